Context: an optimization exercise on an open-source flow, tuned for small area. The choices shown serve that exercise and are no tape-out recipe. RTL that was checked went through simulation tests only; none was proved equivalent to the original. Runs are listed by start time; runs that overlapped did not see each other's results, and the first one shown may already differ from the original design. Not every run is shown, and edits may drop behaviour that the tests do not exercise. Only the layout flow was run in runs 2 to 4; the RTL was not checked for function there. No activity file was given, so power comes from the tool's default toggle rates.

`design/flow/run.sh`:
```
#!/bin/bash
# synth_recipe.tcl (not shown) runs the flow's synth.tcl, then flattens the netlist and writes it again
# the make line also repeats each setting of config.mk as NAME=value (left out here)
make -C /OpenROAD-flow-scripts/flow DESIGN_CONFIG=/design/flow/config.mk WORK_HOME=/design/flow/orfs CLKGATE_MAP_FILE= SYNTH_SCRIPT=/design/flow/synth_recipe.tcl finish
```
`design/flow/config.mk`:
```
export PLATFORM = sky130hd
export DESIGN_NAME = main
export DESIGN_NICKNAME = main
export VERILOG_FILES = /design/flow/design.v
export SDC_FILE = /design/flow/constraint.sdc
export NUM_CORES = 4
export LEC_CHECK = 0
export CAP_MARGIN = 20
export CORE_MARGIN = 2
export CORE_UTILIZATION = 40
export SLEW_MARGIN = 20
```
`design/flow/constraint.sdc`:
```
create_clock -name core_clock -period 10.0 [get_ports {clk}]
set_input_delay 2.0000 -clock core_clock [delete_from_list [all_inputs] [get_ports {clk}]]
set_output_delay 2.0000 -clock core_clock [all_outputs]
set_load 0.01 [all_outputs]
```
`design/flow/design.v`:
```
module clkDivider(input clk, input reset, output tick);
    parameter DIVISOR = 10;
    reg[3:0] counter;
    always@(posedge clk) begin
        if(reset) counter <= 0;
        else if(counter == DIVISOR - 1) counter <= 0;
        else counter <= counter + 1;
    end
    assign tick = (counter == DIVISOR - 1);
endmodule
module decodeState(
    input[2:0] state,
    output reg[2:0] led1,
    output reg[2:0] led2
);  
    parameter RR = 0;
    parameter GG = 1;
    parameter YY = 2;
    parameter GR = 3;
    parameter YR = 4;
    parameter RG = 5;
    parameter RY = 6;
    always@(*) begin
        case(state)
            RR: begin
                led1 = 3'b001;
                led2 = 3'b001;
            end
            GG: begin
                led1 = 3'b100;
                led2 = 3'b100;
            end
            YY: begin
                led1 = 3'b010;
                led2 = 3'b010;
            end
            GR: begin
                led1 = 3'b100;
                led2 = 3'b001;
            end
            YR: begin
                led1 = 3'b010;
                led2 = 3'b001;
            end
            RG: begin
                led1 = 3'b001;
                led2 = 3'b100;
            end
            RY: begin
                led1 = 3'b001;
                led2 = 3'b010;
            end
            default: begin
                led1 = 3'b000;
                led2 = 3'b000;
            end
        endcase
    end
endmodule
module sevenSegmentDisplay(input[6:0] dataIn, output[6:0] dataOut1, output[6:0] dataOut2);
    parameter NONE = 7'b111_1111;    
    parameter ZERO = 7'b000_0001;    
    parameter ONE = 7'b100_1111;     
    parameter TWO = 7'b001_0010;     
    parameter THREE = 7'b000_0110;   
    parameter FOUR = 7'b100_1100;    
    parameter FIVE = 7'b010_0100;    
    parameter SIX = 7'b010_0000;     
    parameter SEVEN = 7'b000_1111;   
    parameter EIGHT = 7'b000_0000;   
    parameter NINE = 7'b000_0100;    
    reg [6:0] led_1;  
    reg [6:0] led_2;  
    wire [3:0] temp[1:0];  
    assign temp[0] = dataIn == 7'b1111111 ? 10 : dataIn % 10;  
    assign temp[1] = dataIn == 7'b1111111 ? 10 : dataIn / 10;  
    always@(*)
        begin
                case(temp[0])
                    4'd0: led_1 = ZERO;
                    4'd1: led_1 = ONE;
                    4'd2: led_1 = TWO;
                    4'd3: led_1 = THREE;
                    4'd4: led_1 = FOUR;
                    4'd5: led_1 = FIVE;
                    4'd6: led_1 = SIX;
                    4'd7: led_1 = SEVEN;
                    4'd8: led_1 = EIGHT;
                    4'd9: led_1 = NINE;
                    default: led_1 = NONE;
                endcase
                case(temp[1])
                    4'd0: led_2 = ZERO;
                    4'd1: led_2 = ONE;
                    4'd2: led_2 = TWO;
                    4'd3: led_2 = THREE;
                    4'd4: led_2 = FOUR;
                    4'd5: led_2 = FIVE;
                    4'd6: led_2 = SIX;
                    4'd7: led_2 = SEVEN;
                    4'd8: led_2 = EIGHT;
                    4'd9: led_2 = NINE;
                    default: led_2 = NONE;
                endcase
            end
        assign dataOut1 = led_1;
        assign dataOut2 = led_2;    
endmodule
module autoMode(
    input clk,
    input tick,
    input reset,
    input enable,
    input[6:0] greenTime,
    input[6:0] yellowTime,
    input[6:0] redTime,
    output reg[6:0] timeLane1,
    output reg[6:0] timeLane2,
    output reg[2:0] state 
);
    parameter GR = 3;
    parameter YR = 4;
    parameter RG = 5;
    parameter RY = 6;    
    always @(posedge clk) begin
        if (reset) begin
            state <= GR;
            timeLane1 <= 5;
            timeLane2 <= 9;
        end else if (tick) begin
        if (enable == 1) begin
            case (state)
                GR: begin
                    if (timeLane1 == 0) begin
                        state <= YR;
                        timeLane1 <= yellowTime - 1;
                    end else begin
                        timeLane1 <= timeLane1 - 1;
                        timeLane2 <= timeLane2 - 1;
                    end 
                end
                YR: begin
                    if (timeLane1 == 0) begin
                        state <= RG;
                        timeLane2 <= greenTime - 1;
                        timeLane1 <= redTime - 1;
                    end else begin
                        timeLane1 <= timeLane1 - 1;
                        timeLane2 <= timeLane2 - 1;
                    end
                end
                RG: begin
                    if (timeLane2 == 0) begin
                        state <= RY;
                        timeLane2 <= yellowTime - 1;
                    end else begin
                        timeLane1 <= timeLane1 - 1;
                        timeLane2 <= timeLane2 - 1;                    
                    end 
                end
                RY: begin
                    if (timeLane2 == 0) begin
                        state <= GR;
                        timeLane1 <= greenTime - 1;
                        timeLane2 <= redTime - 1;
                    end else begin
                        timeLane1 <= timeLane1 - 1;
                        timeLane2 <= timeLane2 - 1; 
                    end
                end
                default: begin
                    state <= GR;
                    timeLane1 <= greenTime - 1;
                    timeLane2 <= redTime - 1;
                end
            endcase
        end else begin
            state <= GR;
            timeLane1 <= greenTime;
            timeLane2 <= redTime;
        end
        end
    end
endmodule
module mannualMode(
    input clk,
    input tick,
    input reset,
    input enable,
    input buttonChangeLight,
    input[6:0] greenTime,
    input[6:0] yellowTime,
    input[6:0] redTime,    
    output reg[6:0] timeLane1,
    output reg[6:0] timeLane2,
    output reg[2:0] state
);
    parameter GR = 3;
    parameter YR = 4;
    parameter RG = 5;
    parameter RY = 6; 
    reg[6:0] tempYellowTime;
    always@(posedge clk) begin
        if(reset) begin
            tempYellowTime <= 4;
            state <= GR;
            timeLane1 <= 7'b1111111;
            timeLane2 <= 7'b1111111;
        end else if(tick) begin
        if(enable == 1) begin
            case (state)
                GR: begin
                    if(buttonChangeLight == 1) state <= YR;
                end
                YR: begin
                    if(tempYellowTime == 1) begin
                        tempYellowTime <= yellowTime;
                        state <= RG;
                    end else tempYellowTime <= tempYellowTime - 1;
                end
                RG: begin
                    if(buttonChangeLight == 1) state <= RY;
                end
                RY: begin
                    if(tempYellowTime == 1) begin
                        tempYellowTime <= yellowTime;
                        state <= GR;
                    end else tempYellowTime <= tempYellowTime - 1;
                end
                default: state <= GR;                
            endcase
        end else begin
            tempYellowTime <= yellowTime;
            state <= GR;    
            timeLane1 <= 7'b1111111;
            timeLane2 <= 7'b1111111;
        end
        end
    end
endmodule
module configMode(
    input clk,
    input tick,
    input reset,
    input enable,
    input buttonChangeLight,
    input buttonIncreaseTime,
    input buttonDecreaseTime,
    input buttonConfirm,
    input[6:0] greenTime,
    input[6:0] yellowTime,
    input[6:0] redTime,
    output reg[6:0] greenTimeModified,
    output reg[6:0] yellowTimeModified,
    output reg[6:0] redTimeModified,
    output reg[6:0] timeLane1,
    output reg[6:0] timeLane2,
    output reg[2:0] state 
);
    parameter RR = 0;
    parameter GG = 1;
    parameter YY = 2;   
    reg[6:0] redTemp;
    reg[6:0] greenTemp;
    reg[6:0] yellowTemp;
    reg[2:0] state_n;
    reg[6:0] redTemp_n;
    reg[6:0] greenTemp_n;
    reg[6:0] yellowTemp_n;
    reg[6:0] greenTimeModified_n;
    reg[6:0] yellowTimeModified_n;
    reg[6:0] redTimeModified_n;
    reg[6:0] timeLane1_n;
    reg[6:0] timeLane2_n;
    always@(*) begin
        state_n = state;
        redTemp_n = redTemp;
        greenTemp_n = greenTemp;
        yellowTemp_n = yellowTemp;
        greenTimeModified_n = greenTimeModified;
        yellowTimeModified_n = yellowTimeModified;
        redTimeModified_n = redTimeModified;
        timeLane1_n = timeLane1;
        timeLane2_n = timeLane2;
        if(enable == 1) begin
            case(state)
                RR: begin
                    if(buttonChangeLight) begin
                        state_n = GG;
                        timeLane1_n = greenTimeModified_n;
                        timeLane2_n = greenTimeModified_n;                            
                    end
                    if(buttonIncreaseTime) begin
                        redTemp_n = redTemp_n + 1; 
                        timeLane1_n = redTemp_n;
                        timeLane2_n = redTemp_n;
                        if(redTemp_n > 99) begin
                            redTemp_n = 1;
                            timeLane1_n = redTemp_n;
                            timeLane2_n = redTemp_n;
                        end
                    end
                    if(buttonDecreaseTime) begin
                        redTemp_n = redTemp_n - 1;
                        timeLane1_n = redTemp_n;
                        timeLane2_n = redTemp_n;
                        if(redTemp_n == 0) begin
                            redTemp_n = 99;
                            timeLane1_n = redTemp_n;
                            timeLane2_n = redTemp_n;                            
                        end
                    end
                    if(buttonConfirm) begin
                        if(redTemp_n > greenTemp_n && redTemp_n > yellowTemp_n && redTemp_n == greenTemp_n + yellowTemp_n) begin
                            redTimeModified_n = redTemp_n;
                            greenTimeModified_n = greenTemp_n;
                            yellowTimeModified_n = yellowTemp_n;
                        end
                    end
                end
                GG: begin
                    if(buttonChangeLight) begin 
                        state_n = YY;
                        timeLane1_n = yellowTimeModified_n;
                        timeLane2_n = yellowTimeModified_n;                        
                    end
                    if(buttonIncreaseTime) begin
                        greenTemp_n = greenTemp_n + 1; 
                        timeLane1_n = greenTemp_n;
                        timeLane2_n = greenTemp_n;
                        if(greenTemp_n > 99) begin
                            greenTemp_n = 1;
                            timeLane1_n = greenTemp_n;
                            timeLane2_n = greenTemp_n;                            
                        end
                    end
                    if(buttonDecreaseTime) begin
                        greenTemp_n = greenTemp_n - 1;
                        timeLane1_n = greenTemp_n;
                        timeLane2_n = greenTemp_n;                        
                        if(greenTemp_n == 0) begin
                            greenTemp_n = 99;
                            timeLane1_n = greenTemp_n;
                            timeLane2_n = greenTemp_n;                            
                        end
                    end
                    if(buttonConfirm) begin
                        if(redTemp_n > greenTemp_n && redTemp_n > yellowTemp_n && redTemp_n == greenTemp_n + yellowTemp_n) begin
                            redTimeModified_n = redTemp_n;
                            greenTimeModified_n = greenTemp_n;
                            yellowTimeModified_n = yellowTemp_n;
                        end
                    end                    
                end
                YY: begin
                    if(buttonChangeLight) begin
                        state_n = RR;
                        timeLane1_n = redTimeModified_n;
                        timeLane2_n = redTimeModified_n;                        
                    end 
                    if(buttonIncreaseTime) begin
                        yellowTemp_n = yellowTemp_n + 1; 
                        timeLane1_n = yellowTemp_n;
                        timeLane2_n = yellowTemp_n;
                        if(yellowTemp_n > 99) begin
                            yellowTemp_n = 1;
                            timeLane1_n = yellowTemp_n;
                            timeLane2_n = yellowTemp_n;                            
                        end
                    end
                    if(buttonDecreaseTime) begin
                        yellowTemp_n = yellowTemp_n - 1;
                        timeLane1_n = yellowTemp_n;
                        timeLane2_n = yellowTemp_n;                        
                        if(yellowTemp_n == 0) begin
                            yellowTemp_n = 99;
                            timeLane1_n = yellowTemp_n;
                            timeLane2_n = yellowTemp_n;                            
                        end
                    end
                    if(buttonConfirm) begin
                        if(redTemp_n > greenTemp_n && redTemp_n > yellowTemp_n && redTemp_n == greenTemp_n + yellowTemp_n) begin
                            redTimeModified_n = redTemp_n;
                            greenTimeModified_n = greenTemp_n;
                            yellowTimeModified_n = yellowTemp_n;
                        end
                    end                    
                end
                default: state_n = RR;
            endcase
        end else begin
            state_n = RR;
            redTemp_n = redTime;
            greenTemp_n = greenTime;
            yellowTemp_n = yellowTime;
            greenTimeModified_n = greenTime;
            redTimeModified_n = redTime;
            yellowTimeModified_n = yellowTime;
            timeLane1_n = redTime;
            timeLane2_n = redTime;
        end
    end
    always@(posedge clk) begin
        if(reset) begin
            state <= RR;
            redTemp <= 9;
            greenTemp <= 5;
            yellowTemp <= 4;
            greenTimeModified <= 5;
            redTimeModified <= 9;
            yellowTimeModified <= 4;
            timeLane1 <= 9;
            timeLane2 <= 9;
        end else if(tick) begin
            state <= state_n;
            redTemp <= redTemp_n;
            greenTemp <= greenTemp_n;
            yellowTemp <= yellowTemp_n;
            greenTimeModified <= greenTimeModified_n;
            redTimeModified <= redTimeModified_n;
            yellowTimeModified <= yellowTimeModified_n;
            timeLane1 <= timeLane1_n;
            timeLane2 <= timeLane2_n;
        end
    end
endmodule
module main(
    input clk,   
    input reset,
    input buttonChangeMode,  
    input buttonConfig,  
    input buttonChangeLight,  
    input buttonIncreaseTime,  
    input buttonDecreaseTime,  
    input buttonConfirm,  
    output[6:0] led7_1,
    output[6:0] led7_2,
    output[6:0] led7_3,
    output[6:0] led7_4,
    output[2:0] led1,
    output[2:0] led2
);
    reg[2:0] enable;
    parameter autoMode = 3'b100;
    parameter configMode = 3'b010;
    parameter mannualMode = 3'b001;
    wire[2:0] stateAuto;
    wire[2:0] stateMannual;
    wire[2:0] stateConfig;
    wire[2:0] state;
    reg[6:0] greenTime;
    reg[6:0] redTime;
    reg[6:0] yellowTime;
    wire[6:0] redTimeModified;
    wire[6:0] greenTimeModified;
    wire[6:0] yellowTimeModified;
    wire[6:0] timeLane1;
    wire[6:0] timeLane1Auto;
    wire[6:0] timeLane1Mannual;
    wire[6:0] timeLane1Config;
    wire[6:0] timeLane2;
    wire[6:0] timeLane2Auto;
    wire[6:0] timeLane2Mannual;  
    wire[6:0] timeLane2Config;  
    always@(posedge clk) begin
        if(reset) begin
            enable <= autoMode;
            greenTime <= 5;
            redTime <= 9;
            yellowTime <= 4;
        end else begin
            case(enable)
                autoMode: begin 
                    if(buttonChangeMode == 1) enable <= mannualMode;
                    else if (buttonConfig == 1) enable <= configMode;
                end 
                mannualMode: begin
                    if(buttonChangeMode == 1) enable <= autoMode;
                end
                configMode: begin
                    if(buttonConfig == 1) begin
                        greenTime <= greenTimeModified;
                        redTime <= redTimeModified;
                        yellowTime <= yellowTimeModified;
                        enable <= autoMode;
                    end
                end
                default: enable <= autoMode;
            endcase
        end
    end
    wire tick;
    decodeState decode(state, led1, led2);
    sevenSegmentDisplay display7Led1(timeLane1, led7_1, led7_2);
    sevenSegmentDisplay display7Led2(timeLane2, led7_3, led7_4);
    clkDivider clkDiv(clk, reset, tick);
    assign state     = enable == autoMode    ? stateAuto :
                       enable == mannualMode ? stateMannual : 
                                               stateConfig;
    assign timeLane1 = enable == autoMode    ? timeLane1Auto :
                       enable == mannualMode ? timeLane1Mannual : 
                                               timeLane1Config;
    assign timeLane2 = enable == autoMode    ? timeLane2Auto : 
                       enable == mannualMode ? timeLane2Mannual : 
                                               timeLane2Config;
    autoMode auto(
        .clk(clk),
        .tick(tick),
        .reset(reset),
        .enable(enable[2]),
        .greenTime(greenTime),
        .yellowTime(yellowTime),
        .redTime(redTime),
        .timeLane1(timeLane1Auto),
        .timeLane2(timeLane2Auto),
        .state(stateAuto) 
    );
    mannualMode mannual(
        .clk(clk),
        .tick(tick),
        .reset(reset),
        .enable(enable[0]),
        .buttonChangeLight(buttonChangeLight),
        .greenTime(greenTime),
        .yellowTime(yellowTime),
        .redTime(redTime),    
        .timeLane1(timeLane1Mannual),
        .timeLane2(timeLane2Mannual),
        .state(stateMannual)
    );
    configMode configuration(
        .clk(clk),
        .tick(tick),
        .reset(reset),
        .enable(enable[1]),
        .buttonChangeLight(buttonChangeLight),
        .buttonIncreaseTime(buttonIncreaseTime),
        .buttonDecreaseTime(buttonDecreaseTime),
        .buttonConfirm(buttonConfirm),
        .greenTime(greenTime),
        .yellowTime(yellowTime),
        .redTime(redTime),
        .greenTimeModified(greenTimeModified),
        .yellowTimeModified(yellowTimeModified),
        .redTimeModified(redTimeModified),
        .timeLane1(timeLane1Config),
        .timeLane2(timeLane2Config),
        .state(stateConfig) 
    );
endmodule
```
==> results of run 1 <==
metal layers:
| metal | vias up | part of all wire [%] | global-route usage (%) |
|---|---|---|---|
| li1 | 6588 | - | - |
| met1 | 6358 | 45 | 34.0 |
| met2 | 498 | 46 | 43.1 |
| met4 | 0 | 2.9 | 7.37 |
| met5 | - | 0 | 0 |
| met3 | 81 | 5.7 | 3.40 |
final cells by class:
cell class / count / area, µm²
fill: 3330 / 18300
multi-input combinational: 1501 / 10100
sequential: 106 / 2130
timing repair buffer: 64 / 583
tap: 442 / 553
inverter: 108 / 410
clock buffer: 10 / 239
clock inverter: 6 / 75.1
worst paths after layout:
check                                   startpoint                            endpoint  depth (start not counted)
setup / recovery                         enable[0]                           led7_4[6]                         27
hold / removal    configuration.redTimeModified[2]                          redTime[2]                          2
setup reg to reg       configuration.yellowTemp[0]  configuration.greenTimeModified[5]                         31
hold reg to reg   configuration.redTimeModified[2]                          redTime[2]                          2
power breakdown:
| part | total [mW] | switching [mW] | internal, mW | leakage (nW) |
|---|---|---|---|---|
| sequential | 0.430 | 0.00606 | 0.424 | 0.856 |
| combinational | 1.19 | 0.633 | 0.558 | 4.26 |
| clock | 0.380 | 0.175 | 0.204 | 0.151 |
| total | 2.00 | 0.814 | 1.19 | 5.27 |
cells by family after synthesis:
group,after synthesis
AND/OR/NAND/NOR,597
multiplexers,67
adder cells (fa/ha/maj),129
buffers and inverters,220
flip-flops,106
XOR/XNOR,104
AO/OA/AOI/OAI,604
worst register-to-register path, delay by kind of cell (launching register included):
family                     cells  cell delay (ns)
AOI/OAI and AO/OA             11             3.80
xor gates and xnor gates       3             0.70
adders and majority gates      4             1.20
buffers and inverters          4             0.51
DFF                            1             0.64
muxes                          2             0.58
and+or+nand+nor                7             1.36
synth_stat cells (all sizes together) (10+ instances only):
library cell    n
nand2         175
a21oi         171
nor2          167
ha            122
o21ai         117
dfxtp         106
inv           105
clkbuf         80
nor3           68
xnor2          65
mux2i          56
a211oi         44
nand3          44
xor2           39
buf            32
o211ai         32
o22ai          25
a21o           24
nor2b          24
o21a           23
nand4          20
o221ai         20
nand2b         17
a31oi          15
a221oi         14
or3            13
or2            12
mux2           11
o31ai          11
a211o          10
and2           10
and3           10
nand3b         10
state kept, by name, indices dropped and copies added (netlist names):
name	cells
configuration.timeLane1	7
mannual.state	3
auto.state	3
greenTime	7
yellowTime	7
configuration.greenTimeModified	7
clkDiv.counter	4
configuration.redTemp	7
configuration.state	2
auto.timeLane2	7
configuration.yellowTemp	7
mannual.tempYellowTime	7
enable	3
configuration.yellowTimeModified	7
configuration.greenTemp	7
configuration.redTimeModified	7
redTime	7
auto.timeLane1	7
through the flow:
step           util (%)  area, µm²  worst slack (ns)  instances  power (mW)
2_1_floorplan         -      13100             0.862       1827        1.23
3_3_place_gp       42.6      13800             0.848       2221        1.62
3_5_place_dp       42.6      13800             0.837       2221        1.63
4_1_cts            43.5      14100             0.602       2237        2.01
5_1_grt            43.5      14100             0.132       2237        2.14
6_report           43.5      14100             0.906       2237        2.00
cell usage in the layout, fill, tap and decap left out, drive strengths merged, types with 14 or more instances in the layout:
master           n
a211oi          44
a21o            24
a21oi          171
a221oi          14
a31oi           15
buf             26
clkdlybuf4s50   38
dfxtp          106
ha             122
inv            106
mux2i           56
nand2          175
nand2b          17
nand3           44
nand4           20
nor2           167
nor2b           24
nor3            68
o211ai          32
o21a            23
o21ai          117
o221ai          20
o22ai           25
xnor2           65
xor2            39
==> results.toml, run 1 <==
[outcome]
status = "finished clean"

[logic_synthesis]
synth_xor_area_share_pct = 6.94
synth_compound_area_share_pct = 30.7
syn-num-nets = 1960
yosys.cell_types.count = 103
synthMuxAreaShare_pct = 5.27
synth_top_family_by_area = "compound AO/OA/AOI/OAI gates"
synth_top_area_cell = "dfxtp_1"
synth_cells = 1827
yosysSeqAreaShare_pct = 16.2
synth_top_flop_cell = "dfxtp_1"
syn_area_um2 = 13100
synth_area_leaders = "dfxtp_1, ha_1, a21oi_1"
synthAdderAreaFrac_pct = 12.4
synth_top_area_share_pct = 16.2
yosys.area_share.simple_pct = 21.8
ys_warn_count = 7
avgSynthCellArea_um2 = 7.19
synth-seq-cells = 106
ys_async_sr_fraction_pct = 0
synth_edf_count = 0

[sta]
period_needed_ns = 9.09
finalSetupViolations = 0
slew_headroom_pct = 28.1
clock_skew_ns = 0.00990
period_share_pct = 90.9
tightest_slew_ns = 1.08
slew_violations = 0
timing.fmax_mhz = 110
tns_ns = 0
grt_setup_unrepaired = "false"
hold_ws_ns = 0.479
finalHoldViolCount = 0

[finish]
area_growth_pct = 7.55
fin_nets = 1923
antenna_cells = 0
drive_gt1_share_pct = 5.74

[floorplanning]
die_h_um = 185
std_cell_rows = 66
start_util_pct = 40.5
core_um2 = 32500
fp.dieArea_um2 = 34300
die_w_um = 185
io_pins = 42

[clock_network]
root_buffer = "clkbuf_16"
numClockSinks = 106
worstSkewPairLatency_ns = 0.37
cts_resized = 0
clk_pin_slew_ns = 0.08
cts_max_level = 3
ctsHoldBuffers = 0
tritoncts = "yes"
postCtsSetupBuffers = 0
clockBufferDepth = 2
cts_buffers = 9

[routing]
vias = 13500
wirelength_um = 43600
drc_errors = 0
first_pass_iters = 7
ant_nets = 0
via_per_inst = 6.05
drtIter0Drc = 1252
wire_per_inst_um = 19.5

[setup_path]
startpoint_type = "register"
cpLargestDelayFamily = "compound AO/OA/AOI/OAI gates"
crit_required_ns = 8.00
critPathMaxFanout = 17
arrival_ns = 7.09
max_stage_delay_ns = 0.63
cpMaxStageDelayCell = "dfxtp_1"
end_kind = "primary output"
crit_buf_inv = 7
reg2reg_slack_ns = 1.01
path_class = "reg2out"

[power_and_ir_drop]
power_density_nw_per_um2 = 142
p_leak_nw = 5.27
ir_drop_mv = 0.136

[placement]
place_hpwl_um = 33100
place.gp.congestion = 0.983
port_buffers = 41

[global_routing]
grt-ovfl-total = 0
grt_max_degree = 100
grt_pass1_vias = 12600
antenna_found_initial = 0
grt_usage_pct = 25.6
grt_pass1_wl_um = 69700

[worst_hold_path]
hp-class = "reg2reg"

[flow_run]
drv_cap = 0
==> run 2, diff against run 1 <==
==> design/flow/design.v (replaced) <==
module sevenSegmentDisplay(input [6:0] dataIn, output reg [6:0] dataOut1, output reg [6:0] dataOut2);
    function [6:0] seg(input [3:0] d);
        case (d)
            4'd0: seg = 7'b000_0001;
            4'd1: seg = 7'b100_1111;
            4'd2: seg = 7'b001_0010;
            4'd3: seg = 7'b000_0110;
            4'd4: seg = 7'b100_1100;
            4'd5: seg = 7'b010_0100;
            4'd6: seg = 7'b010_0000;
            4'd7: seg = 7'b000_1111;
            4'd8: seg = 7'b000_0000;
            4'd9: seg = 7'b000_0100;
            default: seg = 7'b111_1111;
        endcase
    endfunction
    always @(*) begin
        if (dataIn == 7'b1111111) begin
            dataOut1 = 7'b111_1111;
            dataOut2 = 7'b111_1111;
        end else begin
            dataOut1 = seg(dataIn % 10);
            dataOut2 = seg(dataIn / 10);
        end
    end
endmodule
module main(
    input clk,
    input reset,
    input buttonChangeMode,
    input buttonConfig,
    input buttonChangeLight,
    input buttonIncreaseTime,
    input buttonDecreaseTime,
    input buttonConfirm,
    output [6:0] led7_1,
    output [6:0] led7_2,
    output [6:0] led7_3,
    output [6:0] led7_4,
    output reg [2:0] led1,
    output reg [2:0] led2
);
    localparam M_AUTO = 2'd0, M_CONF = 2'd1, M_MAN = 2'd2;
    reg [1:0] mode;
    reg [6:0] gT, yT, rT;            
    reg [6:0] mg, my, mr;            
    wire inAuto = (mode == M_AUTO);
    wire inConf = (mode == M_CONF);
    wire inMan  = (mode == M_MAN);
    always @(posedge clk) begin
        if (reset) begin
            mode <= M_AUTO;
            gT <= 7'd5; yT <= 7'd4; rT <= 7'd9;
        end else begin
            case (mode)
                M_AUTO: if (buttonChangeMode) mode <= M_MAN;
                        else if (buttonConfig) mode <= M_CONF;
                M_MAN:  if (buttonChangeMode) mode <= M_AUTO;
                default: if (buttonConfig) begin
                        mode <= M_AUTO;
                        gT <= mg; yT <= my; rT <= mr;
                    end
            endcase
        end
    end
    reg [3:0] cnt;
    wire tick = cnt[3] & cnt[0];     
    always @(posedge clk) begin
        if (reset | tick) cnt <= 4'd0;
        else cnt <= cnt + 4'd1;
    end
    reg [1:0] aPh;
    reg [6:0] a1, a2;
    wire aLane2 = aPh[1];
    wire aZero = ((aLane2 ? a2 : a1) == 7'd0);
    always @(posedge clk) begin
        if (reset) begin
            aPh <= 2'd0; a1 <= 7'd5; a2 <= 7'd9;
        end else if (tick) begin
            if (!inAuto) begin
                aPh <= 2'd0; a1 <= gT; a2 <= rT;
            end else if (!aZero) begin
                a1 <= a1 - 7'd1; a2 <= a2 - 7'd1;
            end else begin
                aPh <= aPh + 2'd1;
                case (aPh)
                    2'd0: a1 <= yT - 7'd1;
                    2'd1: begin a1 <= rT - 7'd1; a2 <= gT - 7'd1; end
                    2'd2: a2 <= yT - 7'd1;
                    default: begin a1 <= gT - 7'd1; a2 <= rT - 7'd1; end
                endcase
            end
        end
    end
    reg [1:0] nPh;
    reg [6:0] nY;
    always @(posedge clk) begin
        if (reset) begin
            nPh <= 2'd0; nY <= 7'd4;
        end else if (tick) begin
            if (!inMan) begin
                nPh <= 2'd0; nY <= yT;
            end else if (!nPh[0]) begin
                if (buttonChangeLight) nPh <= nPh + 2'd1;
            end else if (nY == 7'd1) begin
                nY <= yT; nPh <= nPh + 2'd1;
            end else nY <= nY - 7'd1;
        end
    end
    reg [1:0] cPh;
    reg [6:0] tg, ty, tr;
    reg [6:0] cD;
    wire [6:0] cur = cPh[1] ? ty : cPh[0] ? tg : tr;
    wire incB = buttonIncreaseTime, decB = buttonDecreaseTime;
    wire [6:0] curN = (incB & ~decB) ? ((cur == 7'd99) ? 7'd1 : cur + 7'd1) :
                      (decB & ~incB) ? ((cur == 7'd1) ? 7'd99 : cur - 7'd1) : cur;
    wire [6:0] trN = (cPh == 2'd0) ? curN : tr;
    wire [6:0] tgN = (cPh == 2'd1) ? curN : tg;
    wire [6:0] tyN = cPh[1] ? curN : ty;
    wire ok = ({1'b0, trN} == {1'b0, tgN} + {1'b0, tyN});
    wire [6:0] nextMod = cPh[1] ? mr : cPh[0] ? my : mg;
    always @(posedge clk) begin
        if (reset) begin
            cPh <= 2'd0;
            tr <= 7'd9; tg <= 7'd5; ty <= 7'd4;
            mr <= 7'd9; mg <= 7'd5; my <= 7'd4;
            cD <= 7'd9;
        end else if (tick) begin
            if (!inConf) begin
                cPh <= 2'd0;
                tr <= rT; tg <= gT; ty <= yT;
                mr <= rT; mg <= gT; my <= yT;
                cD <= rT;
            end else begin
                if (buttonChangeLight) cPh <= cPh[1] ? 2'd0 : cPh + 2'd1;
                if (incB | decB) cD <= curN;
                else if (buttonChangeLight) cD <= nextMod;
                tr <= trN; tg <= tgN; ty <= tyN;
                if (buttonConfirm & ok) begin
                    mr <= trN; mg <= tgN; my <= tyN;
                end
            end
        end
    end
    wire [6:0] lane1 = inAuto ? a1 : inConf ? cD : 7'h7f;
    wire [6:0] lane2 = inAuto ? a2 : inConf ? cD : 7'h7f;
    sevenSegmentDisplay d1(lane1, led7_1, led7_2);
    sevenSegmentDisplay d2(lane2, led7_3, led7_4);
    always @(*) begin
        if (inConf) begin
            led1 = cPh[1] ? 3'b010 : cPh[0] ? 3'b100 : 3'b001;
            led2 = led1;
        end else begin : lights
            reg [1:0] ph;
            ph = inAuto ? aPh : nPh;
            case (ph)
                2'd0: begin led1 = 3'b100; led2 = 3'b001; end
                2'd1: begin led1 = 3'b010; led2 = 3'b001; end
                2'd2: begin led1 = 3'b001; led2 = 3'b100; end
                default: begin led1 = 3'b001; led2 = 3'b010; end
            endcase
        end
    end
endmodule
==> design/flow/flow/run.sh (new file) <==
#!/bin/bash
# Own layout flow: the standard ORFS flow with an area-oriented synthesis mapping
# (see synth.tcl). Each tool's output goes to its own log under orfs/logs/; make's own
# output goes to flow_make.log in this folder.
set -euo pipefail
HERE=$(pwd)
bash standard.sh SYNTH_SCRIPT="$HERE/flow/synth.tcl" ADDER_MAP_FILE= finish > "$HERE/flow_make.log" 2>&1
==> design/flow/flow/abc.script (new file) <==
strash
dc2
&get -n
&dch -f
&nf -R 1000
&put
==> design/flow/flow/synth.tcl (new file) <==
set ::my_abc_script [file join [file dirname [file normalize [info script]]] abc.script]
proc synth {args} { yosys synth -nofsm -noshare {*}$args }
proc abc {args} {
  foreach opt {-script -D -constr} {
    set i [lsearch -exact $args $opt]
    if {$i >= 0} { set args [lreplace $args $i [expr {$i + 1}]] }
  }
  yosys abc -script $::my_abc_script {*}$args
}
source $::env(SCRIPTS_DIR)/synth.tcl
# left out here: clear keep_hierarchy, flatten, clean up, hide names made inside functions, write 1_2_yosys.v
==> design/flow/standard.sh (new file) <==
#!/bin/bash
# synth_recipe.tcl (not shown) runs the flow's synth.tcl, then flattens the netlist and writes it again
# the make line also repeats each setting of config.mk as NAME=value (left out here)
make -C /OpenROAD-flow-scripts/flow DESIGN_CONFIG=/design/flow/config.mk WORK_HOME=/design/flow/orfs CLKGATE_MAP_FILE= SYNTH_SCRIPT=/design/flow/synth_recipe.tcl "${@:-finish}"
removed: design/flow/run.sh
==> run 2 against run 1 <==
  * Power fell by 36%
  * Routed wire length down 51%
  * Non-clock buffer count is 11 lower
  * Fmax grew 4.0%
  * Sequential power is 2% lower
  * Clock power is 5.3% lower
  * Sequential cell count down 3
  * Largest cell class unchanged
  * Setup slack better by 0.35 ns
==> results.toml, run 2 <==
[outcome]
status = "finished clean"

[finish]
antenna_cells = 0
drive_gt1_share_pct = 3.34
final_common_cell = "nand2_1"
final_cell_mix = "nand2_1, nor2_1, a21oi_1"
fin_nets = 990
area_growth_pct = 16.5

[power_and_ir_drop]
power_density_nw_per_um2 = 168
p_leak_nw = 2.69
ir_drop_mv = 0.0944

[logic_synthesis]
ys_async_sr_fraction_pct = 0
synth_top_area_cell = "dfxtp_1"
syn-num-nets = 926
yosysSeqAreaShare_pct = 31.6
synth_top_flop_cell = "dfxtp_1"
avgSynthCellArea_um2 = 7.11
synth_top_area_share_pct = 31.6
syn_area_um2 = 6530
synth_area_leaders = "dfxtp_1, a21oi_1, nand2_1"
synth_edf_count = 0
synth_cells = 918
synth_most_common_cell = "nand2_1"
yosys.cell_types.count = 50
synth-seq-cells = 103
ys_warn_count = 2
synthTopCellsByCount = "nand2_1, nor2_1, a21oi_1"

[worst_hold_path]
holdPathStages = 2
hp-class = "reg2reg"
min_to = "gT[0]"
min_from = "mg[0]"

[floorplanning]
std_cell_rows = 46
die_h_um = 132
start_util_pct = 41.0
core_um2 = 15900
fp.dieArea_um2 = 17400
die_w_um = 132
io_pins = 42

[sta]
period_needed_ns = 8.74
tightest_slew_ns = 0.902
timing.fmax_mhz = 114
finalSetupViolations = 0
slew_violations = 0
grt_setup_unrepaired = "false"
finalHoldViolCount = 0
slew_headroom_pct = 39.2
setup_slack_ns = 1.26
clock_skew_ns = 0.0152
period_share_pct = 87.4
tns_ns = 0

[global_routing]
grt_max_degree = 52
grt-ovfl-total = 0
grt_pass1_vias = 6450
grt_usage_pct = 24.7
antenna_found_initial = 0
grt_pass1_wl_um = 34500

[clock_network]
root_buffer = "clkbuf_16"
worstSkewPairLatency_ns = 0.37
clk_pin_slew_ns = 0.08
cts_buffers = 9
tritoncts = "yes"
cts_resized = 0
clockBufferDepth = 2
ctsHoldBuffers = 0
numClockSinks = 103
postCtsSetupBuffers = 0
cts_max_level = 3

[routing]
drtIter0Drc = 647
via_per_inst = 5.87
wire_per_inst_um = 17.9
ant_nets = 0
first_pass_iters = 5
drc_errors = 0
vias = 7056
wirelength_um = 21500

[setup_path]
reg2reg_slack_ns = 3.19
rr_endpoint = "mr[3]"
crit_required_ns = 8.00
r2r_start = "cPh[1]"
end_kind = "primary output"
reg2regPathDepth = 23
startpoint_type = "register"
critPathMaxFanout = 14
path_class = "reg2out"
arrival_ns = 6.74

[placement]
pre_cts_ws_ns = 1.67
port_buffers = 41
place_hpwl_um = 15600
place.gp.congestion = 0.951

[flow_run]
drv_cap = 0
[run 2: where the power goes]
part	internal, mW	switching [mW]	total, mW
Clock	0.177	0.183	0.360
Combinational	0.238	0.261	0.500
Sequential	0.413	0.00637	0.420
[run 2: layout make-up]
cell class | instances | area, µm²
Fill cell | 1661 | 8340
Multi-Input combinational cell | 796 | 4410
Inverter | 19 | 71.3
Clock buffer | 9 | 225
Timing Repair Buffer | 53 | 495
Clock inverter | 7 | 73.8
Sequential cell | 103 | 2060
Tap cell | 216 | 270
[run 2: cells by family after synthesis]
kind of cell	count (synthesis)	share of synthesized area [%]
and+or+nand+nor	377	25.1
AOI/OAI and AO/OA	356	33.6
DFF	103	31.6
xor gates and xnor gates	56	7.51
buffers and inverters	19	1.09
adders and majority gates	4	0.613
muxes	3	0.460
[run 2: layer usage]
layer	vias up	GRT usage (%)	part of all wire (%)
li1	3520	-	-
met1	3269	32.3	46
met2	235	40.8	46
met3	32	5.00	6.2
met4	0	8.09	2.1
met5	-	0	0
[run 2: stage by stage]
| stage | total power [mW] | instances | util (%) | hold WS, ns | instance area (µm²) |
|---|---|---|---|---|---|
| after floorplan | 0.718 | 918 | - | 0.430 | 6530 |
| after global placement | 0.927 | 1187 | 45.8 | 0.449 | 7300 |
| after detailed placement | 0.929 | 1187 | 45.8 | 0.453 | 7300 |
| after CTS | 1.29 | 1203 | 47.7 | 0.465 | 7600 |
| after global routing | 1.35 | 1203 | 47.7 | 0.486 | 7600 |
| final | 1.28 | 1203 | 47.7 | 0.463 | 7600 |
[run 2: how the worst max path moves through the flow]
stage | startpoint | to | slack [ns] | cells after the start
after detailed placement | mode[0] | led7_3[3] | 1.67 | 21
after global routing | mode[0] | led7_3[3] | 0.63 | 21
after floorplan | mode[1] | led7_3[5] | 2.31 | 19
final | mode[0] | led7_3[3] | 1.26 | 21
after global placement | mode[0] | led7_3[3] | 1.85 | 21
after CTS | mode[0] | led7_3[3] | 1.31 | 21
[run 2: critical path, stage by stage (launching register included)]
cell,delay [ns]
dfxtp_1,0.57
or2_0,0.57
o22ai_1,0.32
nand2_1,0.18
nand2_1,0.13
xnor2_1,0.21
nand2_1,0.13
clkinv_1,0.06
o21ai_0,0.62
xor2_1,0.38
nand2_1,0.12
and2_0,0.19
or2_0,0.33
xnor2_1,0.37
nor3_1,0.13
nor3_1,0.75
xnor2_1,0.26
nor2_1,0.21
nand2b_1,0.14
a22oi_1,0.08
nor2_1,0.11
clkdlybuf4s50_1,0.54
==> run 3, diff against run 2 <==
==> design/flow/flow/run.sh (replaced) <==
#!/bin/bash
# Own layout flow: the standard ORFS flow (standard.sh) with
#  - an area-oriented synthesis mapping (see synth.tcl),
#  - the smallest buffer for the port buffers,
#  - clock tree built from small clock buffers, without dummy loads.
# Each tool's output goes to its own log under orfs/logs/; make's output to flow_make.log.
set -euo pipefail
HERE=$(pwd)
bash standard.sh \
  SYNTH_SCRIPT="$HERE/flow/synth.tcl" \
  ADDER_MAP_FILE= \
  BUFFER_PORTS_ARGS="-buffer_cell sky130_fd_sc_hd__buf_1" \
  CTS_ARGS="-sink_clustering_enable -repair_clock_nets -dont_use_dummy_load -buf_list {sky130_fd_sc_hd__clkbuf_8}" \
  finish > "$HERE/flow_make.log" 2>&1
==> run 3 against run 2 <==
  * Synthesized area did not move
  * Clock power shrank 39%
  * Core utilization shrank 2.7 points
  * Critical path depth down 1
  * Clock skew up 0.019 ns
  * Non-clock buffer count increased by 1
  * Routed wire length decreased by 0.74%
  * Sequential power is essentially flat
  * Synthesized cell count unchanged
  * Global-route usage decreased by 0.17 points
  * Critical endpoint is now led7_1[6]
==> results.toml, run 3 <==
[outcome]
status = "finished clean"

[clock_network]
worstSkewPairLatency_ns = 0.40
postCtsSetupBuffers = 0
cts_buffers = 9
tritoncts = "yes"
clk_pin_slew_ns = 0.11
clockBufferDepth = 2
root_buffer = "clkbuf_8"
numClockSinks = 103
cts_max_level = 3
cts_resized = 0
ctsHoldBuffers = 0

[logic_synthesis]
ys_async_sr_fraction_pct = 0
syn_area_um2 = 6530
synth_top_flop_cell = "dfxtp_1"
avgSynthCellArea_um2 = 7.11
synth_top_area_share_pct = 31.6
synth-seq-cells = 103
yosys.cell_types.count = 50
synth_cells = 918
synth_top_area_cell = "dfxtp_1"
ys_warn_count = 2
synthTopCellsByCount = "nand2_1, nor2_1, a21oi_1"
syn-num-nets = 926
synth_area_leaders = "dfxtp_1, a21oi_1, nand2_1"
synth_edf_count = 0
synth_most_common_cell = "nand2_1"
yosysSeqAreaShare_pct = 31.6

[global_routing]
grt_max_degree = 66
grt_pass1_vias = 6412
grt-ovfl-total = 0
grt_usage_pct = 24.5
grt_pass1_wl_um = 34700
antenna_found_initial = 0

[setup_path]
path_common_cell = "nor2_1"
arrival_ns = 6.05
max_stage_delay_ns = 0.70
reg2reg_slack_ns = 3.21
cpMaxStageDelayCell = "o21ai_0"
startpoint_type = "register"
path_class = "reg2out"
rr_endpoint = "mr[5]"
critPathMaxFanout = 58
reg2regPathDepth = 20
path_cells = "nand2b_2 -> buf_4 -> o22ai_1 -> a21boi_0 -> xor2_1 -> nand2_1 -> nand2b_1 -> nand2_1 -> xnor2_1 -> nor2_1 -> nor2_1 -> nor2_1 -> nor2_1 -> xnor2_1 -> o21ai_0 -> xnor2_1 -> or3_1 -> a21boi_0 -> o21ai_0 -> buf_1"
r2r_start = "cPh[1]"
crit_required_ns = 8.00
end_kind = "primary output"

[placement]
place.gp.congestion = 0.882
dpl_cell_area_um2 = 7060
pre_cts_ws_ns = 2.41
dp.cells = 1188
port_buffers = 41
place_hpwl_um = 15400

[sta]
setup_slack_ns = 1.95
slew_headroom_pct = 22.5
period_needed_ns = 8.05
clock_skew_ns = 0.0342
finalHoldViolCount = 0
tightest_slew_ns = 1.15
timing.fmax_mhz = 124
finalSetupViolations = 0
period_share_pct = 80.5
tns_ns = 0
grt_setup_unrepaired = "false"
slew_violations = 0

[floorplanning]
fp.dieArea_um2 = 17400
std_cell_rows = 46
core_um2 = 15900
start_util_pct = 41.0
die_w_um = 132
io_pins = 42
die_h_um = 132

[routing]
via_per_inst = 5.92
wirelength_um = 21400
ant_nets = 0
drtIter0Drc = 677
drc_errors = 0
first_pass_iters = 6
vias = 7089
wire_per_inst_um = 17.8

[worst_hold_path]
hp-class = "reg2reg"
min_from = "mg[2]"
holdPathStages = 2
min_to = "gT[2]"

[finish]
final_cell_mix = "nand2_1, nor2_1, a21oi_1"
design_area_um2 = 7180
fin_nets = 991
final_common_cell = "nand2_1"
area_growth_pct = 9.98
drive_gt1_share_pct = 2.55
fin_cells = 1197
antenna_cells = 0

[power_and_ir_drop]
p_leak_nw = 2.51
total_power_mw = 1.05
ir_drop_mv = 0.0991
power_density_nw_per_um2 = 146

[flow_run]
drv_cap = 0
-- run 3: cell counts after synthesis --
No cell type changed its count.
-- run 3: cell families after synthesis --
kind of cell / share of synthesized area [%]
DFF: 31.6
AOI/OAI and AO/OA: 33.6
buffers and inverters: 1.09
and+or+nand+nor: 25.1
xor gates and xnor gates: 7.51
muxes: 0.460
adders and majority gates: 0.613
-- run 3: report_power, final --
group,switching (mW),internal (mW),leakage [nW]
Clock,0.137,0.0812,0.0647
Combinational,0.265,0.143,1.61
Sequential,0.00624,0.413,0.832
Total,0.408,0.637,2.51
-- run 3: cell type report --
cell class | count | area, µm²
fillers | 1677 | 8760
repair buffers | 54 | 253
well taps | 216 | 270
clock buffers | 9 | 124
inverters | 19 | 71.3
multi-input cells | 796 | 4400
flip-flops and latches | 103 | 2060
-- run 3: per-stage QoR --
stage	util (%)	hold slack, ns
3_5_place_dp	44.3	0.460
2_1_floorplan	-	0.430
5_1_grt	45.0	0.492
6_report	45.0	0.461
4_1_cts	45.0	0.465
3_3_place_gp	44.3	0.452
-- run 3: critical path, delay by kind of cell (launching register included) --
kind | cells | cell delay (ns)
xor+xnor | 4 | 0.94
simple gates | 9 | 1.79
flops | 1 | 0.47
compound gates | 5 | 1.83
buf+inv | 2 | 0.65
-- run 3: layer usage --
| metal | global-route usage, % | share of wire (%) | up-vias |
|---|---|---|---|
| met3 | 4.84 | 6.9 | 43 |
| met1 | 33.2 | 45 | 3257 |
| met4 | 8.88 | 3.2 | 0 |
| met2 | 38.8 | 45 | 273 |
| li1 | - | - | 3516 |
| met5 | 0 | 0 | - |
-- run 3: worst max path at each step --
stage | cells after the start | startpoint | endpoint
final | 20 | mode[1] | led7_1[6]
after floorplan | 19 | mode[1] | led7_3[5]
after global placement | 21 | mode[0] | led7_3[3]
after global routing | 20 | mode[1] | led7_1[6]
after detailed placement | 20 | mode[1] | led7_1[6]
after CTS | 20 | mode[1] | led7_1[6]
==> run 4, diff against run 3 <==
==> design/flow/design.v (replaced) <==
module sevenSegmentDisplay(input [6:0] dataIn, output reg [6:0] dataOut1, output reg [6:0] dataOut2);
    function [6:0] seg(input [3:0] d);
        case (d)
            4'd0: seg = 7'b000_0001;
            4'd1: seg = 7'b100_1111;
            4'd2: seg = 7'b001_0010;
            4'd3: seg = 7'b000_0110;
            4'd4: seg = 7'b100_1100;
            4'd5: seg = 7'b010_0100;
            4'd6: seg = 7'b010_0000;
            4'd7: seg = 7'b000_1111;
            4'd8: seg = 7'b000_0000;
            4'd9: seg = 7'b000_0100;
            default: seg = 7'b111_1111;
        endcase
    endfunction
    always @(*) begin
        if (dataIn == 7'b1111111) begin
            dataOut1 = 7'b111_1111;
            dataOut2 = 7'b111_1111;
        end else begin
            dataOut1 = seg(dataIn % 10);
            dataOut2 = seg(dataIn / 10);
        end
    end
endmodule
module main(
    input clk,
    input reset,
    input buttonChangeMode,
    input buttonConfig,
    input buttonChangeLight,
    input buttonIncreaseTime,
    input buttonDecreaseTime,
    input buttonConfirm,
    output [6:0] led7_1,
    output [6:0] led7_2,
    output [6:0] led7_3,
    output [6:0] led7_4,
    output reg [2:0] led1,
    output reg [2:0] led2
);
    localparam M_AUTO = 2'd0, M_CONF = 2'd1, M_MAN = 2'd2;
    reg [1:0] mode;
    wire inAuto = (mode == M_AUTO);
    wire inConf = (mode == M_CONF);
    wire inMan  = (mode == M_MAN);
    wire leave  = inConf & buttonConfig;     
    always @(posedge clk) begin
        if (reset) mode <= M_AUTO;
        else case (mode)
            M_AUTO: if (buttonChangeMode) mode <= M_MAN;
                    else if (buttonConfig) mode <= M_CONF;
            M_MAN:  if (buttonChangeMode) mode <= M_AUTO;
            default: if (buttonConfig) mode <= M_AUTO;
        endcase
    end
    reg [3:0] cnt;
    wire tick = cnt[3] & cnt[0];     
    always @(posedge clk) begin
        if (reset | tick) cnt <= 4'd0;
        else cnt <= cnt + 4'd1;
    end
    reg L;       
    reg X;       
    reg P;       
    wire useBank = inConf & L & ~X;
    always @(posedge clk) begin
        if (reset) L <= 1'b0;
        else if (tick) L <= inConf;
    end
    always @(posedge clk) begin      
        if (tick) X <= leave;
        else if (leave) X <= 1'b1;
    end
    reg [6:0] mg, my;                
    wire [6:0] mr = mg + my;
    reg [1:0] aPh;
    reg [6:0] a1, a2;
    wire aZero = ((aPh[1] ? a2 : a1) == 7'd0);
    wire aRel = ~inAuto;
    reg [6:0] s1, s2;
    always @(*) begin
        s1 = a1; s2 = a2;
        if (aRel) begin
            s1 = mg; s2 = mr;
        end else if (aZero) begin
            case (aPh)
                2'd0: s1 = my;
                2'd1: begin s1 = mr; s2 = mg; end
                2'd2: s2 = my;
                default: begin s1 = mg; s2 = mr; end
            endcase
        end
    end
    wire dn1 = ~aRel & ~(aZero & (aPh == 2'd2));
    wire dn2 = ~aRel & ~(aZero & (aPh == 2'd0));
    always @(posedge clk) begin
        if (reset) begin
            aPh <= 2'd0; a1 <= 7'd5; a2 <= 7'd9;
        end else if (tick & ~(aRel & useBank)) begin
            a1 <= s1 - {6'd0, dn1};
            a2 <= s2 - {6'd0, dn2};
            if (aRel) aPh <= 2'd0;
            else if (aZero) aPh <= aPh + 2'd1;
        end
    end
    reg [1:0] nPh;
    reg [6:0] nY;
    always @(posedge clk) begin
        if (reset) begin
            nPh <= 2'd0; nY <= 7'd4;
        end else if (tick) begin
            if (!inMan) begin
                if (!useBank) begin
                    nPh <= 2'd0; nY <= my;
                end
            end else if (!nPh[0]) begin
                if (buttonChangeLight) nPh <= nPh + 2'd1;
            end else if (nY == 7'd1) begin
                nY <= my; nPh <= nPh + 2'd1;
            end else nY <= nY - 7'd1;
        end
    end
    reg [1:0] cPh;
    reg [6:0] tg, ty, tr;
    reg [6:0] cD;
    wire [6:0] cur = cPh[1] ? ty : cPh[0] ? tg : tr;
    wire incB = buttonIncreaseTime, decB = buttonDecreaseTime;
    wire edit = incB ^ decB;
    wire [6:0] run = incB ? cur : ~cur;
    wire [6:0] tgl = {&run[5:0], &run[4:0], &run[3:0], &run[2:0], &run[1:0], run[0], 1'b1};
    wire wrap = incB ? (cur == 7'd99) : (cur == 7'd1);
    wire [6:0] curN = ~edit ? cur : wrap ? (incB ? 7'd1 : 7'd99) : (cur ^ tgl);
    wire selR = (cPh == 2'd0), selG = (cPh == 2'd1), selY = cPh[1];
    wire [6:0] trN = selR ? curN : tr;
    wire [6:0] tgN = selG ? curN : tg;
    wire [6:0] tyN = selY ? curN : ty;
    wire ok = buttonConfirm & ({1'b0, trN} == {1'b0, tgN} + {1'b0, tyN});
    wire [6:0] eg = P ? tg : mg;
    wire [6:0] ey = P ? ty : my;
    wire [6:0] er = P ? tr : mr;
    wire [6:0] nextMod = cPh[1] ? er : cPh[0] ? ey : eg;
    wire cTick = tick & inConf;
    wire takeNew = cTick & ok & ~buttonConfig;
    wire loadM = takeNew | (P & inConf & (tick | buttonConfig));
    wire [6:0] z = takeNew ? curN : cur;
    always @(posedge clk) begin
        if (reset) begin
            mg <= 7'd5; my <= 7'd4;
        end else if (loadM) begin
            mg <= selG ? z : tg;
            my <= selY ? z : ty;
        end
    end
    wire cRel = ~inConf & (tick | ~L);
    always @(posedge clk) begin
        if (cRel) begin
            cPh <= 2'd0;
            tr <= mr; tg <= mg; ty <= my;
            cD <= mr;
        end else if (cTick) begin
            if (buttonChangeLight) cPh <= cPh[1] ? 2'd0 : cPh + 2'd1;
            if (incB | decB) cD <= curN;
            else if (buttonChangeLight) cD <= nextMod;
            tr <= trN; tg <= tgN; ty <= tyN;
        end
    end
    always @(posedge clk) begin
        if (tick) P <= cTick & buttonConfig & ok;
        else if (leave) P <= 1'b0;
    end
    wire [6:0] lane1 = inAuto ? a1 : inConf ? cD : 7'h7f;
    wire [6:0] lane2 = inAuto ? a2 : inConf ? cD : 7'h7f;
    sevenSegmentDisplay d1(lane1, led7_1, led7_2);
    sevenSegmentDisplay d2(lane2, led7_3, led7_4);
    always @(*) begin
        if (inConf) begin
            led1 = cPh[1] ? 3'b010 : cPh[0] ? 3'b100 : 3'b001;
            led2 = led1;
        end else begin : lights
            reg [1:0] ph;
            ph = inAuto ? aPh : nPh;
            case (ph)
                2'd0: begin led1 = 3'b100; led2 = 3'b001; end
                2'd1: begin led1 = 3'b010; led2 = 3'b001; end
                2'd2: begin led1 = 3'b001; led2 = 3'b100; end
                default: begin led1 = 3'b001; led2 = 3'b010; end
            endcase
        end
    end
endmodule
==> design/flow/flow/abc.script (replaced) <==
strash
dc2
balance -l
resub -K 6 -l
rewrite -l
resub -K 6 -N 2 -l
refactor -l
resub -K 8 -l
balance -l
resub -K 8 -N 2 -l
rewrite -l
resub -K 10 -l
rewrite -z -l
resub -K 10 -N 2 -l
balance -l
resub -K 12 -l
refactor -z -l
resub -K 12 -N 2 -l
rewrite -z -l
balance -l
balance -l
resub -K 6 -l
rewrite -l
resub -K 6 -N 2 -l
refactor -l
resub -K 8 -l
balance -l
resub -K 8 -N 2 -l
rewrite -l
resub -K 10 -l
rewrite -z -l
resub -K 10 -N 2 -l
balance -l
resub -K 12 -l
refactor -z -l
resub -K 12 -N 2 -l
rewrite -z -l
balance -l
dc2
dch -f
amap
==> run 4 against run 3 <==
  * First-iteration DRC count fell by 2.5%
  * Critical endpoint is now led7_1[5]
  * Combinational power down 1%
  * Synthesized area shrank 13%
  * Fmax fell by 8.6%
  * Die area down 13%
  * Synthesized cell count fell by 12%
  * Largest cell class unchanged
==> results.toml, run 4 <==
[outcome]
status = "finished clean"

[clock_network]
numClockSinks = 78
tritoncts = "yes"
root_buffer = "clkbuf_8"
ctsHoldBuffers = 0
worstSkewPairLatency_ns = 0.37
clk_pin_slew_ns = 0.07
cts_max_level = 3
cts_buffers = 9
clockBufferDepth = 2
postCtsSetupBuffers = 0
cts_resized = 0

[power_and_ir_drop]
ir_drop_mv = 0.0984
switching_share_pct = 41.3
p_switching_mw = 0.393
seqPwrFrac_pct = 37.9
combPwrFrac_pct = 42.2
power_density_nw_per_um2 = 152
intPower_mw = 0.559
pwr-share-clk_pct = 20.0
p_leak_nw = 2.02

[setup_path]
end_kind = "primary output"
crit_required_ns = 8.00
reg2regPathDepth = 37
arrival_ns = 6.81
rr_endpoint = "mg[0]"
critPathMaxFanout = 20
max_stage_delay_ns = 0.64
reg2reg_slack_ns = 1.92
path_class = "reg2out"
startpoint_type = "register"
r2r_start = "cPh[1]"
cpMaxStageDelayCell = "clkinv_1"
path_common_cell = "nor2_1"

[sta]
tns_ns = 0
hold_ws_ns = 0.480
grt_setup_unrepaired = "false"
period_needed_ns = 8.81
finalSetupViolations = 0
timing.fmax_mhz = 114
finalHoldViolCount = 0
setup_slack_ns = 1.19
slew_violations = 0
period_share_pct = 88.1
clock_skew_ns = 0.0238
tightest_slew_ns = 0.927
slew_headroom_pct = 38.1

[floorplanning]
die_w_um = 123
std_cell_rows = 43
die_h_um = 123
io_pins = 42
start_util_pct = 40.9
core_um2 = 13800
fp.dieArea_um2 = 15100

[global_routing]
grt-ovfl-total = 0
grt_pass1_wl_um = 29700
grt_usage_pct = 25.1
grt_max_degree = 29
grt_pass1_vias = 5667
antenna_found_initial = 0

[logic_synthesis]
syn-num-nets = 815
ys_warn_count = 2
yosysSeqAreaShare_pct = 32.9
synth-seq-cells = 78
syn_area_um2 = 5660
yosys.cell_types.count = 44
synthTopCellsByCount = "nor2_1, o21ai_0, clkinv_1"
synth_top_area_cell = "dfxtp_1"
avgSynthCellArea_um2 = 7.02
ys_async_sr_fraction_pct = 0
synth_area_leaders = "dfxtp_1, edfxtp_1, nor2_1"
synth_most_common_cell = "nor2_1"
synth_cells = 807
synth_top_area_share_pct = 17.0
synth_edf_count = 30
synth_top_flop_cell = "dfxtp_1"

[routing]
drtIter0Drc = 660
vias = 6443
drc_errors = 0
wirelength_um = 18500
ant_nets = 0
first_pass_iters = 7
wire_per_inst_um = 17.6
via_per_inst = 6.15

[placement]
dp.cells = 1039
pre_cts_ws_ns = 1.61
port_buffers = 41
place.gp.congestion = 0.890
place_hpwl_um = 14000

[finish]
area_growth_pct = 10.4
fin_cells = 1048
drive_gt1_share_pct = 2.42
fin_nets = 878
final_common_cell = "nor2_1"
fin_util_pct = 45.2
antenna_cells = 0
final_cell_mix = "nor2_1, o21ai_0, clkinv_1"

[worst_hold_path]
hp-class = "reg2reg"
min_to = "cnt[0]"
holdPathStages = 1
min_from = "cnt[0]"

[flow_run]
drv_cap = 0
[run 4: cell count changes in the layout (fill, tap and decap cells not counted), moves of 30 or more]
| cell | before | now |
|---|---|---|
| xnor2_1 | 34 | 0 |
| a21oi_1 | 112 | 61 |
| dfxtp_1 | 103 | 48 |
| o22ai_1 | 27 | 73 |
| nand2_1 | 149 | 77 |
| edfxtp_1 | 0 | 30 |
| clkinv_1 | 19 | 94 |
[run 4: cells by family after synthesis]
group / count (synthesis) / synth area share [%]
AND/OR/NAND/NOR: 279 / 20.9
flip-flops: 78 / 32.9
AO/OA/AOI/OAI: 356 / 40.0
buffers and inverters: 94 / 6.23
[run 4: metal layers]
metal | global-route usage [%] | wire length (µm)
met1 | 34.3 | 8370
met2 | 39.2 | 8110
met4 | 8.45 | 576
met3 | 5.86 | 1400
met5 | 0 | 0
[run 4: final cells by class]
cell class,instances,area (µm²)
Fill cell,1468,7580
Multi-Input combinational cell,635,3450
Sequential cell,78,1860
Inverter,94,353
Timing Repair Buffer,52,236
Tap cell,180,225
Clock buffer,9,124
[run 4: power by group through the flow]
stage               logic [mW]  clock network [mW]  registers (mW)
floorplan                0.288                   0           0.361
global placement         0.400                   0           0.367
detailed placement       0.398                   0           0.367
CTS                      0.400               0.194           0.359
global route             0.459               0.204           0.362
finish                   0.401               0.190           0.360
[run 4: through the flow]
stage / cell area, µm² / power (mW)
3_5_place_dp: 6130 / 0.765
6_report: 6250 / 0.951
5_1_grt: 6250 / 1.02
4_1_cts: 6250 / 0.954
2_1_floorplan: 5660 / 0.649
3_3_place_gp: 6130 / 0.767
[run 4: worst max-delay path by stage]
stage | cells after the start | endpoint | slack, ns | startpoint
after floorplan | 35 | mg[1] | 2.33 | cPh[1]
after global placement | 32 | led7_1[5] | 1.64 | mode[0]
after detailed placement | 32 | led7_1[5] | 1.61 | mode[0]
after CTS | 32 | led7_1[5] | 1.18 | mode[0]
after global routing | 32 | led7_1[5] | 0.25 | mode[0]
final | 32 | led7_1[5] | 1.19 | mode[0]
[run 4: critical path: cells and delay by family, from the launching register on]
kind	cells	cell delay, ns
simple gates	14	2.12
buf+inv	7	1.48
flops	1	0.36
compound gates	11	2.44
==> run 5, diff against run 4 <==
--- a/design/flow/design.v
+++ b/design/flow/design.v
@@ -77,29 +77,19 @@
     wire [6:0] mr = mg + my;
     reg [1:0] aPh;
-    reg [6:0] a1, a2;
-    wire aZero = ((aPh[1] ? a2 : a1) == 7'd0);
+    reg [6:0] act, oth;
+    wire [6:0] a1 = aPh[1] ? oth : act;
+    wire [6:0] a2 = aPh[1] ? act : oth;
+    wire aZero = (act == 7'd0);
     wire aRel = ~inAuto;
-    reg [6:0] s1, s2;
-    always @(*) begin
-        s1 = a1; s2 = a2;
-        if (aRel) begin
-            s1 = mg; s2 = mr;
-        end else if (aZero) begin
-            case (aPh)
-                2'd0: s1 = my;
-                2'd1: begin s1 = mr; s2 = mg; end
-                2'd2: s2 = my;
-                default: begin s1 = mg; s2 = mr; end
-            endcase
-        end
-    end
-    wire dn1 = ~aRel & ~(aZero & (aPh == 2'd2));
-    wire dn2 = ~aRel & ~(aZero & (aPh == 2'd0));
+    wire [6:0] sA = aRel ? mg : aZero ? (aPh[0] ? mg : my) : act;
+    wire [6:0] sO = (aRel | (aZero & aPh[0])) ? mr : oth;
+    wire dnA = ~aRel;
+    wire dnO = ~aRel & ~(aZero & ~aPh[0]);
     always @(posedge clk) begin
         if (reset) begin
-            aPh <= 2'd0; a1 <= 7'd5; a2 <= 7'd9;
+            aPh <= 2'd0; act <= 7'd5; oth <= 7'd9;
         end else if (tick & ~(aRel & useBank)) begin
-            a1 <= s1 - {6'd0, dn1};
-            a2 <= s2 - {6'd0, dn2};
+            act <= sA - {6'd0, dnA};
+            oth <= sO - {6'd0, dnO};
             if (aRel) aPh <= 2'd0;
             else if (aZero) aPh <= aPh + 2'd1;
==> run 5 against run 4 <==
  * Hold slack better by 0.0059 ns
  * Highest routed layer unchanged
  * Final area fell by 3.0%
  * Sequential share of layout area is 0.92 points higher
  * Via count fell by 1.7%
==> results.toml, run 5 <==
[outcome]
status = "finished clean"

[setup_path]
arrival_ns = 7.26
cpMaxStageDelayCell = "nor2_1"
max_stage_delay_ns = 0.70
path_class = "reg2out"
startpoint_type = "register"
crit_required_ns = 8.00
path_common_cell = "clkinv_1"
critPathMaxFanout = 13
end_kind = "primary output"

[finish]
antenna_cells = 0
drive_gt1_share_pct = 2.66
area_growth_pct = 10.8
final_common_cell = "nor2_1"
final_cell_mix = "nor2_1, clkinv_1, o21ai_0"
fin_nets = 836

[clock_network]
postCtsSetupBuffers = 0
clockBufferDepth = 2
cts_resized = 0
tritoncts = "yes"
root_buffer = "clkbuf_8"
worstSkewPairLatency_ns = 0.37
cts_max_level = 3
ctsHoldBuffers = 0
clk_pin_slew_ns = 0.08
cts_buffers = 9
numClockSinks = 78

[sta]
period_needed_ns = 9.26
tightest_slew_ns = 1.01
timing.fmax_mhz = 108
slew_violations = 0
period_share_pct = 92.6
finalSetupViolations = 0
clock_skew_ns = 0.0265
setup_slack_ns = 0.742
finalHoldViolCount = 0
slew_headroom_pct = 32.8
grt_setup_unrepaired = "false"
tns_ns = 0

[global_routing]
grt_usage_pct = 25.4
grt_max_degree = 30
grt_pass1_vias = 5834
grt-ovfl-total = 0
antenna_found_initial = 0
grt_pass1_wl_um = 29400

[floorplanning]
die_h_um = 121
die_w_um = 121
std_cell_rows = 42
io_pins = 42
core_um2 = 13300
fp.dieArea_um2 = 14600
start_util_pct = 41.2

[logic_synthesis]
synthTopCellsByCount = "nor2_1, clkinv_1, o21ai_0"
ys_async_sr_fraction_pct = 0
synth-seq-cells = 78
syn_area_um2 = 5470
synth_top_area_share_pct = 17.6
synth_most_common_cell = "nor2_1"
synth_top_flop_cell = "dfxtp_1"
synth_edf_count = 30
synth_top_area_cell = "dfxtp_1"
avgSynthCellArea_um2 = 7.16
synth_area_leaders = "dfxtp_1, edfxtp_1, nor2_1"
synth_cells = 764
yosysSeqAreaShare_pct = 34.0
ys_warn_count = 2
syn-num-nets = 772
yosys.cell_types.count = 39

[placement]
place_hpwl_um = 13500
place.gp.congestion = 0.895
pre_cts_ws_ns = 1.38
port_buffers = 41

[routing]
wire_per_inst_um = 18.4
via_per_inst = 6.32
drtIter0Drc = 552
ant_nets = 0
wirelength_um = 18400
first_pass_iters = 7
drc_errors = 0
vias = 6332

[power_and_ir_drop]
p_leak_nw = 1.93
ir_drop_mv = 0.0586
power_density_nw_per_um2 = 141

[worst_hold_path]
hp-class = "reg2reg"

[flow_run]
drv_cap = 0
[run 5: cell count changes in the layout (fill, tap and decap cells not counted), moves of 4 or more]
cell      previous run  this run
a21oi_1             61        55
a221oi_1            10        23
clkinv_1            94       100
nand2_1             77        59
nor2_1             135       129
nor3_1              20        16
o21ai_0             97        90
o22ai_1             73        67
[run 5: logic make-up (layout without fill, tap and decap cells)]
kind of cell | Yosys count | in the layout | synth area share, %
AO/OA/AOI/OAI | 339 | 339 | 39.9
buffers and inverters | 100 | 162 | 6.86
flip-flops | 78 | 78 | 34.0
AND/OR/NAND/NOR | 247 | 247 | 19.3
[run 5: path summary, 6_finish.rpt]
check	cells after the start	slack, ns	to	start
hold / removal	1	0.49	cnt[0]	cnt[0]
setup / recovery	30	0.74	led7_1[2]	mode[1]
hold reg to reg	1	0.49	cnt[0]	cnt[0]
setup reg to reg	30	2.73	my[2]	cPh[1]
[run 5: where the power goes]
part	total [mW]	switching [mW]	internal [mW]
combinational	0.316	0.214	0.101
clock	0.192	0.111	0.0805
sequential	0.349	0.00823	0.341
[run 5: layout make-up]
cell class                      instances  area (µm²)
Sequential cell                        78        1860
Tap cell                              176         220
Multi-Input combinational cell        586        3240
Timing Repair Buffer                   53         244
Fill cell                            1376        7230
Inverter                              100         375
Clock buffer                            9         124
[run 5: routing by layer]
layer	track usage [%]	part of all wire [%]	up-vias	routed length, µm
li1	-	-	3020	-
met3	3.29	8.2	42	1510
met1	33.0	42	2932	7810
met2	41.7	46	338	8540
met5	0	0	-	0
met4	12.3	3.0	0	547
[run 5: through the flow]
| stage | instances | power [mW] | cell area [µm²] | hold WS (ns) | utilization, % |
|---|---|---|---|---|---|
| detailed placement | 993 | 0.667 | 5940 | 0.465 | 44.7 |
| floorplan | 764 | 0.576 | 5470 | 0.430 | - |
| global route | 1002 | 0.912 | 6060 | 0.509 | 45.6 |
| global placement | 993 | 0.656 | 5940 | 0.446 | 44.7 |
| finish | 1002 | 0.856 | 6060 | 0.486 | 45.6 |
| CTS | 1002 | 0.857 | 6060 | 0.485 | 45.6 |
[run 5: critical path: cells and delay by family, from the launching register on]
kind | cells | cell delay, ns
simple gates | 11 | 2.58
compound gates | 11 | 2.50
buf+inv | 8 | 1.41
flops | 1 | 0.38
==> run 6, diff against run 5 <==
--- a/design/flow/config.mk
+++ b/design/flow/config.mk
@@ -6,6 +6,6 @@
 export NUM_CORES = 4
 export LEC_CHECK = 0
-export CAP_MARGIN = 20
+export CAP_MARGIN = 0
 export CORE_MARGIN = 2
-export CORE_UTILIZATION = 40
-export SLEW_MARGIN = 20
+export CORE_UTILIZATION = 70
+export SLEW_MARGIN = 0
==> run 6 against run 5 <==
  * Still clean on timing, DRC and antenna
  * Setup slack gained 0.11 ns
  * Power is essentially flat
  * Die area down 42%
  * Global-route usage grew 15 points
  * Via count grew 3.2%
  * Clock skew rose by 0.0022 ns
  * Synthesized cell count stayed put
  * Routed wire length is 5.5% lower
  * Register-to-register slack got worse by 0.35 ns
  * Combinational power barely moved
  * First-iteration DRC count up 72%
  * Synthesized area unchanged
==> results.toml, run 6 <==
[clock_network]
postCtsSetupBuffers = 0
clockBufferDepth = 2
cts_resized = 0
root_buffer = "clkbuf_8"
cts_buffers = 9
cts_max_level = 3
tritoncts = "yes"
ctsHoldBuffers = 0
worstSkewPairLatency_ns = 0.36
clk_pin_slew_ns = 0.08
numClockSinks = 78

[logic_synthesis]
avgSynthCellArea_um2 = 7.16
yosys.cell_types.count = 39
synth_top_area_share_pct = 17.6
synth-seq-cells = 78
synthTopCellsByCount = "nor2_1, clkinv_1, o21ai_0"
synth_top_area_cell = "dfxtp_1"
synth_most_common_cell = "nor2_1"
ys_async_sr_fraction_pct = 0
yosysSeqAreaShare_pct = 34.0
synth_top_flop_cell = "dfxtp_1"
syn_area_um2 = 5470
syn-num-nets = 772
synth_area_leaders = "dfxtp_1, edfxtp_1, nor2_1"
synth_cells = 764
synth_edf_count = 30
ys_warn_count = 2

[finish]
area_growth_pct = 9.05
multi_input_area_um2 = 3240
fin_util_pct = 78.0
drive_gt1_share_pct = 2.54
final_common_cell = "nor2_1"
fin_cells = 928
final_cell_mix = "nor2_1, clkinv_1, o21ai_0"
fin_nets = 836
fillers = 605
design_area_um2 = 5970
antenna_cells = 0
regArea_um2 = 1860

[routing]
wirelength_um = 17400
vias = 6535
first_pass_iters = 9
wire_per_inst_um = 18.7
ant_nets = 0
drtIter0Drc = 952
via_per_inst = 7.04
drc_errors = 0

[setup_path]
arrival_ns = 7.15
startpoint_type = "register"
r2r_start = "cPh[1]"
path_class = "reg2out"
cpMaxStageDelayCell = "nor2_1"
end_kind = "primary output"
cpLargestDelayFamily = "simple AND/OR/NAND/NOR gates"
reg2regPathDepth = 33
crit_buf_inv = 8
max_stage_delay_ns = 0.70
path_depth = 30
crit_required_ns = 8.00
rr_endpoint = "mg[3]"
reg2reg_slack_ns = 2.38
path_common_cell = "clkinv_1"
critPathMaxFanout = 13

[power_and_ir_drop]
power_density_nw_per_um2 = 143
total_power_mw = 0.855
p_leak_nw = 1.93
ir_drop_mv = 0.0928

[outcome]
status = "finished clean"

[global_routing]
grt_usage_pct = 40.7
grt_max_degree = 30
antenna_found_initial = 0
grt_pass1_vias = 5862
grt-ovfl-total = 0
grt_pass1_wl_um = 27800

[worst_hold_path]
min_to = "cnt[3]"
holdPathStages = 2
hp-class = "reg2reg"
min_from = "cnt[3]"

[sta]
setup_slack_ns = 0.853
finalSetupViolations = 0
period_share_pct = 91.5
slew_violations = 0
slew_headroom_pct = 29.6
grt_setup_unrepaired = "false"
tns_ns = 0
timing.fmax_mhz = 109
tightest_slew_ns = 1.05
period_needed_ns = 9.15
hold_ws_ns = 0.479
finalHoldViolCount = 0
clock_skew_ns = 0.0287

[placement]
dpl_cell_area_um2 = 5840
port_buffers = 41
pre_cts_ws_ns = 1.50
place_hpwl_um = 12700
dp.cells = 919
place.gp.congestion = 0.989

[floorplanning]
io_pins = 42
start_util_pct = 71.6
die_h_um = 92.4
die_w_um = 92.4
core_um2 = 7650
std_cell_rows = 32
fp.dieArea_um2 = 8540

[flow_run]
drv_cap = 0
run 6: cell families (layout without fill, tap and decap cells):
group,count (synthesis),after routing,share of synthesized area [%]
buffers and inverters,100,162,6.86
AOI/OAI and AO/OA,339,339,39.9
and+or+nand+nor,247,247,19.3
DFF,78,78,34.0
run 6: layer usage:
metal	global-route usage (%)	part of all wire, %
met5	0	0
met4	19.8	5.3
met3	9.85	13
met2	65.6	45
met1	51.3	37
run 6: how the worst max path moves through the flow:
stage,start,to,slack [ns]
after detailed placement,mode[1],led7_1[2],1.50
final,mode[1],led7_1[2],0.85
after global placement,mode[1],led7_1[2],2.18
after global routing,mode[1],led7_1[2],0.006
after floorplan,cPh[1],my[6],2.56
after CTS,mode[1],led7_1[2],1.07
run 6: area by class of cell:
cell class	instances	share of cell area [%]
repair buffers	53	4.09
inverters	100	6.29
clock buffers	9	2.08
multi-input cells	586	54.2
well taps	102	2.14
flip-flops and latches	78	31.2
run 6: report_power, final:
part	internal [mW]	switching [mW]	total [mW]	leakage (nW)
combinational	0.101	0.218	0.319	1.16
clock	0.0806	0.108	0.188	0.0647
sequential	0.341	0.00768	0.348	0.710
total	0.523	0.333	0.855	1.93
run 6: worst register-to-register path: cells and delay by family (launching register included):
kind,cells,cell delay [ns]
DFF,1,0.32
buffers and inverters,8,2.07
and+or+nand+nor,10,1.85
AOI/OAI and AO/OA,15,3.29
==> run 7, diff against run 6 <==
--- a/design/flow/design.v
+++ b/design/flow/design.v
@@ -133,13 +133,11 @@
     wire [6:0] nextMod = cPh[1] ? er : cPh[0] ? ey : eg;
     wire cTick = tick & inConf;
-    wire takeNew = cTick & ok & ~buttonConfig;
-    wire loadM = takeNew | (P & inConf & (tick | buttonConfig));
-    wire [6:0] z = takeNew ? curN : cur;
+    wire loadM = P & inConf & (tick | buttonConfig);
     always @(posedge clk) begin
         if (reset) begin
             mg <= 7'd5; my <= 7'd4;
         end else if (loadM) begin
-            mg <= selG ? z : tg;
-            my <= selY ? z : ty;
+            mg <= tg;
+            my <= ty;
         end
     end
@@ -158,5 +156,5 @@
     end
     always @(posedge clk) begin
-        if (tick) P <= cTick & buttonConfig & ok;
+        if (tick) P <= cTick & ok;
         else if (leave) P <= 1'b0;
     end
--- a/design/flow/config.mk
+++ b/design/flow/config.mk
@@ -6,6 +6,7 @@
 export NUM_CORES = 4
 export LEC_CHECK = 0
-export CAP_MARGIN = 0
+export CAP_MARGIN = 20
 export CORE_MARGIN = 2
-export CORE_UTILIZATION = 70
-export SLEW_MARGIN = 0
+export CORE_UTILIZATION = 40
+export GPL_TIMING_DRIVEN = 0
+export SLEW_MARGIN = 20
==> run 7 against run 6 <==
  * Core utilization down 33 points
  * Final cell count increased by 5.3%
  * Power increased by 0.98%
  * Largest cell class unchanged
==> results.toml, run 7 <==
[outcome]
status = "finished clean"

[routing]
drtIter0Drc = 549
drc_errors = 0
ant_nets = 0
first_pass_iters = 5
wirelength_um = 16200
vias = 5916
via_per_inst = 6.06
wire_per_inst_um = 16.6

[floorplanning]
start_util_pct = 40.6
io_pins = 42
die_h_um = 120
core_um2 = 13100
fp.dieArea_um2 = 14300
die_w_um = 120
std_cell_rows = 42

[global_routing]
grt_max_degree = 40
grt-ovfl-total = 0
grt_pass1_wl_um = 26500
grt_usage_pct = 23.0
antenna_found_initial = 0
grt_pass1_vias = 5279

[logic_synthesis]
synth_area_leaders = "dfxtp_1, edfxtp_1, o21ai_0"
synth_edf_count = 30
synth_top_area_cell = "dfxtp_1"
synth_most_common_cell = "nor2_1"
avgSynthCellArea_um2 = 7.14
synthTopCellsByCount = "nor2_1, clkinv_1, o21ai_0"
synth_cells = 748
ys_warn_count = 2
syn-num-nets = 756
syn_area_um2 = 5340
ys_async_sr_fraction_pct = 0
synth-seq-cells = 78
yosysSeqAreaShare_pct = 34.9
synth_top_area_share_pct = 18.0
yosys.cell_types.count = 36
synth_top_flop_cell = "dfxtp_1"

[sta]
tns_ns = 0
tightest_slew_ns = 1.03
slew_headroom_pct = 30.8
finalHoldViolCount = 0
slew_violations = 0
period_needed_ns = 9.04
grt_setup_unrepaired = "false"
timing.fmax_mhz = 111
period_share_pct = 90.4
finalSetupViolations = 0
clock_skew_ns = 0.0221

[setup_path]
crit_required_ns = 8.00
critPathMaxFanout = 16
arrival_ns = 7.04
max_stage_delay_ns = 0.63
startpoint_type = "register"
path_common_cell = "o21ai_0"
end_kind = "primary output"
cpMaxStageDelayCell = "nor2_2"
path_class = "reg2out"

[finish]
fin_util_pct = 44.8
final_cell_mix = "nor2_1, clkinv_1, o21ai_0"
design_area_um2 = 5890
fillers = 1346
area_growth_pct = 10.2
drive_gt1_share_pct = 2.12
final_common_cell = "nor2_1"
fin_nets = 811
antenna_cells = 0

[placement]
dpl_cell_area_um2 = 5740
place_hpwl_um = 12300
port_buffers = 41
place.gp.congestion = 0.879

[clock_network]
cts_max_level = 3
numClockSinks = 78
clockBufferDepth = 2
tritoncts = "yes"
cts_resized = 0
postCtsSetupBuffers = 0
ctsHoldBuffers = 0
root_buffer = "clkbuf_8"
worstSkewPairLatency_ns = 0.37
cts_buffers = 9
clk_pin_slew_ns = 0.09

[power_and_ir_drop]
ir_drop_mv = 0.0529
p_leak_nw = 1.85
power_density_nw_per_um2 = 147

[flow_run]
drv_cap = 0

[worst_hold_path]
hp-class = "reg2reg"
-- run 7: critical path: cells and delay by family, from the launching register on --
| kind | cells | cell delay [ns] |
|---|---|---|
| AOI/OAI and AO/OA | 12 | 2.58 |
| and+or+nand+nor | 10 | 2.37 |
| buffers and inverters | 7 | 1.28 |
| DFF | 1 | 0.41 |
-- run 7: path summary, 6_finish.rpt --
check	start	endpoint	slack [ns]	cells past startpoint
setup / recovery	mode[1]	led7_3[4]	0.96	29
hold / removal	cnt[0]	cnt[0]	0.47	1
setup reg to reg	cPh[1]	P	2.40	29
hold reg to reg	cnt[0]	cnt[0]	0.47	1
-- run 7: metrics by stage --
stage                     hold slack (ns)  cells  worst slack (ns)  total power, mW
final                               0.472    977             0.957            0.864
after global routing                0.515    977             0.297            0.920
after CTS                           0.479    976             0.714            0.864
after detailed placement            0.459    967              1.17            0.675
after global placement              0.441    965              1.35            0.662
after floorplan                     0.430    748              2.50            0.582
-- run 7: cells by family (layout without fill, tap and decap cells) --
kind of cell / after synthesis / after routing / synth area share (%)
AO/OA/AOI/OAI: 332 / 332 / 39.3
flip-flops: 78 / 78 / 34.9
AND/OR/NAND/NOR: 228 / 228 / 18.1
buffers and inverters: 110 / 163 / 7.73
-- run 7: final cells by class --
class                           count  area, µm²  share of cell area (%)
Multi-Input combinational cell    560       3080                    52.3
Clock buffer                        9        124                    2.10
Timing Repair Buffer               44        188                    3.19
Inverter                          110        413                    7.02
Tap cell                          176        220                    3.74
Sequential cell                    78       1860                    31.6
-- run 7: where the power goes --
part           internal [mW]  switching, mW  total [mW]
clock network         0.0806          0.111       0.192
registers              0.340        0.00745       0.348
logic                  0.105          0.220       0.325
-- run 7: metal layers --
metal  global-route usage [%]  routed length (µm)  vias up
met2                     37.3                7400      240
met3                     4.80                1020       35
li1                         -                   -     2916
met4                     9.04                 449        0
met5                        0                   0        -
met1                     30.0                7350     2725
==> run 8, diff against run 7 <==
--- a/design/flow/config.mk
+++ b/design/flow/config.mk
@@ -9,4 +9,3 @@
 export CORE_MARGIN = 2
 export CORE_UTILIZATION = 40
-export GPL_TIMING_DRIVEN = 0
 export SLEW_MARGIN = 20
==> run 8 against run 7 <==
  * Synthesized cell count unchanged
  * Die area did not move
  * Sequential cell count did not move
  * Critical path depth did not move
  * Critical path type unchanged
  * Via count rose by 1.8%
  * Largest power group unchanged
  * Power is essentially flat
  * Register-to-register slack improved by 0.12 ns
  * Final cell count increased by 0.31%
  * Clock-buffer cell count unchanged
  * Routed wire length rose by 5.7%
  * First-iteration DRC count increased by 12%
==> results.toml, run 8 <==
[setup_path]
critPathMaxFanout = 16
arrival_ns = 7.06
crit_start = "mode[1]"
reg2reg_slack_ns = 2.52
rr_endpoint = "P"
reg2regPathDepth = 30
end_kind = "primary output"
cpMaxStageDelayCell = "nor2_1"
crit_buf_inv = 7
cpLargestDelayFamily = "compound AO/OA/AOI/OAI gates"
r2r_start = "cPh[1]"
max_stage_delay_ns = 0.79
path_class = "reg2out"
path_depth = 29
path_common_cell = "o21ai_0"
startpoint_type = "register"
crit_required_ns = 8.00

[outcome]
status = "finished clean"

[sta]
period_share_pct = 90.6
slew_headroom_pct = 31.1
slew_violations = 0
timing.fmax_mhz = 110
clock_skew_ns = 0.0212
tightest_slew_ns = 1.03
tns_ns = 0
finalSetupViolations = 0
grt_setup_unrepaired = "false"
finalHoldViolCount = 0
period_needed_ns = 9.06

[finish]
drive_gt1_share_pct = 1.99
area_growth_pct = 10.2
multi_input_area_um2 = 3070
final_cell_mix = "nor2_1, clkinv_1, o21ai_0"
fin_util_pct = 44.8
regArea_um2 = 1860
fillers = 1345
antenna_cells = 0
design_area_um2 = 5880
fin_nets = 814
final_common_cell = "nor2_1"

[floorplanning]
fp.dieArea_um2 = 14300
start_util_pct = 40.6
die_w_um = 120
core_um2 = 13100
io_pins = 42
die_h_um = 120
std_cell_rows = 42

[routing]
via_per_inst = 6.15
ant_nets = 0
wirelength_um = 17100
drtIter0Drc = 613
first_pass_iters = 7
vias = 6023
wire_per_inst_um = 17.5
drc_errors = 0

[worst_hold_path]
holdPathStages = 1
min_from = "cnt[0]"
min_to = "cnt[0]"
hp-class = "reg2reg"

[logic_synthesis]
synth_edf_count = 30
synth_cells = 748
avgSynthCellArea_um2 = 7.14
synthTopCellsByCount = "nor2_1, clkinv_1, o21ai_0"
synth_most_common_cell = "nor2_1"
synth_top_area_cell = "dfxtp_1"
yosys.cell_types.count = 36
synth_top_flop_cell = "dfxtp_1"
yosysSeqAreaShare_pct = 34.9
syn_area_um2 = 5340
synth-seq-cells = 78
syn-num-nets = 756
synth_area_leaders = "dfxtp_1, edfxtp_1, o21ai_0"
synth_top_area_share_pct = 18.0
ys_async_sr_fraction_pct = 0
ys_warn_count = 2

[clock_network]
root_buffer = "clkbuf_8"
ctsHoldBuffers = 0
clockBufferDepth = 2
worstSkewPairLatency_ns = 0.37
clk_pin_slew_ns = 0.09
numClockSinks = 78
cts_buffers = 9
postCtsSetupBuffers = 0
tritoncts = "yes"
cts_max_level = 3
cts_resized = 0

[global_routing]
grt_usage_pct = 24.0
grt_pass1_vias = 5312
grt_pass1_wl_um = 27200
antenna_found_initial = 0
grt_max_degree = 36
grt-ovfl-total = 0

[power_and_ir_drop]
ir_drop_mv = 0.0659
p_leak_nw = 1.86
power_density_nw_per_um2 = 147

[placement]
port_buffers = 41
place_hpwl_um = 12800
dpl_cell_area_um2 = 5750
place.gp.congestion = 0.879

[flow_run]
drv_cap = 0
[run 8: layout make-up]
| cell class | count | share of cell area, % |
|---|---|---|
| Clock buffer | 9 | 2.11 |
| Inverter | 110 | 7.02 |
| Multi-Input combinational cell | 560 | 52.1 |
| Sequential cell | 78 | 31.7 |
| Tap cell | 176 | 3.74 |
| Timing Repair Buffer | 47 | 3.34 |
[run 8: metrics by stage]
stage	setup WS, ns	cells	hold WS, ns	total power, mW
after global placement	1.98	970	0.452	0.665
final	0.939	980	0.471	0.864
after floorplan	2.50	748	0.430	0.582
after global routing	0.155	980	0.514	0.919
after detailed placement	1.53	970	0.459	0.676
after CTS	1.08	979	0.479	0.864
[run 8: worst register-to-register path, delay by kind of cell (launching register included)]
kind            cells  cell delay [ns]
simple gates       15             2.59
flops               1             0.75
compound gates     12             2.31
buf+inv             3             1.61
[run 8: routing by layer]
metal / vias up / track usage [%] / share of wire [%]
met3: 28 / 4.52 / 8.2
met1: 2764 / 31.3 / 43
met4: 0 / 6.18 / 1.6
met5: - / 0 / 0
li1: 2921 / - / -
met2: 310 / 40.8 / 47
[run 8: worst max-delay path by stage]
stage,slack [ns],endpoint
floorplan,2.50,led7_3[4]
global placement,1.98,led7_3[4]
finish,0.94,led7_3[4]
CTS,1.08,led7_3[4]
detailed placement,1.53,led7_3[4]
global route,0.15,led7_3[4]
[run 8: cell families (layout without fill, tap and decap cells)]
logic type | count (synthesis) | in the layout | share of synthesized area (%)
buffers and inverters | 110 | 166 | 7.73
AOI/OAI and AO/OA | 332 | 332 | 39.3
DFF | 78 | 78 | 34.9
and+or+nand+nor | 228 | 228 | 18.1
[run 8: report_power, final]
| part | switching [mW] | internal (mW) | total (mW) |
|---|---|---|---|
| Clock | 0.109 | 0.0805 | 0.189 |
| Combinational | 0.223 | 0.105 | 0.327 |
| Sequential | 0.00725 | 0.340 | 0.347 |
==> run 9, diff against run 8 <==
--- a/design/flow/flow/abc.script
+++ b/design/flow/flow/abc.script
@@ -37,5 +37,4 @@
 rewrite -z -l
 balance -l
-dc2
 dch -f
-amap
+amap -F 8 -A 16 -C 1000
==> run 9 against run 8 <==
  * Power rose by 1.1%
  * Die area fell by 0.75%
  * Clock-buffer cell count did not move
  * Still clean on timing, DRC and antenna
  * Clock skew fell by 0.0072 ns
  * Highest routed layer unchanged
  * Largest cell class unchanged
  * Critical path type unchanged
  * Setup slack improved by 0.11 ns
  * Final area fell by 0.64%
  * Sequential share of layout area rose by 0.20 points
  * Largest power group unchanged
==> results.toml, run 9 <==
[routing]
via_per_inst = 6.23
ant_nets = 0
vias = 5985
first_pass_iters = 5
drc_errors = 0
wirelength_um = 16900
wire_per_inst_um = 17.6
drtIter0Drc = 549

[power_and_ir_drop]
ir_drop_mv = 0.0562
combPwrFrac_pct = 38.3
power_density_nw_per_um2 = 149
intPower_mw = 0.530
pwr-share-clk_pct = 21.8
switching_share_pct = 39.3
seqPwrFrac_pct = 39.9
p_switching_mw = 0.343
p_leak_nw = 1.87

[outcome]
status = "finished clean"

[setup_path]
startpoint_type = "register"
arrival_ns = 6.95
path_common_cell = "clkinv_1"
cpMaxStageDelayCell = "nor2_1"
path_class = "reg2out"
max_stage_delay_ns = 0.48
end_kind = "primary output"
critPathMaxFanout = 14
crit_required_ns = 8.00

[clock_network]
ctsHoldBuffers = 0
cts_buffers = 9
cts_resized = 0
worstSkewPairLatency_ns = 0.36
tritoncts = "yes"
clk_pin_slew_ns = 0.07
postCtsSetupBuffers = 0
clockBufferDepth = 2
root_buffer = "clkbuf_8"
cts_max_level = 3
numClockSinks = 78

[finish]
fillers = 1339
final_common_cell = "clkinv_1"
fin_util_pct = 44.7
multi_input_area_um2 = 3020
fin_nets = 794
drive_gt1_share_pct = 2.04
area_growth_pct = 10.3
regArea_um2 = 1860
final_cell_mix = "clkinv_1, nor2_1, o21ai_0"
antenna_cells = 0

[logic_synthesis]
synthTopCellsByCount = "clkinv_1, nor2_1, o21ai_0"
synth_most_common_cell = "clkinv_1"
ys_async_sr_fraction_pct = 0
syn-num-nets = 736
ys_warn_count = 2
synth_area_leaders = "dfxtp_1, edfxtp_1, o21ai_0"
yosys.cell_types.count = 40
syn_area_um2 = 5300
yosysSeqAreaShare_pct = 35.1
synth_top_area_share_pct = 18.1
synth_top_flop_cell = "dfxtp_1"
synth_top_area_cell = "dfxtp_1"
avgSynthCellArea_um2 = 7.28
synth_edf_count = 30
synth_cells = 728
synth-seq-cells = 78

[global_routing]
grt_pass1_vias = 5405
grt-ovfl-total = 0
antenna_found_initial = 0
gr-usage-met1_pct = 31.0
grt_busiest_layer = "met2"
grt_max_degree = 32
grt_use_met3_pct = 2.83
grtUsageMet2_pct = 40.2
grt_pass1_wl_um = 27200
grt_usage_pct = 23.8

[placement]
place_hpwl_um = 12700
port_buffers = 41
pre_cts_ws_ns = 1.61
place.gp.congestion = 0.908

[sta]
period_share_pct = 89.5
tightest_slew_ns = 0.839
tns_ns = 0
grt_setup_unrepaired = "false"
timing.fmax_mhz = 112
finalSetupViolations = 0
clock_skew_ns = 0.0140
slew_violations = 0
slew_headroom_pct = 43.7
period_needed_ns = 8.95
finalHoldViolCount = 0
hold_ws_ns = 0.454
setup_slack_ns = 1.05

[floorplanning]
die_h_um = 119
std_cell_rows = 42
core_um2 = 13100
start_util_pct = 40.5
io_pins = 42
fp.dieArea_um2 = 14200
die_w_um = 119

[worst_hold_path]
hp-class = "reg2reg"

[flow_run]
drv_cap = 0
-- run 9: cell families after synthesis --
logic type | Yosys count | synth area share, %
DFF | 78 | 35.1
xor gates and xnor gates | 1 | 0.165
AOI/OAI and AO/OA | 328 | 39.9
and+or+nand+nor | 208 | 16.8
buffers and inverters | 113 | 8.01
-- run 9: layout make-up --
class,instances,area share [%]
Inverter,113,7.26
Sequential cell,78,31.9
Clock buffer,9,2.12
Tap cell,176,3.77
Multi-Input combinational cell,537,51.6
Timing Repair Buffer,47,3.40
-- run 9: path summary, 6_finish.rpt --
| kind | start | endpoint | slack (ns) | cells past startpoint |
|---|---|---|---|---|
| worst min register to register | cnt[2] | cnt[2] | 0.45 | 1 |
| worst max-delay path | mode[1] | led7_3[4] | 1.05 | 30 |
| worst min-delay path | cnt[2] | cnt[2] | 0.45 | 1 |
| worst max register to register | cPh[1] | P | 2.49 | 26 |
-- run 9: per-layer routing --
metal	share of wire, %	up-vias
met2	47	282
met4	3.1	0
li1	-	2875
met1	43	2789
met3	7.1	39
met5	0	-
-- run 9: per-stage QoR --
step | total power, mW | instance area [µm²] | std cells
5_1_grt | 0.930 | 5840 | 960
4_1_cts | 0.874 | 5840 | 960
3_3_place_gp | 0.676 | 5720 | 951
6_report | 0.874 | 5840 | 960
2_1_floorplan | 0.589 | 5300 | 728
3_5_place_dp | 0.686 | 5720 | 951
-- run 9: worst max-delay path: cells and delay by family, from the launching register on --
| family | cells | cell delay [ns] |
|---|---|---|
| DFF | 1 | 0.37 |
| buffers and inverters | 12 | 2.16 |
| and+or+nand+nor | 8 | 2.04 |
| AOI/OAI and AO/OA | 10 | 2.01 |
-- run 9: power by group through the flow --
stage | Sequential (mW) | Combinational [mW] | Clock (mW)
2_1_floorplan | 0.353 | 0.237 | 0
3_3_place_gp | 0.355 | 0.320 | 0
3_5_place_dp | 0.355 | 0.331 | 0
4_1_cts | 0.348 | 0.332 | 0.194
5_1_grt | 0.349 | 0.375 | 0.206
6_report | 0.348 | 0.335 | 0.191
==> run 10, diff against run 9 <==
--- a/design/flow/design.v
+++ b/design/flow/design.v
@@ -116,6 +116,7 @@
     reg [6:0] tg, ty, tr;
     reg [6:0] cD;
-    wire [6:0] cur = cPh[1] ? ty : cPh[0] ? tg : tr;
     wire incB = buttonIncreaseTime, decB = buttonDecreaseTime;
+    wire [1:0] cIdx = (incB | decB) ? cPh : (cPh[1] ? 2'd0 : cPh + 2'd1);
+    wire [6:0] cur = cIdx[1] ? ty : cIdx[0] ? tg : tr;
     wire edit = incB ^ decB;
     wire [6:0] run = incB ? cur : ~cur;
@@ -124,12 +125,9 @@
     wire [6:0] curN = ~edit ? cur : wrap ? (incB ? 7'd1 : 7'd99) : (cur ^ tgl);
     wire selR = (cPh == 2'd0), selG = (cPh == 2'd1), selY = cPh[1];
-    wire [6:0] trN = selR ? curN : tr;
-    wire [6:0] tgN = selG ? curN : tg;
-    wire [6:0] tyN = selY ? curN : ty;
+    wire [6:0] trN = (selR & edit) ? curN : tr;
+    wire [6:0] tgN = (selG & edit) ? curN : tg;
+    wire [6:0] tyN = (selY & edit) ? curN : ty;
     wire ok = buttonConfirm & ({1'b0, trN} == {1'b0, tgN} + {1'b0, tyN});
-    wire [6:0] eg = P ? tg : mg;
-    wire [6:0] ey = P ? ty : my;
-    wire [6:0] er = P ? tr : mr;
-    wire [6:0] nextMod = cPh[1] ? er : cPh[0] ? ey : eg;
+    wire [6:0] nextMod = P ? cur : cPh[1] ? mr : cPh[0] ? my : mg;
     wire cTick = tick & inConf;
     wire loadM = P & inConf & (tick | buttonConfig);
==> run 10 against run 9 <==
  * Hold slack got worse by 0.012 ns
  * Global-route usage increased by 0.61 points
  * Sequential share of layout area rose by 0.25 points
  * Fmax grew 0.29%
  * Critical path type unchanged
  * Largest cell class unchanged
  * Highest routed layer unchanged
==> results.toml, run 10 <==
[logic_synthesis]
synth_most_common_cell = "nor2_1"
synth_edf_count = 30
ys_async_sr_fraction_pct = 0
yosysSeqAreaShare_pct = 35.5
synthTopCellsByCount = "nor2_1, clkinv_1, o21ai_0"
syn_area_um2 = 5250
synth_cells = 722
synth_area_leaders = "dfxtp_1, edfxtp_1, nor2_1"
ys_warn_count = 2
synth-seq-cells = 78
synth_top_area_share_pct = 18.3
syn-num-nets = 730
synth_top_area_cell = "dfxtp_1"
yosys.cell_types.count = 36
synth_top_flop_cell = "dfxtp_1"
avgSynthCellArea_um2 = 7.27

[clock_network]
tritoncts = "yes"
ctsHoldBuffers = 0
cts_max_level = 3
clk_pin_slew_ns = 0.08
clockBufferDepth = 2
worstSkewPairLatency_ns = 0.36
root_buffer = "clkbuf_8"
postCtsSetupBuffers = 0
cts_buffers = 9
numClockSinks = 78
cts_resized = 0

[sta]
period_share_pct = 89.3
slew_violations = 0
timing.fmax_mhz = 112
tightest_slew_ns = 0.954
clock_skew_ns = 0.0175
hold_ws_ns = 0.441
finalSetupViolations = 0
slew_headroom_pct = 36.2
period_needed_ns = 8.93
tns_ns = 0
finalHoldViolCount = 0
grt_setup_unrepaired = "false"

[finish]
fin_cells = 951
antenna_cells = 0
fin_util_pct = 45.6
drive_gt1_share_pct = 2.31
area_growth_pct = 10.5
fillers = 1357
final_cell_mix = "nor2_1, clkinv_1, o21ai_0"
final_common_cell = "nor2_1"
fin_nets = 789

[power_and_ir_drop]
ir_drop_mv = 0.0802
power_density_nw_per_um2 = 154
p_leak_nw = 1.88

[setup_path]
startpoint_type = "register"
cp-endpoint = "led7_1[2]"
max_stage_delay_ns = 0.39
end_kind = "primary output"
reg2regPathDepth = 27
crit_required_ns = 8.00
r2r_start = "cPh[1]"
path_class = "reg2out"
arrival_ns = 6.93
cpMaxStageDelayCell = "clkinvlp_4"
critPathMaxFanout = 17
reg2reg_slack_ns = 3.41
path_common_cell = "nor2_1"
rr_endpoint = "P"
crit_start = "mode[1]"

[global_routing]
grt_max_degree = 31
antenna_found_initial = 0
grt_usage_pct = 24.4
grt_pass1_vias = 5486
grt_pass1_wl_um = 27600
grt-ovfl-total = 0

[outcome]
status = "finished clean"

[routing]
ant_nets = 0
drc_errors = 0
vias = 5821
wirelength_um = 17200
via_per_inst = 6.12
drtIter0Drc = 507
first_pass_iters = 5
wire_per_inst_um = 18.1

[floorplanning]
die_h_um = 119
std_cell_rows = 41
core_um2 = 12700
die_w_um = 119
io_pins = 42
fp.dieArea_um2 = 14000
start_util_pct = 41.2

[worst_hold_path]
holdPathStages = 2
hp-class = "reg2reg"

[placement]
dp.cells = 942
place_hpwl_um = 13300
port_buffers = 41
place.gp.congestion = 0.933

[flow_run]
drv_cap = 0
## run 10: per-stage QoR
| stage | worst slack, ns | total power, mW | instance area [µm²] |
|---|---|---|---|
| floorplan | 2.48 | 0.602 | 5250 |
| global placement | 1.82 | 0.695 | 5670 |
| detailed placement | 1.24 | 0.707 | 5670 |
| CTS | 0.783 | 0.892 | 5790 |
| global route | 0.194 | 0.948 | 5800 |
| finish | 1.07 | 0.892 | 5800 |
## run 10: per-layer routing
layer	global-route usage (%)	routed length, µm	part of all wire (%)	up-vias
met4	9.90	497	2.9	0
met3	5.45	1290	7.5	38
li1	-	-	-	2831
met1	31.8	7580	44	2734
met2	39.0	7820	46	218
met5	0	0	0	-
## run 10: kinds of logic (layout without fill, tap and decap cells)
logic type,after synthesis,count (layout),synth area share [%]
AND/OR/NAND/NOR,214,214,17.2
buffers and inverters,112,169,8.01
flip-flops,78,78,35.5
AO/OA/AOI/OAI,317,317,39.2
XOR/XNOR,1,1,0.167
## run 10: how the worst min path moves through the flow
stage / start / endpoint / slack [ns]
final: cnt[3] / cnt[3] / 0.44
after global routing: cnt[3] / cnt[3] / 0.46
after CTS: cnt[3] / cnt[3] / 0.44
after detailed placement: cnt[3] / cnt[3] / 0.43
after global placement: cnt[3] / cnt[3] / 0.43
after floorplan: cnt[3] / cnt[3] / 0.42
## run 10: layout make-up
cell class | instances | area, µm² | area share (%)
Sequential cell | 78 | 1860 | 32.1
Inverter | 112 | 424 | 7.32
Tap cell | 172 | 215 | 3.71
Timing Repair Buffer | 48 | 206 | 3.56
Multi-Input combinational cell | 532 | 2970 | 51.2
Clock buffer | 9 | 124 | 2.14
## run 10: report_power, final
| part | internal, mW | total [mW] | switching, mW | leakage [nW] |
|---|---|---|---|---|
| Clock | 0.0805 | 0.187 | 0.106 | 0.0647 |
| Combinational | 0.115 | 0.356 | 0.241 | 1.10 |
| Sequential | 0.341 | 0.349 | 0.00782 | 0.711 |
| Total | 0.536 | 0.892 | 0.356 | 1.88 |
## run 10: critical path, delay by kind of cell (launching register included)
family / cells / cell delay [ns]
AOI/OAI and AO/OA: 11 / 2.44
and+or+nand+nor: 12 / 2.30
buffers and inverters: 7 / 1.43
DFF: 1 / 0.38
==> run 11, diff against run 10 <==
--- a/design/flow/design.v
+++ b/design/flow/design.v
@@ -78,6 +78,4 @@
     reg [1:0] aPh;
     reg [6:0] act, oth;
-    wire [6:0] a1 = aPh[1] ? oth : act;
-    wire [6:0] a2 = aPh[1] ? act : oth;
     wire aZero = (act == 7'd0);
     wire aRel = ~inAuto;
@@ -157,6 +155,7 @@
         else if (leave) P <= 1'b0;
     end
-    wire [6:0] lane1 = inAuto ? a1 : inConf ? cD : 7'h7f;
-    wire [6:0] lane2 = inAuto ? a2 : inConf ? cD : 7'h7f;
+    wire [6:0] laneC = inAuto ? act : inConf ? cD : 7'h7f;
+    wire [6:0] lane1 = (inAuto & aPh[1]) ? oth : laneC;
+    wire [6:0] lane2 = (inAuto & ~aPh[1]) ? oth : laneC;
     sevenSegmentDisplay d1(lane1, led7_1, led7_2);
     sevenSegmentDisplay d2(lane2, led7_3, led7_4);
==> run 11 against run 10 <==
  * Sequential cell count stayed put
  * Die area shrank 1.0%
  * Setup slack better by 0.022 ns
  * Fmax is 0.25% higher
  * Synthesized cell count fell by 0.42%
  * Synthesized area fell by 1.0%
  * Routed wire length up 3.5%
  * Combinational power grew 2%
  * Largest power group unchanged
==> results.toml, run 11 <==
[outcome]
status = "finished clean"

[logic_synthesis]
synth_most_common_cell = "nor2_1"
synth-seq-cells = 78
synth_area_leaders = "dfxtp_1, edfxtp_1, nor2_1"
avgSynthCellArea_um2 = 7.22
synth_top_area_share_pct = 18.5
synth_top_area_cell = "dfxtp_1"
synth_top_flop_cell = "dfxtp_1"
ys_warn_count = 2
synthTopCellsByCount = "nor2_1, clkinv_1, o21ai_0"
yosys.cell_types.count = 37
synth_cells = 719
syn_area_um2 = 5190
yosysSeqAreaShare_pct = 35.9
syn-num-nets = 727
synth_edf_count = 30
ys_async_sr_fraction_pct = 0

[power_and_ir_drop]
pwr-share-clk_pct = 21.5
p_leak_nw = 1.89
intPower_mw = 0.535
ir_drop_mv = 0.0853
switching_share_pct = 41.1
seqPwrFrac_pct = 38.6
p_switching_mw = 0.373
power_density_nw_per_um2 = 158
combPwrFrac_pct = 40.0

[placement]
port_buffers = 41
pre_cts_ws_ns = 1.49
place.gp.congestion = 1.07
place_hpwl_um = 13700

[global_routing]
grt_pass1_wl_um = 28500
antenna_found_initial = 0
grt_usage_pct = 25.7
grt_pass1_vias = 5259
grt-ovfl-total = 0
grt_max_degree = 31

[setup_path]
path_class = "reg2out"
reg2regPathDepth = 27
cpLargestDelayFamily = "compound AO/OA/AOI/OAI gates"
critPathMaxFanout = 16
crit_buf_inv = 7
crit_start = "mode[1]"
path_common_cell = "o21ai_0"
crit_required_ns = 8.00
cpMaxStageDelayCell = "nor2_1"
startpoint_type = "register"
end_kind = "primary output"
reg2reg_slack_ns = 2.99
arrival_ns = 6.91
max_stage_delay_ns = 0.56
path_depth = 28
r2r_start = "cPh[1]"

[routing]
drc_errors = 0
via_per_inst = 6.17
first_pass_iters = 7
wirelength_um = 17800
wire_per_inst_um = 18.8
ant_nets = 0
drtIter0Drc = 593
vias = 5853

[clock_network]
tritoncts = "yes"
worstSkewPairLatency_ns = 0.38
postCtsSetupBuffers = 0
cts_buffers = 9
cts_resized = 0
numClockSinks = 78
clk_pin_slew_ns = 0.09
clockBufferDepth = 2
cts_max_level = 3
ctsHoldBuffers = 0
root_buffer = "clkbuf_8"

[finish]
final_cell_mix = "nor2_1, clkinv_1, o21ai_0"
area_growth_pct = 10.7
drive_gt1_share_pct = 2.32
fin_nets = 787
final_common_cell = "nor2_1"
antenna_cells = 0
fillers = 1308

[sta]
finalSetupViolations = 0
period_share_pct = 89.1
period_needed_ns = 8.91
finalHoldViolCount = 0
timing.fmax_mhz = 112
setup_slack_ns = 1.09
grt_setup_unrepaired = "false"
tightest_slew_ns = 0.937
tns_ns = 0
slew_violations = 0
slew_headroom_pct = 36.9
clock_skew_ns = 0.0218

[worst_hold_path]
hp-class = "reg2reg"
holdPathStages = 2
min_from = "cnt[3]"

[floorplanning]
std_cell_rows = 41
die_h_um = 118
die_w_um = 118
start_util_pct = 41.0
core_um2 = 12700
fp.dieArea_um2 = 13900
io_pins = 42

[flow_run]
drv_cap = 0
[run 11: changes by cell type after synthesis, sizes merged, moves of 6 or more]
| cell | change |
|---|---|
| o21ai | +6 |
| clkinv | -15 |
| nand2 | +9 |
| a222oi | -6 |
| nor2 | +7 |
| o221ai | -7 |
[run 11: path summary, 6_finish.rpt]
check	to
worst min register to register	cnt[3]
worst max register to register	P
worst max-delay path	led7_3[4]
worst min-delay path	cnt[3]
[run 11: stage by stage]
step | util (%) | instances | power, mW | hold WS [ns] | area (µm²)
floorplan | - | 719 | 0.603 | 0.417 | 5190
global placement | 44.4 | 940 | 0.705 | 0.425 | 5620
detailed placement | 44.4 | 940 | 0.714 | 0.433 | 5620
CTS | 45.3 | 949 | 0.904 | 0.447 | 5740
global route | 45.3 | 949 | 0.962 | 0.469 | 5750
finish | 45.3 | 949 | 0.907 | 0.443 | 5750
[run 11: layout make-up]
cell class	instances	area [µm²]	share of cell area (%)
Clock buffer	9	124	2.16
Inverter	97	364	6.34
Multi-Input combinational cell	544	2970	51.6
Sequential cell	78	1860	32.4
Tap cell	172	215	3.75
Timing Repair Buffer	49	215	3.75
[run 11: worst min-delay path, cell delays in order (launching register included)]
cell and delay (ns):
dfxtp_1 0.32, clkinv_1 0.04, a21oi_1 0.04
[run 11: layer usage]
layer	vias to the layer above	part of all wire [%]	GRT usage (%)
met5	-	0	0
met4	0	1.9	6.55
met3	38	8.7	5.18
met2	275	44	38.3
met1	2706	46	37.9
li1	2834	-	-
[run 11: power by group through the flow]
stage / logic [mW] / clock network (mW) / registers [mW]
after floorplan: 0.251 / 0 / 0.352
after global placement: 0.348 / 0 / 0.357
after detailed placement: 0.357 / 0 / 0.357
after CTS: 0.358 / 0.196 / 0.350
after global routing: 0.404 / 0.207 / 0.351
final: 0.363 / 0.195 / 0.350
[run 11: logic make-up (layout without fill, tap and decap cells)]
logic type      Yosys count  after routing  share of synthesized area, %
compound gates          316            316                          38.7
simple gates            226            226                          18.1
xor+xnor                  2              2                         0.337
buf+inv                  97            155                          7.01
flops                    78             78                          35.9

==> afterwards: timing with drivers on the ports <==
The results above use ideal ports. As a check the final layouts listed here were re-extracted and re-timed, cells and wires unchanged. Step 1 sets driving cells, clkbuf_16 on the clock port and buf_2 on the other inputs (assumed; they add their load-dependent delay and slew). Step 2 times the ports against the registers' clock, not the clock port: input delays grow and output delays shrink by t, the midpoint of the rising clock arrivals with the driver on. Three values: ideal, step 1, step 2; two values: the first two.
| run | t, ns | setup WS [ns] | worst setup path after step 2 | worst register clock-pin slew, ns | worst data-port slew with drivers (ns) |
|---|---|---|---|---|---|
| run 1 | 0.405 | 0.906 / 0.864 / 0.619 | input to register | 0.08 / 0.08 | 0.06 |
| run 2 | 0.403 | 1.258 / 1.215 / 1.618 | register to output | 0.08 / 0.08 | 0.06 |
| run 3 | 0.417 | 1.951 / 1.914 / 2.331 | register to output | 0.11 / 0.11 | 0.04 |
| run 4 | 0.395 | 1.191 / 1.158 / 1.553 | register to output | 0.08 / 0.08 | 0.03 |
| run 5 | 0.394 | 0.742 / 0.708 / 1.102 | register to output | 0.08 / 0.08 | 0.03 |
| run 6 | 0.386 | 0.853 / 0.813 / 1.199 | register to output | 0.09 / 0.09 | 0.04 |
| run 7 | 0.395 | 0.957 / 0.921 / 1.316 | register to output | 0.09 / 0.09 | 0.03 |
| run 8 | 0.400 | 0.939 / 0.904 / 1.304 | register to output | 0.09 / 0.09 | 0.03 |
| run 9 | 0.389 | 1.047 / 1.012 / 1.401 | register to output | 0.08 / 0.08 | 0.03 |
| run 10 | 0.392 | 1.073 / 1.037 / 1.429 | register to output | 0.08 / 0.08 | 0.03 |
| run 11 | 0.399 | 1.095 / 1.062 / 1.346 | input to register | 0.09 / 0.09 | 0.03 |
After both steps every run listed still meets setup and hold. For run 1, which loses most, drivers alone change the setup slack by -0.042 ns; drivers and shift together by -0.287 ns.
